This design comes from an exercise in tuning for small area, a short achievable clock period and few clock cycles per item on the open sky130 flow, not from production work. At most, simulation tests tie the RTL to the original design; equivalence was not proved. The runs stand in the order in which they began. Some may have run side by side, so a run need not build on the results above it, and the first need not be the original design. Some runs may be left out. An edit can pass the tests and still lose a function that they never use. The RTL of runs 3 to 5, 9, 12 and 13 was laid out without a check of its function. Power figures rest on the tool's default switching activity, not on a simulated workload.

==> flow/design.v <==
module alu(alu_out, multiply_top_in, divide_top_in, multiplicand_or_divider_in, sel);  
    input [64:0] multiply_top_in;  
    input [64:0] divide_top_in;  
    input [64:0] multiplicand_or_divider_in;  
    input sel;  
    output [64:0] alu_out;  
    wire [64:0] sum;  
    wire [64:0] diff;  
    assign sum = multiplicand_or_divider_in + multiply_top_in;
    assign diff = divide_top_in - multiplicand_or_divider_in;
    assign alu_out = sel ? sum : diff;
endmodule
module control(clk, reset, start, m_d, data_in, alu_sel, ready, wr, initial_wr, sh_right, sh_left);  
    input clk, reset, start, m_d;  
    input [1:0] data_in;  
    output ready, wr, initial_wr, sh_right, sh_left, alu_sel;  
    wire ready_check;
    wire wr_check;
    wire initial_wr_check;
    wire sh_right_check;
    wire sh_left_check;
    wire mul_wr;
    wire div_wr;
    reg [1:0] state;
    reg [9:0] counter;
    always @(posedge clk) begin
        if (reset) begin  
            state <= 2'd0;
            counter <= 10'd0;
        end
        else begin  
            case (state)  
                2'b00: begin  
                    if (start == 1) state <= 2'b01;  
                end
                2'b01: begin  
                    counter <= 0;  
                    state <= 2'b10;  
                end
                2'b10: begin  
                    if (counter == 63) state <= 2'b00;  
                    counter <= counter + 1;  
                end
            endcase
        end
    end
    assign alu_sel = m_d;  
    assign mul_wr = data_in[0] && m_d;  
    assign div_wr = !(data_in[1] || m_d);  
    assign wr_check = (state == 2'b10) && (mul_wr || div_wr);  
    assign wr = wr_check ? 1 : 0;  
    assign initial_wr_check = (state == 2'b01);  
    assign initial_wr = initial_wr_check ? 1 : 0;  
    assign sh_right_check = (state == 2'b10) && m_d;  
    assign sh_right = sh_right_check ? 1 : 0;  
    assign sh_left_check = (state == 2'b10) && (!m_d);  
    assign sh_left = sh_left_check ? 1 : 0;  
    assign ready_check = (state == 2'b00);  
    assign ready = ready_check ? 1 : 0;  
endmodule
module multiplicand_n_divider_register(clk, reset, data_in, data_out);
    input [63:0] data_in;  
    input clk, reset;  
    output [63:0] data_out;  
    reg [63:0] mul_div_reg;  
    always @(posedge clk) begin
        if (reset)  
            mul_div_reg <= 64'd0;  
        else 
            mul_div_reg <= data_in;  
    end
    assign data_out = mul_div_reg;
endmodule
module result_register(clk, reset, data_in, wr, initial_data_in, initial_wr, sh_right, sh_left, result);
    input [64:0] data_in;  
    input [63:0] initial_data_in;  
    input clk, reset, wr, initial_wr, sh_right, sh_left;  
    output [128:0] result;  
    reg [128:0] result_reg;  
    always @(posedge clk) begin
        if (reset)  
            result_reg <= 129'd0;  
        else begin
            if (initial_wr == 1)  
                result_reg <= {65'd0, initial_data_in};  
            else begin
                if (wr && sh_right)  
                    result_reg <= {1'd0, data_in, result_reg[63:1]}; 
                else if (wr && sh_left)  
                    result_reg <= {data_in, result_reg[62:0], 1'b1};
                else if (sh_right)  
                    result_reg <= {1'd0, result_reg[128:1]};
                else if (sh_left)  
                    result_reg <= {result_reg[127:0], 1'b0};
            end
        end
    end
    assign result = result_reg;
endmodule
module multiply_n_divide_top(clk, reset, a_in, b_in, m_d, start, result, ready);
    input [63:0] a_in, b_in;  
    input clk, reset, start, m_d;  
    output ready;  
    output [128:0] result;  
    wire [63:0] mul_div_reg_out;  
    wire [64:0] alu_out;  
    wire [128:0] res_reg_out;  
    wire control_wr;  
    wire control_initial_wr;  
    wire control_sh_right;  
    wire control_alu_sel;  
    wire control_sh_left;  
    multiplicand_n_divider_register mndr1(
        .clk(clk),
        .reset(reset),
        .data_in(b_in),
        .data_out(mul_div_reg_out)
    );
    alu alu1(
        .multiply_top_in(res_reg_out[128:64]),
        .divide_top_in(res_reg_out[127:63]),
        .multiplicand_or_divider_in({1'b0,mul_div_reg_out}),
        .sel(control_alu_sel),
        .alu_out(alu_out)
    );
    result_register resr1(
        .clk(clk),
        .reset(reset),
        .data_in(alu_out),
        .wr(control_wr),
        .initial_data_in(a_in),
        .initial_wr(control_initial_wr),
        .sh_right(control_sh_right),
        .sh_left(control_sh_left),
        .result(res_reg_out)
    );
    control cu1(
        .clk(clk),
        .reset(reset),
        .start(start),
        .m_d(m_d),
        .data_in({alu_out[64], res_reg_out[0]}),
        .alu_sel(control_alu_sel),
        .ready(ready),
        .wr(control_wr),
        .initial_wr(control_initial_wr),
        .sh_right(control_sh_right),
        .sh_left(control_sh_left)
    );
    assign result = res_reg_out;
endmodule
==> flow/run.sh <==
#!/bin/bash
# synth_recipe.tcl (not shown) runs the flow's synth.tcl, then flattens the netlist and writes it again
# the make line also repeats each setting of config.mk as NAME=value (left out here)
make -C /OpenROAD-flow-scripts/flow DESIGN_CONFIG=/design/flow/config.mk WORK_HOME=/design/flow/orfs CLKGATE_MAP_FILE= SYNTH_SCRIPT=/design/flow/synth_recipe.tcl finish
==> flow/config.mk <==
export PLATFORM = sky130hd
export DESIGN_NAME = multiply_n_divide_top
export DESIGN_NICKNAME = multiply_n_divide_top
export VERILOG_FILES = /design/flow/design.v
export SDC_FILE = /design/flow/constraint.sdc
export NUM_CORES = 4
export LEC_CHECK = 0
export CAP_MARGIN = 20
export CORE_MARGIN = 2
export CORE_UTILIZATION = 40
export SLEW_MARGIN = 20
==> flow/constraint.sdc <==
create_clock -name core_clock -period 4.5 [get_ports {clk}]
set_input_delay 0.9000 -clock core_clock [delete_from_list [all_inputs] [get_ports {clk}]]
set_output_delay 0.9000 -clock core_clock [all_outputs]
set_load 0.01 [all_outputs]
==> impl_metrics.json, run 1 <==
{
  "drv_slew": 0,
  "yosys_warnings": 3,
  "finalSetupViolations": 0,
  "drtIter0Drc": 1245,
  "ctsHoldBuffers": 0,
  "critPathKind": "reg2reg",
  "finClkSkew_ps": 25.0,
  "stdcell_area_sq_um": 21400,
  "syn_avg_cell_area_sq_um": 7.59,
  "die_y_um": 213,
  "numCtsBuffers": 27,
  "netSwitchingFraction": 0.440,
  "num_io_pins": 262,
  "grt_pass1_vias": 17632,
  "setup_ws_ps": 475,
  "cts_buffer_depth": 3,
  "grt.overflow.total": 0,
  "cts_resized": 0,
  "globalplace.congestion": 0.940,
  "drtAntennaViolNets": 0,
  "io_buffers": 261,
  "largest_reg_flops": 129,
  "yosysSeqAreaShare": 0.235,
  "clock_sinks": 205,
  "post-place-ws_ps": 502,
  "final.fill_count": 4262,
  "power_per_cell_area_nw_per_um2": 485,
  "hp-class": "reg2reg",
  "synth_common_cells": "217 x nor2_1, 205 x dfxtp_1, 200 x a21oi_1",
  "syn_nets": 2563,
  "cts_tree": "built",
  "grt_max_degree": 127,
  "p_switching_w": 0.00456,
  "tns_ps": 0,
  "syn_area_sq_um": 17400,
  "outcome": "no timing/DRC/antenna violations",
  "dr_wl_met3_um": 5120,
  "initial_utilization": 0.405,
  "cts-root-buf": "clkbuf_16",
  "rrSetupSlack_ps": 480,
  "cp.required_ps": 4930,
  "synth-edff-count": 0,
  "dieArea_sq_um": 45300,
  "antenna_cells": 0,
  "p_clk_frac": 0.216,
  "finish.net_count": 2734,
  "route.met2.wl_um": 28300,
  "wire_per_inst_um": 20.7,
  "fmax_mhz": 248,
  "synth.area.top_cells": "dfxtp_1 24%, ha_1 9.5%, mux2i_1 8.2%, a21oi_1 5.7%, o21ai_0 5.1%",
  "hold_violations": 0,
  "seqPwrFrac": 0.239,
  "intPower_w": 0.00580,
  "grt_first_pass_wirelength_um": 97900,
  "synth_most_common_cell": "nor2_1",
  "htreeDepth": 1,
  "rows": 76,
  "finalCritPeriodShare": 0.894,
  "drcViolationCount": 0,
  "coreArea_sq_um": 43100,
  "p_leak_nw": 9.28,
  "worst_pin_slew_ps": 1080,
  "cap_viol_max_count": 0,
  "rsz0062_at_grt": "false",
  "min_period_ps": 4020,
  "yosys.area.top_type": "dfxtp_1",
  "layout-drive-gt1-share": 0.0535,
  "die_w_um": 213,
  "endpoint_kind": "flop",
  "postCtsSetupBuffers": 0,
  "async_flop_share": 0,
  "clkLatencyLatePin_ps": 590,
  "synth.distinct_cells": 94,
  "cp_max_fo": 16,
  "peakVddDrop_uv": 330,
  "combPwrFrac": 0.545,
  "finalWirelength_um": 63500,
  "relSlewSlack": 0.280,
  "routed.top_layer": "met5",
  "path_clk_slew_ps": 70,
  "ys.flop_type": "dfxtp_1",
  "wl_met1_um": 27300,
  "syn_inst": 2296,
  "dp_hpwl_um": 47600,
  "grtUsageTotal": 0.274,
  "cp-start-kind": "flop",
  "route.vias.total": 17920,
  "ys_ff_latch": 205,
  "synth_top_area_frac": 0.235,
  "crit_arrival_ps": 4450,
  "area_growth_pct": 22.7,
  "firstDrtPassIters": 5,
  "antenna_found_initial": 1,
  "viasPerCell": 5.84,
  "post_dp_cell_area_sq_um": 20500
}
layout by cell type, fill, tap and decap left out, drive strengths merged, types with 19 or more instances in the layout:
cell type      netlist  layout
a21o                74      74
a31oi               26      26
dfxtp              205     205
nor3                40      40
buf                 41      37
xor2                51      51
nand2              195     195
o21ai              200     200
a211oi              30      30
nor2b               74      74
ha                 133     133
clkdlybuf4s50        0     259
nor2               217     217
xnor2               74      74
o31ai               20      20
a21oi              202     202
clkbuf             113      43
inv                 96      97
nand4               45      45
mux2i              144     144
o221ai              26      26
o22ai               19      19
nand3               48      48
power groups by stage:
stage / Combinational [W] / Sequential (W) / Clock [W]
after floorplan: 0.00376 / 0.00247 / 0
after global placement: 0.00555 / 0.00250 / 0
after detailed placement: 0.00557 / 0.00251 / 0
after CTS: 0.00560 / 0.00247 / 0.00229
after global routing: 0.00614 / 0.00251 / 0.00236
final: 0.00564 / 0.00248 / 0.00224
area by class of cell:
class | instances | area, sq um | share of cell area
Sequential cell | 205 | 4100 | 0.192
Tap cell | 585 | 732 | 0.0342
Multi-Input combinational cell | 1840 | 12400 | 0.579
Timing Repair Buffer | 296 | 2900 | 0.135
Clock buffer | 43 | 806 | 0.0377
Inverter | 97 | 364 | 0.0170
Clock inverter | 5 | 92.6 | 0.00433
kinds of logic (layout without fill, tap and decap cells):
kind of cell / count (synthesis) / count (layout) / share of synthesized area
muxes: 151 / 151 / 0.0879
DFF: 205 / 205 / 0.235
and+or+nand+nor: 698 / 698 / 0.187
buffers and inverters: 251 / 441 / 0.0571
AOI/OAI and AO/OA: 731 / 731 / 0.271
adders and majority gates: 135 / 135 / 0.0978
xor gates and xnor gates: 125 / 125 / 0.0639
through the flow:
stage,hold WS (ps),util,power (W),cells
4_1_cts,492,0.496,0.0104,3071
3_3_place_gp,470,0.476,0.00805,3023
5_1_grt,528,0.496,0.0110,3071
6_report,489,0.496,0.0104,3071
2_1_floorplan,458,-,0.00623,2296
3_5_place_dp,486,0.476,0.00808,3023
worst paths after layout:
kind | cells after the start | start | endpoint
min reg2reg | 2 | cu1.counter[1] | cu1.counter[1]
min | 2 | cu1.counter[1] | cu1.counter[1]
max reg2reg | 13 | resr1.result_reg[64] | resr1.result_reg[78]
max | 13 | resr1.result_reg[64] | resr1.result_reg[78]
metal layers:
| layer | up-vias | GRT usage |
|---|---|---|
| met5 | - | 0 |
| met3 | 154 | 0.0644 |
| li1 | 8661 | - |
| met4 | 2 | 0.114 |
| met2 | 680 | 0.447 |
| met1 | 8423 | 0.347 |
worst max-delay path, cell delays in order, from the launching register on:
cell	delay, ps
dfxtp_1	410
inv_1	130
fa_1	450
nand2b_1	190
a21oi_1	240
o21ai_1	180
o31ai_1	380
a31oi_1	230
o21ba_4	300
xnor2_4	140
a21oi_4	510
nand2_1	330
a211oi_1	290
a311oi_1	80
Testbench counts, summed over its fixed seeds: cycles 84,480, items 1,280.
==> run 2: changes to the inputs <==
==> flow/design.v (replaced) <==
module multiply_n_divide_top(clk, reset, a_in, b_in, m_d, start, result, ready);
    input [63:0] a_in, b_in;
    input clk, reset, start, m_d;
    output ready;
    output [128:0] result;
    function [6:0] len64;
        input [63:0] x;
        integer i;
        begin
            len64 = 7'd0;
            for (i = 0; i < 64; i = i + 1)
                if (x[i]) len64 = i + 1;
        end
    endfunction
    reg [63:0] H, L, Y;
    reg [5:0]  idx;
    reg        mb, op_mul, swap, busy, run;
    assign ready  = ~busy;
    assign result = {1'b0, H, L};
    wire [6:0] la = len64(a_in);
    wire [6:0] lb = len64(b_in);
    wire        sw_n   = lb < la;                  
    wire [6:0]  m_n    = sw_n ? lb : la;
    wire [63:0] mlt_n  = sw_n ? b_in : a_in;       
    wire [63:0] mcd_n  = sw_n ? a_in : b_in;       
    wire [5:0]  mi_n   = m_n[5:0] - 6'd2;          
    wire        b_zero = (lb == 7'd0);
    wire        a_lt_b = la < lb;
    wire [6:0]  k_n    = la - lb;
    wire [5:0]  kr_n   = k_n[5:0] | 6'd15;
    wire [5:0]  la1    = la[5:0] - 6'd1;
    wire        use_la = la1 <= kr_n;
    wire [5:0]  s0_n   = b_zero ? 6'd63 : (use_la ? la1 : kr_n);
    reg  [63:0] r0_n;
    always @* begin
        if (b_zero || use_la) r0_n = 64'd0;
        else case (kr_n[5:4])
            2'd0: r0_n = {16'd0, a_in[63:16]};
            2'd1: r0_n = {32'd0, a_in[63:32]};
            default: r0_n = {48'd0, a_in[63:48]};
        endcase
    end
    wire [63:0] src = (op_mul & swap) ? b_in : a_in;
    wire [5:0]  idx_m1 = idx - 6'd1;
    wire [64:0] xa = op_mul ? {L, 1'b0} : {H, mb};
    wire [64:0] xb = op_mul ? {1'b0, Y & {64{mb}}} : {1'b1, ~Y};
    wire [65:0] s  = {1'b0, xa} + {1'b0, xb} + {65'd0, ~op_mul};
    wire        co = s[65];
    wire [62:0] hinc = H[62:0] + {62'd0, co};
    always @(posedge clk) begin
        if (reset) begin
            busy <= 1'b0;
            run  <= 1'b0;
        end else if (!busy) begin
            if (start) begin
                busy   <= 1'b1;
                op_mul <= m_d;
                swap   <= sw_n;
                if (m_d) begin
                    Y   <= mcd_n;
                    H   <= 64'd0;
                    L   <= (m_n == 7'd0) ? 64'd0 : mcd_n;
                    idx <= mi_n;
                    mb  <= mlt_n[mi_n];
                    run <= (m_n >= 7'd2);
                end else begin
                    Y   <= b_in;
                    L   <= 64'd0;
                    idx <= s0_n;
                    mb  <= a_in[s0_n];
                    if (a_lt_b && !b_zero) begin
                        H   <= a_in;
                        run <= 1'b0;
                    end else begin
                        H   <= r0_n;
                        run <= 1'b1;
                    end
                end
            end
        end else begin
            if (run) begin
                if (op_mul) begin
                    H <= {hinc, s[64]};
                    L <= s[63:0];
                end else begin
                    H <= co ? s[63:0] : xa[63:0];
                    L <= {L[62:0], co};
                end
                idx <= idx_m1;
                mb  <= src[idx_m1];
                if (idx == 6'd0) begin
                    busy <= 1'b0;
                    run  <= 1'b0;
                end
            end else
                busy <= 1'b0;
        end
    end
endmodule
==> run 2 against run 1 <==
Net effect: now fails the layout checks on setup timing; non-clock buffer count increased by 900; sequential power decreased by 5%; sequential share of layout area decreased by 2.5 points; critical path type unchanged; highest routed layer unchanged.
==> impl_metrics.json, run 2 <==
{
  "num_io_pins": 262,
  "synth.area.top_cells": "edfxtp_1 27%, mux2i_1 9.1%, mux2_2 6.9%, nand2_1 6.4%, o21ai_0 4.8%",
  "so.violations": "setup timing",
  "initial_utilization": 0.404,
  "viasPerCell": 6.19,
  "route.vias.total": 27739,
  "rsz0062_at_grt": "true",
  "globalplace.congestion": 0.988,
  "post-place-cells": 4314,
  "io_buffers": 260,
  "outcome": "failed layout checks",
  "clock_sinks": 203,
  "fin_util": 0.648,
  "async_flop_share": 0,
  "syn_nets": 2896,
  "worst_pin_slew_ps": 988,
  "area_growth_pct": 60.5,
  "coreArea_sq_um": 56300,
  "slowest_stage": "edfxtp_1",
  "cts_buffer_depth": 3,
  "yosysSeqAreaShare": 0.268,
  "hold_violations": 0,
  "critPathKind": "reg2reg",
  "final_common_cell": "buf_4",
  "layout_common_cells": "803 x buf_4, 370 x nand2_1, 205 x mux2i_1",
  "endpoint_kind": "flop",
  "cp.required_ps": 4840,
  "antenna_found_initial": 6,
  "yosys.area.top_type": "edfxtp_1",
  "crit_arrival_ps": 6900,
  "dp_hpwl_um": 92100,
  "p_leak_nw": 15.3,
  "path_clk_slew_ps": 70,
  "grt.overflow.total": 0,
  "peakVddDrop_uv": 314,
  "wire_per_inst_um": 27.5,
  "min_period_ps": 6550,
  "synth.distinct_cells": 92,
  "ys_ff_latch": 203,
  "synth-edff-count": 201,
  "ys.flop_type": "edfxtp_1",
  "syn_avg_cell_area_sq_um": 8.46,
  "finalCritPeriodShare": 1.46,
  "layout-drive-gt1-share": 0.409,
  "drv_slew": 0,
  "cts_tree": "built",
  "relSlewSlack": 0.341,
  "setup_ws_ps": -2050,
  "synth_top_area_frac": 0.266,
  "finalWirelength_um": 123000,
  "synth_common_cells": "388 x nand2_1, 218 x o21ai_0, 206 x mux2i_1",
  "grt_pass1_vias": 27066,
  "firstDrtPassIters": 7,
  "drtIter0Drc": 3542,
  "grtUsageTotal": 0.403,
  "dieArea_sq_um": 58700,
  "cpPeakStageDelay_ps": 490,
  "syn_area_sq_um": 22700,
  "htreeDepth": 1,
  "crit_path_frequent_cell": "buf_6",
  "drtAntennaViolNets": 0,
  "grt_first_pass_wirelength_um": 178000,
  "syn_inst": 2683,
  "grt_max_degree": 77,
  "rows": 87,
  "die_y_um": 242,
  "clkLatencyLatePin_ps": 600,
  "final.fill_count": 4822,
  "cts-root-buf": "clkbuf_16",
  "hp-class": "reg2reg",
  "cp_max_fo": 4,
  "numCtsBuffers": 26,
  "yosys_warnings": 1,
  "cap_viol_max_count": 0,
  "cp-start-kind": "flop",
  "die_w_um": 242,
  "tns_ps": -137650,
  "drcViolationCount": 0,
  "finClkSkew_ps": 26.4,
  "fmax_mhz": 153,
  "synth_most_common_cell": "nand2_1",
  "finalSetupViolations": 198,
  "power_per_cell_area_nw_per_um2": 270,
  "fin_cells": 4484,
  "finish.net_count": 3916
}
run 2: changes by cell type after synthesis, sizes merged, moves of 32 or more:
cell	before	now
dfxtp	205	2
edfxtp	0	201
nand2	195	390
mux2	7	141
mux2i	144	207
a21oi	202	148
ha	133	79
nor2b	74	27
clkbuf	113	154
mux4	0	41
nor2	217	177
a21o	74	39
inv	96	64
run 2: final timing paths:
check,cells after the start,end,slack (ps),startpoint
setup / recovery,33,H[59],-2050,op_mul
hold / removal,2,run,590,run
setup reg to reg,33,H[59],-2050,op_mul
hold reg to reg,2,run,590,run
run 2: area by class of cell:
| type | instances | area, sq um | share of cell area |
|---|---|---|---|
| diodes | 6 | 15.0 | 0.000412 |
| clock buffers | 34 | 681 | 0.0187 |
| clock inverters | 13 | 179 | 0.00491 |
| inverters | 65 | 263 | 0.00721 |
| multi-input cells | 2211 | 17700 | 0.486 |
| flip-flops and latches | 203 | 6080 | 0.167 |
| well taps | 756 | 946 | 0.0260 |
| repair buffers | 1196 | 10600 | 0.290 |
run 2: routing by layer:
metal / track usage / share of wire / routed length, um
met1: 0.563 / 0.41 / 51000
met2: 0.598 / 0.42 / 52300
met3: 0.0802 / 0.11 / 13700
met4: 0.185 / 0.052 / 6440
met5: 0 / 0.00011 / 13
run 2: kinds of logic after synthesis:
family / Yosys count / synth area share
compound gates: 730 / 0.208
flops: 203 / 0.268
buf+inv: 269 / 0.0477
fa+ha+maj: 81 / 0.0453
other cells: 1 / 0.000165
xor+xnor: 128 / 0.0494
mux: 389 / 0.203
simple gates: 882 / 0.180
run 2: what timing repair did:
item,CTS,global route
buffers inserted,99,17
cloned,10,2
gates resized for setup,655,69
hold buffers,0,0
setup endpoints to repair,200,199
pin swaps,214,73
run 2: per-stage QoR:
stage	setup slack, ps	hold slack [ps]	cell area (sq um)	power [W]
floorplan	-1670	534	23200	0.00481
global placement	-2490	559	32200	0.00695
detailed placement	-2720	577	32200	0.00699
CTS	-1830	597	36000	0.00965
global route	-2270	666	36400	0.0102
finish	-2050	588	36400	0.00985
run 2: where the power goes:
group	total (W)	leakage (nW)	internal, W	switching [W]
clock network	0.00224	0.412	0.00129	0.000950
logic	0.00526	13.0	0.00245	0.00281
registers	0.00235	1.92	0.00227	0.0000763
total	0.00985	15.3	0.00601	0.00384
run 2: worst max-delay path: cells and delay by family, from the launching register on:
family / cells / cell delay [ps]
AOI/OAI and AO/OA: 10 / 1640
adders and majority gates: 3 / 720
xor gates and xnor gates: 1 / 60
and+or+nand+nor: 9 / 1880
buffers and inverters: 10 / 1510
DFF: 1 / 490
Testbench counts for the RTL of run 2, summed over its fixed seeds: cycles 23,631, items 1,280.
==> run 3: changes to the inputs <==
==> flow/design.v (replaced) <==
module multiply_n_divide_top(clk, reset, a_in, b_in, m_d, start, result, ready);
    input [63:0] a_in, b_in;
    input clk, reset, start, m_d;
    output ready;
    output [128:0] result;
    function [6:0] len64;
        input [63:0] x;
        integer i;
        begin
            len64 = 7'd0;
            for (i = 0; i < 64; i = i + 1)
                if (x[i]) len64 = i + 1;
        end
    endfunction
    reg [63:0] H, L, Y;
    reg [6:0]  la, lb;
    reg [5:0]  idx;
    reg        mb, op_mul, swap, busy, setup, run;
    assign ready  = ~busy;
    assign result = {1'b0, H, L};
    wire        sw_n   = lb < la;                  
    wire [6:0]  m_n    = sw_n ? lb : la;
    wire [63:0] mlt_n  = sw_n ? b_in : a_in;       
    wire [63:0] mcd_n  = sw_n ? a_in : b_in;       
    wire [5:0]  mi_n   = m_n[5:0] - 6'd2;          
    wire        b_zero = (lb == 7'd0);
    wire        a_lt_b = (la < lb) & ~b_zero;
    wire [6:0]  k_n    = la - lb;
    wire [5:0]  kr_n   = k_n[5:0] | 6'd15;
    wire [5:0]  la1    = la[5:0] - 6'd1;
    wire        use_la = la1 <= kr_n;
    wire [5:0]  s0_n   = b_zero ? 6'd63 : (use_la ? la1 : kr_n);
    reg  [63:0] r0_n;
    reg         d0_n;
    always @* begin
        if (b_zero) begin
            r0_n = 64'd0;
            d0_n = a_in[63];
        end else if (a_lt_b) begin
            r0_n = a_in;
            d0_n = 1'b0;
        end else if (use_la) begin
            r0_n = 64'd0;
            d0_n = 1'b1;
        end else case (kr_n[5:4])
            2'd0: begin r0_n = {16'd0, a_in[63:16]}; d0_n = a_in[15]; end
            2'd1: begin r0_n = {32'd0, a_in[63:32]}; d0_n = a_in[31]; end
            default: begin r0_n = {48'd0, a_in[63:48]}; d0_n = a_in[47]; end
        endcase
    end
    wire run_n = m_d_r ? (m_n >= 7'd2) : ~a_lt_b;
    wire m_d_r = op_mul;
    wire [63:0] src = (op_mul & swap) ? b_in : a_in;
    wire [5:0]  idx_m1 = idx - 6'd1;
    wire [64:0] xa = op_mul ? {L, 1'b0} : {H, mb};
    wire [64:0] xb = op_mul ? {1'b0, Y & {64{mb}}} : {1'b1, ~Y};
    wire [66:0] s1 = {1'b0, xa, 1'b1} + {1'b0, xb, ~op_mul};
    wire [65:0] s  = s1[66:1];
    wire        co = s[65];
    wire [62:0] hp1  = H[62:0] + 63'd1;
    wire [62:0] hinc = co ? hp1 : H[62:0];
    always @(posedge clk) begin
        if (reset) begin
            busy  <= 1'b0;
            setup <= 1'b0;
            run   <= 1'b0;
        end else if (!busy) begin
            if (start) begin
                busy   <= 1'b1;
                setup  <= 1'b1;
                op_mul <= m_d;
                la     <= len64(a_in);
                lb     <= len64(b_in);
            end
        end else if (setup) begin
            setup <= 1'b0;
            run   <= run_n;
            if (!run_n) busy <= 1'b0;
            swap  <= sw_n;
            if (op_mul) begin
                Y   <= mcd_n;
                H   <= 64'd0;
                L   <= (m_n == 7'd0) ? 64'd0 : mcd_n;
                idx <= mi_n;
                mb  <= mlt_n[mi_n];
            end else begin
                Y   <= b_in;
                H   <= r0_n;
                L   <= 64'd0;
                idx <= s0_n;
                mb  <= d0_n;
            end
        end else begin
            if (op_mul) begin
                H <= {hinc, s[64]};
                L <= s[63:0];
            end else begin
                H <= co ? s[63:0] : xa[63:0];
                L <= {L[62:0], co};
            end
            idx <= idx_m1;
            mb  <= src[idx_m1];
            if (idx == 6'd0) begin
                busy <= 1'b0;
                run  <= 1'b0;
            end
        end
    end
endmodule
==> run 3 against run 2 <==
Net effect: combinational power down about 20%; sequential cell count up 14; critical path depth down 13; clock power up 5%; routed wire length down 1.4%; sequential power up 8%; largest power group unchanged; clock-buffer cell count down 3; non-clock buffer count down 390; the layout still fails its checks (setup timing).
==> impl_metrics.json, run 3 <==
{
  "final_common_cell": "buf_4",
  "viasPerCell": 6.56,
  "grt_first_pass_wirelength_um": 170000,
  "drv_slew": 0,
  "die_w_um": 240,
  "synth.area.top_cells": "edfxtp_1 29%, mux4_2 6.6%, mux2i_1 6.3%, mux2_2 5.4%, o21ai_0 5.3%",
  "power_per_cell_area_nw_per_um2": 284,
  "ys.flop_type": "edfxtp_1",
  "rsz0062_at_grt": "true",
  "synth_top_area_frac": 0.289,
  "route.met2.wl_um": 51600,
  "async_flop_share": 0,
  "layout-drive-gt1-share": 0.299,
  "finClkSkew_ps": 12.4,
  "syn_inst": 2565,
  "syn_avg_cell_area_sq_um": 8.71,
  "numCtsBuffers": 29,
  "routed.top_layer": "met4",
  "wire_per_inst_um": 30.6,
  "synth_most_common_cell": "nand2_1",
  "io_buffers": 260,
  "layout_common_cells": "471 x buf_4, 269 x nand2_1, 260 x clkdlybuf4s50_1",
  "path_clk_slew_ps": 60,
  "seqPwrFrac": 0.279,
  "outcome": "failed layout checks",
  "htreeDepth": 1,
  "cts-root-buf": "clkbuf_16",
  "dieArea_sq_um": 57800,
  "finalSetupViolations": 36,
  "synth_common_cells": "278 x nand2_1, 237 x o21ai_0, 215 x edfxtp_1",
  "peakVddDrop_uv": 347,
  "min_period_ps": 4750,
  "worstSetupEndpoint": "H[35]",
  "intPower_w": 0.00558,
  "netSwitchingFraction": 0.384,
  "reg2reg_to": "H[35]",
  "p_switching_w": 0.00349,
  "so.violations": "setup timing",
  "synth-edff-count": 215,
  "grtUsageTotal": 0.404,
  "yosys_warnings": 1,
  "cap_viol_max_count": 0,
  "fmax_mhz": 210,
  "globalplace.congestion": 1.05,
  "min-delay-start": "busy",
  "relSlewSlack": 0.232,
  "grt_pass1_vias": 24929,
  "ys_ff_latch": 217,
  "setup_ws_ps": -253,
  "hold-worst-slack_ps": 469,
  "dr_wl_met3_um": 16000,
  "syn_area_sq_um": 22400,
  "drtIter0Drc": 3866,
  "worst_pin_slew_ps": 1150,
  "num_io_pins": 262,
  "yosys.area.top_type": "edfxtp_1",
  "crit_arrival_ps": 5050,
  "p_leak_nw": 12.4,
  "cts_buffer_depth": 3,
  "p_clk_frac": 0.259,
  "p_total_w": 0.00907,
  "hold_violations": 0,
  "firstDrtPassIters": 7,
  "grt.overflow.total": 0,
  "coreArea_sq_um": 55200,
  "cp-start-kind": "flop",
  "drcViolationCount": 0,
  "route.vias.total": 26126,
  "fin_cells": 3983,
  "combPwrFrac": 0.462,
  "die_y_um": 240,
  "cp_max_fo": 7,
  "startpoint": "op_mul",
  "rows": 86,
  "clkLatencyLatePin_ps": 600,
  "cp.required_ps": 4800,
  "syn_nets": 2776,
  "endpoint_kind": "flop",
  "critPathKind": "reg2reg",
  "cts_tree": "built",
  "wl_met1_um": 47100,
  "r2r-start": "op_mul",
  "initial_utilization": 0.405,
  "drtAntennaViolNets": 0,
  "area_growth_pct": 42.9,
  "finalCritPeriodShare": 1.06,
  "rrSetupSlack_ps": -250,
  "clock_sinks": 217,
  "hp-class": "reg2reg",
  "post-place-cells": 3847,
  "grt_max_degree": 80,
  "antenna_found_initial": 1,
  "r2r_cells": 20,
  "finalWirelength_um": 122000,
  "finish.net_count": 3422,
  "tns_ps": -1930,
  "dp_hpwl_um": 88400,
  "synth.distinct_cells": 91,
  "yosysSeqAreaShare": 0.291
}
[run 3: cell count changes after synthesis, moves of 26 or more]
cell     delta
a21oi_1    +44
mux2_2     -32
mux2i_1    -66
nand2_1   -110
nor2_1     +26
o22ai_1    +28
xnor2_1    -29
[run 3: area by class of cell]
type | count | area [sq um]
well taps | 748 | 936
diodes | 2 | 5.00
flip-flops and latches | 217 | 6500
inverters | 68 | 258
clock inverters | 22 | 183
multi-input cells | 2089 | 16000
clock buffers | 31 | 733
fillers | 4942 | 23300
repair buffers | 806 | 7320
[run 3: power groups by stage]
stage	Clock (W)	Sequential (W)	Combinational [W]
5_1_grt	0.00245	0.00254	0.00435
4_1_cts	0.00236	0.00252	0.00374
3_5_place_dp	0	0.00256	0.00360
2_1_floorplan	0	0.00258	0.00186
6_report	0.00235	0.00253	0.00419
3_3_place_gp	0	0.00256	0.00358
[run 3: kinds of logic (layout without fill, tap and decap cells)]
group / Yosys count / in the layout / synth area share
AOI/OAI and AO/OA: 828 / 828 / 0.234
xor gates and xnor gates: 109 / 109 / 0.0430
adders and majority gates: 79 / 79 / 0.0446
buffers and inverters: 261 / 927 / 0.0466
DFF: 217 / 217 / 0.291
muxes: 314 / 314 / 0.184
other: 1 / 3 / 0.000168
and+or+nand+nor: 756 / 758 / 0.157
[run 3: metrics by stage]
step                      utilization  setup WS (ps)  area (sq um)
after floorplan                     -           2.59         22400
after global placement          0.524           -527         28900
after detailed placement        0.524           -446         28900
after CTS                       0.552           -169         30500
after global routing            0.578           -266         31900
final                           0.579           -253         31900
[run 3: repair_timing]
item / CTS / global route
cloned: 4 / 5
pin swaps: 42 / 101
buffers inserted: 30 / 50
hold buffers: 0 / 0
setup endpoints to repair: 74 / 96
gates resized for setup: 90 / 224
[run 3: critical path: stages (launching register included)]
cell	delay, ps
edfxtp_1	410
buf_12	170
and2_4	240
buf_6	150
buf_4	140
nand2_1	70
o21ai_0	100
ha_1	340
buf_6	150
a21o_1	210
a31oi_4	230
o221ai_4	220
o2111a_2	320
o2111a_2	300
buf_6	130
o21a_4	230
buf_12	140
nand3_4	70
o21ai_4	80
a222oi_1	590
o22ai_1	160
[run 3: metal layers]
layer  vias to the layer above  track usage
li1                      11121            -
met1                     12603        0.548
met2                      1989        0.602
met3                       413       0.0952
met4                         0        0.197
met5                         -            0
[run 3: worst min-delay path by stage]
stage,cells past startpoint,slack [ps],to
after floorplan,1,420,setup
after global placement,1,450,setup
after detailed placement,1,460,setup
after CTS,1,470,setup
after global routing,1,500,setup
final,1,470,setup
==> run 4: changes to the inputs <==
--- a/flow/config.mk
+++ b/flow/config.mk
@@ -6,4 +6,5 @@
 export NUM_CORES = 4
 export LEC_CHECK = 0
+export ABC_CLOCK_PERIOD_IN_PS = 2500
 export CAP_MARGIN = 20
 export CORE_MARGIN = 2
==> run 4 against run 3 <==
Net effect: the layout still fails its checks (setup timing); core utilization stayed put; sequential power about the same; non-clock buffer count did not move; setup slack is the same; clock power about the same; fmax is the same; design area did not move; critical path type unchanged.
==> impl_metrics.json, run 4 <==
{
  "outcome": "failed layout checks",
  "so.violations": "setup timing",
  "startpoint": "op_mul",
  "layout-drive-gt1-share": 0.299,
  "fmax_mhz": 210,
  "grtUsageTotal": 0.404,
  "peakVddDrop_uv": 347,
  "cp_max_fo": 7,
  "clkLatencyLatePin_ps": 600,
  "endpoint_kind": "flop",
  "rrSetupSlack_ps": -250,
  "netSwitchingFraction": 0.384,
  "critPathKind": "reg2reg",
  "cap_viol_max_count": 0,
  "globalplace.congestion": 1.05,
  "syn_nets": 2776,
  "yosysSeqAreaShare": 0.291,
  "synth_common_cells": "278 x nand2_1, 237 x o21ai_0, 215 x edfxtp_1",
  "grt_max_degree": 80,
  "area_growth_pct": 42.9,
  "die_w_um": 240,
  "intPower_w": 0.00558,
  "grt_first_pass_wirelength_um": 170000,
  "syn_avg_cell_area_sq_um": 8.71,
  "viasPerCell": 6.56,
  "cts_tree": "built",
  "dp_hpwl_um": 88400,
  "grt.overflow.total": 0,
  "min_period_ps": 4750,
  "fin_util": 0.579,
  "power_per_cell_area_nw_per_um2": 284,
  "combPwrFrac": 0.462,
  "drcViolationCount": 0,
  "synth_most_common_cell": "nand2_1",
  "path_clk_slew_ps": 60,
  "finalCritPeriodShare": 1.06,
  "ys.flop_type": "edfxtp_1",
  "setup_ws_ps": -253,
  "worstSetupEndpoint": "H[35]",
  "crit_buf_inv": 6,
  "seqPwrFrac": 0.279,
  "crit_arrival_ps": 5050,
  "finish.net_count": 3422,
  "route.vias.total": 26126,
  "r2r_cells": 20,
  "cpPeakStageDelay_ps": 590,
  "finalSetupViolations": 36,
  "wire_per_inst_um": 30.6,
  "drtAntennaViolNets": 0,
  "drv_slew": 0,
  "rows": 86,
  "cts-root-buf": "clkbuf_16",
  "slowest_stage": "a222oi_1",
  "yosys_warnings": 1,
  "relSlewSlack": 0.232,
  "io_buffers": 260,
  "initial_utilization": 0.405,
  "p_clk_frac": 0.259,
  "dieArea_sq_um": 57800,
  "p_switching_w": 0.00349,
  "reg2reg_to": "H[35]",
  "finClkSkew_ps": 12.4,
  "final_common_cell": "buf_4",
  "num_io_pins": 262,
  "die_y_um": 240,
  "r2r-start": "op_mul",
  "hold_violations": 0,
  "cp-start-kind": "flop",
  "crit_path_frequent_cell": "buf_6",
  "clock_sinks": 217,
  "yosys.area.top_type": "edfxtp_1",
  "cp.required_ps": 4800,
  "crit_chain": "buf_12 > and2_4 > buf_6 > buf_4 > nand2_1 > o21ai_0 > ha_1 > buf_6 > a21o_1 > a31oi_4 > o221ai_4 > o2111a_2 > o2111a_2 > buf_6 > o21a_4 > buf_12 > nand3_4 > o21ai_4 > a222oi_1 > o22ai_1",
  "synth.distinct_cells": 91,
  "ys_ff_latch": 217,
  "antenna_found_initial": 1,
  "numCtsBuffers": 29,
  "ctsHoldBuffers": 0,
  "p_leak_nw": 12.4,
  "drtIter0Drc": 3866,
  "cts_buffer_depth": 3,
  "finalWirelength_um": 122000,
  "rsz0062_at_grt": "true",
  "hp-class": "reg2reg",
  "critical_path.top_delay_family": "compound AO/OA/AOI/OAI gates",
  "async_flop_share": 0,
  "htreeDepth": 1,
  "grt_pass1_vias": 24929,
  "worst_pin_slew_ps": 1150,
  "synth-edff-count": 215,
  "coreArea_sq_um": 55200,
  "firstDrtPassIters": 7,
  "p_total_w": 0.00907,
  "min-delay-start": "busy",
  "syn_area_sq_um": 22400,
  "layout_common_cells": "471 x buf_4, 269 x nand2_1, 260 x clkdlybuf4s50_1",
  "final.fill_count": 4942,
  "synth.area.top_cells": "edfxtp_1 29%, mux4_2 6.6%, mux2i_1 6.3%, mux2_2 5.4%, o21ai_0 5.3%",
  "worstSetupPathDepth": 20,
  "synth_top_area_frac": 0.289,
  "syn_inst": 2565
}
==> run 4: timing repair <==
item	CTS	global route
endpoints found under the setup margin	74	96
resized for setup	90	224
setup buffers	30	50
cloned	4	5
pin swaps	42	101
==> run 4: area by class of cell <==
| class | count | area (sq um) | share of cell area |
|---|---|---|---|
| sequential | 217 | 6500 | 0.204 |
| antenna | 2 | 5.00 | 0.000157 |
| timing repair buffer | 806 | 7320 | 0.229 |
| clock buffer | 31 | 733 | 0.0230 |
| tap | 748 | 936 | 0.0293 |
| inverter | 68 | 258 | 0.00807 |
| clock inverter | 22 | 183 | 0.00572 |
| multi-input combinational | 2089 | 16000 | 0.501 |
==> run 4: cells by family after synthesis <==
logic type | Yosys count | synth area share
buffers and inverters | 261 | 0.0466
AOI/OAI and AO/OA | 828 | 0.234
other | 1 | 0.000168
and+or+nand+nor | 756 | 0.157
muxes | 314 | 0.184
adders and majority gates | 79 | 0.0446
DFF | 217 | 0.291
xor gates and xnor gates | 109 | 0.0430
==> run 4: power by group through the flow <==
stage,registers [W],clock network (W),logic (W)
floorplan,0.00258,0,0.00186
global placement,0.00256,0,0.00358
detailed placement,0.00256,0,0.00360
CTS,0.00252,0.00236,0.00374
global route,0.00254,0.00245,0.00435
finish,0.00253,0.00235,0.00419
==> run 4: metal layers <==
metal / wire length, um / track usage / share of wire / up-vias
met1: 47100 / 0.548 / 0.39 / 12603
met4: 7080 / 0.197 / 0.058 / 0
li1: - / - / - / 11121
met5: 0 / 0 / 0 / -
met2: 51600 / 0.602 / 0.42 / 1989
met3: 16000 / 0.0952 / 0.13 / 413
==> run 4: worst min-delay path by stage <==
| stage | end | slack (ps) | cells past startpoint |
|---|---|---|---|
| 3_3_place_gp | setup | 450 | 1 |
| 3_5_place_dp | setup | 460 | 1 |
| 4_1_cts | setup | 470 | 1 |
| 5_1_grt | setup | 500 | 1 |
| 2_1_floorplan | setup | 420 | 1 |
| 6_report | setup | 470 | 1 |
==> run 4: per-stage QoR <==
step	hold WS, ps	cells	setup WS [ps]	setup TNS, ps	area [sq um]
2_1_floorplan	421	2565	2.59	0	22400
3_3_place_gp	449	3847	-527	-8750	28900
3_5_place_dp	456	3847	-446	-7530	28900
4_1_cts	474	3931	-169	-1480	30500
5_1_grt	497	3981	-266	-7760	31900
6_report	469	3983	-253	-1930	31900
==> run 4: worst register-to-register path: stages, from the launching register on <==
cell and delay, ps:
edfxtp_1 410, buf_12 170, and2_4 240, buf_6 170, buf_4 140, nand2_1 70
o21ai_0 100, ha_1 340, buf_6 150, a21o_1 210, a31oi_4 230, o221ai_4 220
o2111a_2 320, o2111a_2 300, buf_6 130, o21a_4 230, buf_12 140, nand3_4 80
o21ai_4 80, a222oi_1 590, o22ai_1 160
==> run 5: changes to the inputs <==
==> flow/design.v (replaced) <==
module multiply_n_divide_top(clk, reset, a_in, b_in, m_d, start, result, ready);
    input [63:0] a_in, b_in;
    input clk, reset, start, m_d;
    output ready;
    output [128:0] result;
    function [6:0] len64;
        input [63:0] x;
        integer i;
        begin
            len64 = 7'd0;
            for (i = 0; i < 64; i = i + 1)
                if (x[i]) len64 = i + 1;
        end
    endfunction
    reg [63:0] H, L, Y;                            
    reg [5:0]  idx;
    reg        mb, g, op_mul, busy, setup;
    assign ready  = ~busy;
    assign result = {1'b0, H, L};
    wire [6:0] la = len64(a_in);
    wire [6:0] lb = len64(b_in);
    wire       sw_i    = lb < la;                  
    wire [6:0] m_i     = sw_i ? lb : la;
    wire [6:0] k_i     = la - lb;
    wire [5:0] kr_i    = k_i[5:0] | 6'd15;
    wire [5:0] la1_i   = la[5:0] - 6'd1;
    wire       bz_i    = (lb == 7'd0);
    wire       use_la  = la1_i <= kr_i;
    reg        sw_r, m0_r, m1_r, alb_r, d0_r;
    reg [5:0]  mi_r, s0_r;
    reg [1:0]  kq_r;
    always @(posedge clk) begin
        sw_r  <= sw_i;
        m0_r  <= (m_i == 7'd0);
        m1_r  <= (m_i == 7'd1);
        mi_r  <= m_i[5:0] - 6'd2;                  
        alb_r <= (la < lb) & ~bz_i;                
        s0_r  <= bz_i ? 6'd63 : (use_la ? la1_i : kr_i);
        kq_r  <= bz_i ? 2'd3 : k_i[5:4];
        d0_r  <= bz_i ? a_in[63] : (use_la ? 1'b1 : a_in[kr_i]);
    end
    wire        ysel = op_mul & sw_r;
    wire [63:0] ydin = ysel ? a_in : b_in;         
    wire [63:0] src  = ysel ? b_in : a_in;         
    reg  [63:0] r0;
    always @* begin
        case (kq_r)
            2'd0: r0 = {16'd0, a_in[63:16]};
            2'd1: r0 = {32'd0, a_in[63:32]};
            2'd2: r0 = {48'd0, a_in[63:48]};
            default: r0 = 64'd0;
        endcase
    end
    wire run_n = op_mul ? ~(m0_r | m1_r) : ~alb_r;
    wire       last   = (idx == 6'd0);
    wire [5:0] idx_nx = setup ? mi_r : idx - 6'd1;
    wire       mb_nx  = (setup & ~op_mul) ? d0_r : src[idx_nx];
    wire [64:0] xa = {L, mb & ~op_mul};
    wire [64:0] xb = {~op_mul, Y & {64{g}}};
    wire [66:0] s1 = {1'b0, xa, 1'b1} + {1'b0, xb, ~op_mul};
    wire [65:0] s  = s1[66:1];
    wire        co = s[65];                        
    wire [63:0] rem = (co | op_mul) ? s[63:0] : xa[63:0];
    wire [62:0] hp1 = H[62:0] + 63'd1;
    wire [62:0] hsh = (co & op_mul) ? hp1 : H[62:0];
    always @(posedge clk) begin
        Y <= op_mul ? ydin : ~b_in;
        if (reset) begin
            busy  <= 1'b0;
            setup <= 1'b0;
        end else if (!busy) begin
            if (start) begin
                busy   <= 1'b1;
                setup  <= 1'b1;
                op_mul <= m_d;
            end
        end else begin
            setup <= 1'b0;
            if (setup ? !run_n : last) busy <= 1'b0;
            idx <= setup & ~op_mul ? s0_r : idx_nx;
            mb  <= mb_nx;
            g   <= mb_nx | ~op_mul;
            if (setup) begin
                H <= (alb_r & ~op_mul) ? a_in : 64'd0;
                L <= op_mul ? (m0_r ? 64'd0 : ydin) : r0;
            end else if (op_mul | !last) begin
                H <= {hsh, op_mul ? s[64] : co};
                L <= rem;
            end else begin
                H <= rem;
                L <= {H[62:0], co};
            end
        end
    end
endmodule
--- a/flow/config.mk
+++ b/flow/config.mk
@@ -6,5 +6,4 @@
 export NUM_CORES = 4
 export LEC_CHECK = 0
-export ABC_CLOCK_PERIOD_IN_PS = 2500
 export CAP_MARGIN = 20
 export CORE_MARGIN = 2
==> run 5 against run 4 <==
Net effect: still fails the layout checks on setup timing; clock-buffer cell count increased by 2; setup slack improved by 200 ps; die area shrank 10%; total power fell by 0.29%; sequential power increased by 3%; synthesized area shrank 10%; routed wire length fell by 14%; fmax grew 4.4%; critical path type is now in2reg; critical endpoint is now s0_r[4]; highest routed layer is now met5.
==> impl_metrics.json, run 5 <==
{
  "outcome": "failed layout checks",
  "so.violations": "setup timing",
  "cts_buffer_depth": 3,
  "grt_pass1_vias": 22621,
  "synth.area.top_cells": "edfxtp_1 20%, dfxtp_1 8.5%, mux2i_1 7.0%, a21oi_1 5.8%, ha_1 4.9%",
  "globalplace.congestion": 1.02,
  "synth-edff-count": 137,
  "cts-root-buf": "clkbuf_16",
  "ys_ff_latch": 222,
  "post-place-ws_ps": -1340,
  "layout-drive-gt1-share": 0.267,
  "critPathKind": "in2reg",
  "stdcell_area_sq_um": 29000,
  "regArea_sq_um": 5820,
  "area_growth_pct": 44.3,
  "yosys.area.top_type": "edfxtp_1",
  "final_common_cell": "buf_4",
  "syn_area_sq_um": 20100,
  "synth.distinct_cells": 86,
  "synth_top_area_frac": 0.205,
  "route.vias.total": 23811,
  "relSlewSlack": 0.334,
  "worst_pin_slew_ps": 1000,
  "grtUsageTotal": 0.377,
  "ys.flop_type": "edfxtp_1",
  "initial_utilization": 0.403,
  "synth_mux_area_frac": 0.112,
  "post_dp_cell_area_sq_um": 26800,
  "p_leak_nw": 11.8,
  "fmax_mhz": 220,
  "yosys_warnings": 1,
  "clkLatencyLatePin_ps": 580,
  "p_total_w": 0.00904,
  "drv_slew": 0,
  "synth_most_common_cell": "a21oi_1",
  "synth_fa_ha_area_frac": 0.0502,
  "finalSetupViolations": 5,
  "hold_violations": 0,
  "die_y_um": 228,
  "finClkSkew_ps": 18.3,
  "drtIter0Drc": 3294,
  "slowest_stage": "clkdlybuf4s50_1",
  "endpoint_kind": "flop",
  "drcViolationCount": 0,
  "grt_max_degree": 74,
  "min_period_ps": 4550,
  "synthSimpleGateAreaFrac": 0.191,
  "cpPeakStageDelay_ps": 440,
  "layout_common_cells": "511 x buf_4, 209 x a21oi_1, 202 x nand2_1",
  "async_flop_share": 0,
  "syn_nets": 2655,
  "yosysSeqAreaShare": 0.290,
  "coreArea_sq_um": 49900,
  "num_io_pins": 262,
  "synth-xor-area-share": 0.0506,
  "firstDrtPassIters": 8,
  "setup_ws_ps": -53.2,
  "io_buffers": 260,
  "drtAntennaViolNets": 0,
  "syn_inst": 2443,
  "cp-start-kind": "input pin",
  "peakVddDrop_uv": 249,
  "synth_compound_area_frac": 0.255,
  "viasPerCell": 6.32,
  "rsz0062_at_grt": "true",
  "cp.required_ps": 4950,
  "hp-class": "reg2reg",
  "power_per_cell_area_nw_per_um2": 312,
  "path_clk_slew_ps": 60,
  "die_w_um": 228,
  "finalCritPeriodShare": 1.01,
  "clock_sinks": 222,
  "hold-worst-slack_ps": 459,
  "rows": 82,
  "dieArea_sq_um": 52000,
  "multi_input_area_sq_um": 14200,
  "syn_avg_cell_area_sq_um": 8.22,
  "grt.overflow.total": 0,
  "cap_viol_max_count": 0,
  "finish.net_count": 3284,
  "htreeDepth": 1,
  "dp_hpwl_um": 78700,
  "finalWirelength_um": 104000,
  "synth_top_family_by_area": "compound AO/OA/AOI/OAI gates",
  "grt_first_pass_wirelength_um": 149000,
  "final.fill_count": 4619,
  "synth_common_cells": "231 x a21oi_1, 209 x nand2_1, 208 x nor2_1",
  "numCtsBuffers": 27,
  "cp_max_fo": 5,
  "crit_arrival_ps": 5000,
  "cts_tree": "built",
  "wire_per_inst_um": 27.6,
  "antenna_found_initial": 3,
  "crit_chain": "clkdlybuf4s50_1 > a211oi_2 > buf_4 > o311ai_4 > a2111oi_2 > buf_4 > o21ai_2 > nor2b_4 > ha_4 > nor2b_1 > o21a_1 > o21a_1 > o21ai_2 > nand2_1 > xnor2_2 > ha_1 > nand3_2 > nor4b_4 > a211o_1 > mux2i_1 > nand2_1"
}
-- run 5: area by class of cell --
cell class                      instances  share of cell area
Tap cell                              672              0.0290
Timing Repair Buffer                  802               0.238
Antenna cell                            2            0.000173
Inverter                               68             0.00889
Clock inverter                         17             0.00764
Clock buffer                           33              0.0244
Sequential cell                       222               0.201
Multi-Input combinational cell       1951               0.491
-- run 5: worst paths after layout --
kind	startpoint	endpoint	slack, ps	cells after the start
hold / removal	busy	setup	460	1
hold reg to reg	busy	setup	460	1
setup / recovery	a_in[10]	s0_r[4]	-50	21
setup reg to reg	g	L[41]	20	18
-- run 5: repair_timing --
action,in CTS,in global routing
setup endpoints to repair,107,113
resized for setup,204,135
gates cloned,0,3
hold buffers,0,0
pin swaps,63,43
setup buffers,24,18
-- run 5: logic make-up after synthesis --
family / Yosys count
other cells: 1
buf+inv: 270
simple gates: 784
fa+ha+maj: 80
flops: 222
compound gates: 788
mux: 182
xor+xnor: 116
-- run 5: critical path, delay by kind of cell --
| family | cells | cell delay [ps] |
|---|---|---|
| XOR/XNOR | 1 | 150 |
| adder cells (fa/ha/maj) | 2 | 550 |
| multiplexers | 1 | 200 |
| AO/OA/AOI/OAI | 8 | 1560 |
| buffers and inverters | 3 | 830 |
| AND/OR/NAND/NOR | 6 | 800 |
-- run 5: metal layers --
metal / GRT usage / vias to the layer above / wire, um
li1: - / 10471 / -
met1: 0.525 / 11472 / 42100
met2: 0.571 / 1611 / 44400
met3: 0.0674 / 255 / 12000
met4: 0.165 / 2 / 5710
met5: 0 / - / 13
-- run 5: through the flow --
| stage | cells | utilization | setup TNS (ps) |
|---|---|---|---|
| floorplan | 2443 | - | -101 |
| CTS | 3743 | 0.567 | 0 |
| finish | 3767 | 0.581 | -144 |
| global route | 3766 | 0.581 | -1380 |
| global placement | 3671 | 0.537 | -35020 |
| detailed placement | 3671 | 0.537 | -31270 |
-- run 5: power by group --
group / total (W) / internal, W / switching [W]
Sequential: 0.00260 / 0.00243 / 0.000170
Clock: 0.00239 / 0.00141 / 0.000979
Combinational: 0.00406 / 0.00182 / 0.00224
Total: 0.00904 / 0.00565 / 0.00339
==> run 6: changes to the inputs <==
--- a/flow/design.v
+++ b/flow/design.v
@@ -18,8 +18,14 @@
     assign ready  = ~busy;
     assign result = {1'b0, H, L};
-    wire [6:0] la = len64(a_in);
-    wire [6:0] lb = len64(b_in);
-    wire       sw_i    = lb < la;                  
-    wire [6:0] m_i     = sw_i ? lb : la;
+    reg  [6:0] la, lb;
+    always @(posedge clk) begin
+        la <= len64(a_in);
+        lb <= len64(b_in);
+    end
+    wire       sw_r    = lb < la;                  
+    wire [6:0] m_i     = sw_r ? lb : la;
+    wire       m0_r    = (m_i == 7'd0);
+    wire       m1_r    = (m_i == 7'd1);
+    wire [5:0] mi_r    = m_i[5:0] - 6'd2;          
     wire [6:0] k_i     = la - lb;
     wire [5:0] kr_i    = k_i[5:0] | 6'd15;
@@ -27,17 +33,8 @@
     wire       bz_i    = (lb == 7'd0);
     wire       use_la  = la1_i <= kr_i;
-    reg        sw_r, m0_r, m1_r, alb_r, d0_r;
-    reg [5:0]  mi_r, s0_r;
-    reg [1:0]  kq_r;
-    always @(posedge clk) begin
-        sw_r  <= sw_i;
-        m0_r  <= (m_i == 7'd0);
-        m1_r  <= (m_i == 7'd1);
-        mi_r  <= m_i[5:0] - 6'd2;                  
-        alb_r <= (la < lb) & ~bz_i;                
-        s0_r  <= bz_i ? 6'd63 : (use_la ? la1_i : kr_i);
-        kq_r  <= bz_i ? 2'd3 : k_i[5:4];
-        d0_r  <= bz_i ? a_in[63] : (use_la ? 1'b1 : a_in[kr_i]);
-    end
+    wire       alb_r   = (la < lb) & ~bz_i;        
+    wire [5:0] s0_r    = bz_i ? 6'd63 : (use_la ? la1_i : kr_i);
+    wire [1:0] kq_r    = bz_i ? 2'd3 : k_i[5:4];
+    wire       d0_r    = bz_i ? a_in[63] : (use_la ? 1'b1 : a_in[kr_i]);
     wire        ysel = op_mul & sw_r;
     wire [63:0] ydin = ysel ? a_in : b_in;         
==> run 6 against run 5 <==
Net effect: the run now finishes clean; critical path depth is 6 lower; worst hold slack improved by 54 ps; critical endpoint is now L[45]; register-to-register slack improved by 130 ps; synthesized cell count rose by 10%; sequential power is essentially flat; synthesized area increased by 2.1%; largest cell class unchanged; highest routed layer unchanged; via count up 1.9%; routed wire length is 4.8% higher.
==> impl_metrics.json, run 6 <==
{
  "route.vias.total": 24270,
  "area_growth_pct": 24.5,
  "numCtsBuffers": 29,
  "async_flop_share": 0,
  "layout_common_cells": "274 x nand2_1, 261 x nor2_1, 260 x clkdlybuf4s50_1",
  "reg2reg_to": "L[45]",
  "fmax_mhz": 230,
  "hold-worst-slack_ps": 513,
  "drv_slew": 0,
  "cp.required_ps": 4820,
  "worstHoldEndpoint": "setup",
  "rsz0062_at_grt": "true",
  "power_per_cell_area_nw_per_um2": 338,
  "min_period_ps": 4350,
  "r2r-start": "g",
  "slowest_stage": "edfxtp_1",
  "layout-drive-gt1-share": 0.0899,
  "cp-start-kind": "flop",
  "rows": 82,
  "ys.flop_type": "edfxtp_1",
  "drcViolationCount": 0,
  "finalSetupViolations": 0,
  "synth_top_area_frac": 0.201,
  "cap_viol_max_count": 0,
  "initial_utilization": 0.407,
  "drtIter0Drc": 3893,
  "hp-class": "reg2reg",
  "syn_area_sq_um": 20500,
  "crit_chain": "buf_12 > and2_1 > ha_1 > o21ai_0 > nand2b_1 > a41oi_1 > nand3_1 > a221oi_2 > buf_4 > o21a_2 > o21ai_4 > buf_4 > mux2i_1 > a21oi_1 > a221o_1",
  "crit_path_frequent_cell": "buf_4",
  "grt_first_pass_wirelength_um": 155000,
  "peakVddDrop_uv": 299,
  "worst_pin_slew_ps": 1070,
  "regArea_sq_um": 5720,
  "hold_depth": 2,
  "antenna_found_initial": 8,
  "die_y_um": 230,
  "yosysSeqAreaShare": 0.279,
  "r2r_cells": 15,
  "dp_hpwl_um": 83100,
  "critical_path.top_delay_family": "compound AO/OA/AOI/OAI gates",
  "finalWirelength_um": 109000,
  "cts_buffer_depth": 3,
  "critPathKind": "reg2reg",
  "p_leak_nw": 9.60,
  "relSlewSlack": 0.285,
  "synth_common_cells": "276 x nand2_1, 267 x nor2_1, 229 x a21oi_1",
  "finClkSkew_ps": 23.5,
  "endpoint_kind": "flop",
  "synth-edff-count": 137,
  "path_clk_slew_ps": 70,
  "coreArea_sq_um": 50400,
  "grt.overflow.total": 0,
  "globalplace.congestion": 1.01,
  "setup_ws_ps": 146,
  "synth.distinct_cells": 82,
  "yosys_warnings": 1,
  "min-delay-start": "busy",
  "drtAntennaViolNets": 0,
  "firstDrtPassIters": 7,
  "syn_nets": 2903,
  "cts-root-buf": "clkbuf_16",
  "final.fill_count": 4931,
  "num_io_pins": 262,
  "ys_ff_latch": 217,
  "cpPeakStageDelay_ps": 450,
  "synth_most_common_cell": "nand2_1",
  "cp_max_fo": 45,
  "tns_ps": 0,
  "grt_max_degree": 116,
  "final_common_cell": "nand2_1",
  "cts_tree": "built",
  "grtUsageTotal": 0.394,
  "syn_avg_cell_area_sq_um": 7.62,
  "io_buffers": 260,
  "clock_sinks": 217,
  "wire_per_inst_um": 30.1,
  "post-place-ws_ps": 53.6,
  "outcome": "no timing/DRC/antenna violations",
  "yosys.area.top_type": "edfxtp_1",
  "grt_pass1_vias": 22218,
  "die_w_um": 230,
  "synth.area.top_cells": "edfxtp_1 20%, dfxtp_1 7.8%, a21oi_1 5.6%, nand2_1 5.1%, nor2_1 4.9%",
  "rrSetupSlack_ps": 150,
  "hold_violations": 0,
  "htreeDepth": 1,
  "viasPerCell": 6.68,
  "crit_arrival_ps": 4670,
  "finalCritPeriodShare": 0.968,
  "multi_input_area_sq_um": 13800,
  "finish.net_count": 3148,
  "clkLatencyLatePin_ps": 590,
  "dieArea_sq_um": 53100,
  "syn_inst": 2692,
  "crit_buf_inv": 3
}
run 6: changes by cell type after synthesis, sizes merged, moves of 52 or more:
| cell | delta |
|---|---|
| nor3 | +70 |
| nand2 | +67 |
| o211ai | +52 |
| nor2 | +58 |
| o22ai | -57 |
| mux2i | -57 |
run 6: per-layer routing:
layer  wire [um]  GRT usage  share of wire  vias to the layer above
met4        4180      0.130          0.038                        8
li1            -          -              -                    10539
met3       16400      0.111           0.15                      283
met1       44700      0.572           0.41                    11499
met2       43800      0.555           0.40                     1941
met5         104          0        0.00095                        -
run 6: worst max-delay path by stage:
stage / from / end / slack [ps] / cells past startpoint
floorplan: lb[1] / mb / 310 / 20
global placement: g / L[58] / 10 / 15
detailed placement: g / L[58] / 50 / 15
CTS: op_mul / L[58] / 4 / 14
global route: g / H[0] / -9 / 17
finish: g / L[45] / 150 / 15
run 6: repair_timing:
item,4_1_cts,5_1_grt
resized for setup,0,8
hold buffers,0,0
setup endpoints to repair,0,19
setup buffers,0,1
run 6: power by group:
| part | switching, W | internal (W) | total [W] |
|---|---|---|---|
| sequential | 0.000215 | 0.00237 | 0.00258 |
| clock | 0.000978 | 0.00131 | 0.00229 |
| combinational | 0.00231 | 0.00144 | 0.00375 |
run 6: final cells by class:
| class | instances | area share |
|---|---|---|
| Tap cell | 672 | 0.0329 |
| Clock buffer | 46 | 0.0342 |
| Sequential cell | 217 | 0.224 |
| Clock inverter | 6 | 0.00118 |
| Multi-Input combinational cell | 2182 | 0.539 |
| Inverter | 81 | 0.0120 |
| Antenna cell | 1 | 0.0000980 |
| Timing Repair Buffer | 426 | 0.157 |
run 6: metrics by stage:
step           cells  area (sq um)  total power (W)   util
2_1_floorplan   2692         20500          0.00469      -
3_3_place_gp    3577         24600          0.00619  0.488
3_5_place_dp    3577         24600          0.00620  0.488
4_1_cts         3629         25500          0.00846  0.506
5_1_grt         3631         25500          0.00891  0.507
6_report        3631         25500          0.00863  0.507
run 6: tightest hold or removal path: stages (launching register included):
cell	delay, ps
dfxtp_1	330
nor2_1	60
o21a_1	90
run 6: cell families (layout without fill, tap and decap cells):
kind of cell | after synthesis | count (layout) | synth area share
other | 1 | 2 | 0.000183
and+or+nand+nor | 1001 | 1001 | 0.229
buffers and inverters | 293 | 559 | 0.0569
DFF | 217 | 217 | 0.279
AOI/OAI and AO/OA | 872 | 872 | 0.282
xor gates and xnor gates | 126 | 126 | 0.0538
adders and majority gates | 79 | 79 | 0.0486
muxes | 103 | 103 | 0.0515
Testbench counts for the RTL of run 6, summed over its fixed seeds: cycles 24,540, items 1,280.
==> run 7: changes to the inputs <==
==> flow/flow/run.sh (new file) <==
#!/bin/bash
set -e
export BUFFER_PORTS_ARGS="-buffer_cell sky130_fd_sc_hd__buf_1"
echo 'export BUFFER_PORTS_ARGS = -buffer_cell sky130_fd_sc_hd__buf_1' >> config.mk
bash standard.sh finish > standard_sh.log 2>&1
==> flow/standard.sh (new file) <==
#!/bin/bash
# synth_recipe.tcl (not shown) runs the flow's synth.tcl, then flattens the netlist and writes it again
# the make line also repeats each setting of config.mk as NAME=value (left out here)
make -C /OpenROAD-flow-scripts/flow DESIGN_CONFIG=/design/flow/config.mk WORK_HOME=/design/flow/orfs CLKGATE_MAP_FILE= SYNTH_SCRIPT=/design/flow/synth_recipe.tcl "${@:-finish}"
--- a/flow/config.mk
+++ b/flow/config.mk
@@ -8,4 +8,6 @@
 export CAP_MARGIN = 20
 export CORE_MARGIN = 2
-export CORE_UTILIZATION = 40
+export CORE_UTILIZATION = 60
+export SETUP_SLACK_MARGIN = 0.1
 export SLEW_MARGIN = 20
+export BUFFER_PORTS_ARGS = -buffer_cell sky130_fd_sc_hd__buf_1
removed: flow/run.sh
==> run 7 against run 6 <==
Net effect: clock power is 4% lower; core utilization is 19 points higher; via count is 0.69% higher; total power is 6.2% lower; clock-buffer cell count is 4 lower; worst hold slack worse by 19 ps; final cell count is 7.6% lower; global-route usage is 9.0 points higher.
==> impl_metrics.json, run 7 <==
{
  "synth-edff-count": 137,
  "grtUsageTotal": 0.484,
  "finalSetupViolations": 0,
  "drcViolationCount": 0,
  "grt.overflow.total": 0,
  "cp_max_fo": 17,
  "cts-root-buf": "clkbuf_16",
  "synth.distinct_cells": 82,
  "grt_max_degree": 138,
  "rsz0062_at_grt": "true",
  "relSlewSlack": 0.231,
  "power_per_cell_area_nw_per_um2": 347,
  "firstDrtPassIters": 8,
  "ys.flop_type": "edfxtp_1",
  "drv_slew": 0,
  "finClkSkew_ps": 19.3,
  "crit_arrival_ps": 4630,
  "yosys_warnings": 1,
  "initial_utilization": 0.610,
  "htreeDepth": 1,
  "yosys.area.top_type": "edfxtp_1",
  "async_flop_share": 0,
  "finalCritPeriodShare": 0.966,
  "routed.top_layer": "met5",
  "hp-class": "in2reg",
  "post_dp_cell_area_sq_um": 22200,
  "fmax_mhz": 230,
  "post-place-ws_ps": -152,
  "cts_tree": "built",
  "stdcell_area_sq_um": 23300,
  "layout-drive-gt1-share": 0.0816,
  "die_w_um": 189,
  "globalplace.congestion": 1.17,
  "drtIter0Drc": 4242,
  "synth_most_common_cell": "nand2_1",
  "synth_top_area_frac": 0.201,
  "min_period_ps": 4350,
  "clkLatencyLatePin_ps": 580,
  "cap_viol_max_count": 0,
  "fin_util": 0.694,
  "tns_ps": 0,
  "antenna_found_initial": 4,
  "wl_met1_um": 32200,
  "cts_buffer_depth": 3,
  "area_growth_pct": 13.8,
  "hold_depth": 1,
  "route.met2.wl_um": 37100,
  "grt_pass1_vias": 22292,
  "outcome": "no timing/DRC/antenna violations",
  "viasPerCell": 7.28,
  "setup_ws_ps": 151,
  "dr_wl_met3_um": 15000,
  "drtAntennaViolNets": 0,
  "dp_hpwl_um": 63900,
  "critPathKind": "reg2reg",
  "route.vias.total": 24437,
  "layout_common_cells": "273 x nand2_1, 260 x nor2_1, 260 x buf_1",
  "finalWirelength_um": 90800,
  "r2r_cells": 14,
  "syn_avg_cell_area_sq_um": 7.62,
  "synth_common_cells": "276 x nand2_1, 267 x nor2_1, 229 x a21oi_1",
  "numCtsBuffers": 27,
  "yosysSeqAreaShare": 0.279,
  "cp.required_ps": 4780,
  "synth.area.top_cells": "edfxtp_1 20%, dfxtp_1 7.8%, a21oi_1 5.6%, nand2_1 5.1%, nor2_1 4.9%",
  "reg2reg_to": "L[57]",
  "clock_sinks": 217,
  "syn_nets": 2903,
  "cp-start-kind": "flop",
  "syn_inst": 2692,
  "syn_area_sq_um": 20500,
  "finish.net_count": 3095,
  "coreArea_sq_um": 33600,
  "num_io_pins": 262,
  "hold_violations": 0,
  "io_buffers": 260,
  "dieArea_sq_um": 35700,
  "worst_pin_slew_ps": 1150,
  "die_y_um": 189,
  "ys_ff_latch": 217,
  "endpoint_kind": "flop",
  "rows": 67,
  "peakVddDrop_uv": 313,
  "min-delay-start": "m_d",
  "p_leak_nw": 8.66,
  "p_total_w": 0.00809,
  "rrSetupSlack_ps": 150,
  "wire_per_inst_um": 27.1,
  "final_common_cell": "nand2_1",
  "worstHoldEndpoint": "op_mul",
  "grt_first_pass_wirelength_um": 133000,
  "path_clk_slew_ps": 60,
  "r2r-start": "g"
}
[run 7: changes by cell type in the layout (fill, tap and decap cells not counted), moves of 3 or more]
cell             previous run  this run
buf_1                       0       260
clkdlybuf4s50_1           260         0
buf_4                     153       103
ha_1                       78        73
ha_2                        0         5
buf_12                     13        10
clkbuf_1                   11         8
diode_2                     1         4
mux2i_1                    82        79
[run 7: cell type report]
cell class	count	area, sq um
Sequential cell	217	5720
Timing Repair Buffer	375	1990
Inverter	81	307
Tap cell	448	561
Clock buffer	42	825
Antenna cell	4	10.0
Clock inverter	7	36.3
Fill cell	2801	10300
Multi-Input combinational cell	2182	13900
[run 7: worst max path at each step]
stage          startpoint    end  slack [ps]  depth (start not counted)
3_5_place_dp            g  H[19]        -150                         15
5_1_grt                 g  L[52]          80                         16
3_3_place_gp            g  H[19]           8                         15
6_report                g  L[57]         150                         14
4_1_cts                 g  H[19]          30                         15
2_1_floorplan       lb[1]     mb         310                         20
[run 7: metal layers]
layer / global-route usage / vias to the layer above
li1: - / 10463
met1: 0.626 / 11146
met2: 0.705 / 2293
met3: 0.164 / 533
met4: 0.272 / 2
met5: 0 / -
[run 7: cells by family (layout without fill, tap and decap cells)]
kind of cell	Yosys count	count (layout)	synth area share
AO/OA/AOI/OAI	872	872	0.282
XOR/XNOR	126	126	0.0538
adder cells (fa/ha/maj)	79	79	0.0486
buffers and inverters	293	505	0.0569
flip-flops	217	217	0.279
multiplexers	103	103	0.0515
other	1	5	0.000183
AND/OR/NAND/NOR	1001	1001	0.229
[run 7: through the flow]
stage,hold slack [ps],instances
after floorplan,482,2692
after global placement,504,3289
after detailed placement,510,3289
after CTS,487,3341
after global routing,521,3353
final,494,3356
[run 7: repair_timing]
action	in CTS	in global routing
pin swaps	1	8
setup endpoints to repair	29	100
resized for setup	3	33
gates cloned	0	1
buffers inserted	3	10
hold buffers	0	0
[run 7: worst max-delay path, stage by stage (launching register included)]
cell	delay, ps
edfxtp_1	400
buf_4	220
and2_1	190
fa_1	450
a211oi_2	250
o21ai_1	240
a41oi_1	270
nand3_2	220
buf_4	220
a31o_2	340
a221o_1	460
a211oi_1	430
o31ai_2	130
nor2_1	120
o32ai_1	110
[run 7: power by group]
part | leakage (nW) | total [W] | internal, W | switching, W
Sequential | 1.95 | 0.00251 | 0.00237 | 0.000142
Clock | 0.424 | 0.00219 | 0.00125 | 0.000941
Combinational | 6.29 | 0.00339 | 0.00122 | 0.00217
==> run 8: changes to the inputs <==
--- a/flow/config.mk
+++ b/flow/config.mk
@@ -9,5 +9,5 @@
 export CORE_MARGIN = 2
 export CORE_UTILIZATION = 60
-export SETUP_SLACK_MARGIN = 0.1
+export SETUP_SLACK_MARGIN = 0.4
 export SLEW_MARGIN = 20
 export BUFFER_PORTS_ARGS = -buffer_cell sky130_fd_sc_hd__buf_1
==> run 8 against run 7 <==
Net effect: synthesized cell count stayed put; clock skew is 7.0 ps higher; combinational power is 12% higher; via count is 3.0% higher; total power is 7.0% higher; fmax is 3.2% higher; synthesized area stayed put; worst hold slack worse by 17 ps; global-route usage is 2.0 points higher; non-clock buffer count is 44 higher; critical path depth is 4 higher; critical path type unchanged; largest cell class unchanged; highest routed layer unchanged.
==> impl_metrics.json, run 8 <==
{
  "post-place-ws_ps": -54.2,
  "finalCritPeriodShare": 0.937,
  "async_flop_share": 0,
  "final_common_cell": "nand2_1",
  "crit_arrival_ps": 4540,
  "finish.net_count": 3140,
  "cts-root-buf": "clkbuf_16",
  "grt_pass1_vias": 22799,
  "syn_area_sq_um": 20500,
  "yosys.area.top_type": "edfxtp_1",
  "yosysSeqAreaShare": 0.279,
  "synth.distinct_cells": 82,
  "area_growth_pct": 21.5,
  "syn_avg_cell_area_sq_um": 7.62,
  "layout-drive-gt1-share": 0.131,
  "ys.flop_type": "edfxtp_1",
  "dp_hpwl_um": 64900,
  "finalSetupViolations": 0,
  "antenna_found_initial": 8,
  "die_y_um": 189,
  "cp.required_ps": 4830,
  "hold-worst-slack_ps": 477,
  "cts_buffer_depth": 3,
  "wire_per_inst_um": 28.3,
  "finalWirelength_um": 96400,
  "drv_slew": 0,
  "p_total_w": 0.00866,
  "viasPerCell": 7.39,
  "synth_common_cells": "276 x nand2_1, 267 x nor2_1, 229 x a21oi_1",
  "fin_util": 0.741,
  "drcViolationCount": 0,
  "finClkSkew_ps": 26.3,
  "min_period_ps": 4210,
  "final.fill_count": 2578,
  "rsz0062_at_grt": "true",
  "multi_input_area_sq_um": 14800,
  "drtIter0Drc": 4414,
  "hp-class": "in2reg",
  "synth.area.top_cells": "edfxtp_1 20%, dfxtp_1 7.8%, a21oi_1 5.6%, nand2_1 5.1%, nor2_1 4.9%",
  "worst_pin_slew_ps": 1160,
  "grt_max_degree": 138,
  "outcome": "no timing/DRC/antenna violations",
  "ctsHoldBuffers": 0,
  "grtUsageTotal": 0.504,
  "endpoint_kind": "flop",
  "firstDrtPassIters": 9,
  "rows": 67,
  "fmax_mhz": 237,
  "layout_common_cells": "269 x nand2_1, 259 x buf_1, 256 x nor2_1",
  "clock_sinks": 217,
  "syn_nets": 2903,
  "cts_tree": "built",
  "yosys_warnings": 1,
  "synth-edff-count": 137,
  "synth_most_common_cell": "nand2_1",
  "path_clk_slew_ps": 60,
  "critPathKind": "reg2reg",
  "peakVddDrop_uv": 436,
  "grt_first_pass_wirelength_um": 138000,
  "numCtsBuffers": 28,
  "ys_ff_latch": 217,
  "initial_utilization": 0.610,
  "grt.overflow.total": 0,
  "relSlewSlack": 0.226,
  "cp-start-kind": "flop",
  "cp_max_fo": 25,
  "cap_viol_max_count": 0,
  "coreArea_sq_um": 33600,
  "synth_top_area_frac": 0.201,
  "dieArea_sq_um": 35700,
  "regArea_sq_um": 5720,
  "num_io_pins": 262,
  "route.vias.total": 25166,
  "drtAntennaViolNets": 0,
  "power_per_cell_area_nw_per_um2": 348,
  "p_leak_nw": 9.11,
  "clkLatencyLatePin_ps": 600,
  "htreeDepth": 1,
  "io_buffers": 260,
  "syn_inst": 2692,
  "hold_violations": 0,
  "globalplace.congestion": 1.07,
  "die_w_um": 189,
  "setup_ws_ps": 286
}
run 8: cell counts after synthesis:
Identical to the previous run, type by type.
run 8: logic make-up (layout without fill, tap and decap cells):
family | count (synthesis) | after routing | synth area share
adders and majority gates | 79 | 79 | 0.0486
AOI/OAI and AO/OA | 872 | 872 | 0.282
other | 1 | 6 | 0.000183
buffers and inverters | 293 | 552 | 0.0569
muxes | 103 | 103 | 0.0515
xor gates and xnor gates | 126 | 126 | 0.0538
DFF | 217 | 217 | 0.279
and+or+nand+nor | 1001 | 1001 | 0.229
run 8: worst paths after layout:
check             slack (ps)  endpoint  cells after the start  startpoint
setup / recovery         290     L[42]                     18           g
hold / removal           480    op_mul                      1         m_d
setup reg to reg         290     L[42]                     18           g
hold reg to reg          520     setup                      2        busy
run 8: what timing repair did:
item / in CTS / in global routing
endpoints found under the setup margin: 120 / 115
gates cloned: 4 / 7
pin swaps: 24 / 35
setup buffers: 16 / 24
gates resized for setup: 74 / 137
run 8: stage by stage:
step	area, sq um	TNS, ps	std cells
2_1_floorplan	20500	0	2692
3_3_place_gp	22300	0	3296
3_5_place_dp	22300	-68.1	3296
4_1_cts	23800	0	3368
5_1_grt	24900	0	3401
6_report	24900	0	3404
run 8: layout make-up:
class,count,area share
clock inverter,12,0.00517
sequential,217,0.230
antenna,5,0.000502
inverter,81,0.0123
timing repair buffer,419,0.106
tap,448,0.0225
clock buffer,40,0.0312
multi-input combinational,2182,0.592
run 8: critical path: stages, from the launching register on:
cell,delay (ps)
edfxtp_1,380
buf_6,160
buf_12,160
and2_4,150
fa_2,410
a211oi_4,280
o21ai_4,110
a41oi_2,280
nand3_4,150
buf_12,170
a221oi_4,280
buf_6,160
o21a_4,180
o21ai_4,90
buf_12,190
nor2_1,140
a21oi_1,80
mux2_2,270
a221o_1,280
run 8: power by group:
group	internal, W	switching [W]
Sequential	0.00237	0.000160
Combinational	0.00146	0.00234
Clock	0.00136	0.000969
Total	0.00519	0.00347
run 8: metal layers:
metal	vias up	wire, um	global-route usage	share of wire
met3	605	16500	0.170	0.17
met2	2469	38600	0.724	0.40
met4	10	7750	0.304	0.080
met5	-	61	0	0.00063
li1	10566	-	-	-
met1	11516	33500	0.654	0.35
==> run 9: changes to the inputs <==
--- a/flow/design.v
+++ b/flow/design.v
@@ -15,5 +15,5 @@
     reg [63:0] H, L, Y;                            
     reg [5:0]  idx;
-    reg        mb, g, op_mul, busy, setup;
+    reg        mb, op_mul, busy, setup;
     assign ready  = ~busy;
     assign result = {1'b0, H, L};
@@ -54,5 +54,5 @@
     wire       mb_nx  = (setup & ~op_mul) ? d0_r : src[idx_nx];
     wire [64:0] xa = {L, mb & ~op_mul};
-    wire [64:0] xb = {~op_mul, Y & {64{g}}};
+    wire [64:0] xb = {~op_mul, Y};
     wire [66:0] s1 = {1'b0, xa, 1'b1} + {1'b0, xb, ~op_mul};
     wire [65:0] s  = s1[66:1];
@@ -62,5 +62,5 @@
     wire [62:0] hsh = (co & op_mul) ? hp1 : H[62:0];
     always @(posedge clk) begin
-        Y <= op_mul ? ydin : ~b_in;
+        Y <= op_mul ? (ydin & {64{mb_nx}}) : ~b_in;
         if (reset) begin
             busy  <= 1'b0;
@@ -77,5 +77,4 @@
             idx <= setup & ~op_mul ? s0_r : idx_nx;
             mb  <= mb_nx;
-            g   <= mb_nx | ~op_mul;
             if (setup) begin
                 H <= (alb_r & ~op_mul) ? a_in : 64'd0;
==> run 9 against run 8 <==
Net effect: highest routed layer unchanged; first-iteration DRC count down 3.6%; critical path type unchanged; sequential share of layout area rose by 0.27 points; global-route usage is 2.0 points higher; setup slack worse by 150 ps; critical endpoint is now Y[45].
==> impl_metrics.json, run 9 <==
{
  "worstHoldEndpoint": "setup",
  "hold_violations": 0,
  "coreArea_sq_um": 34400,
  "clkLatencyLatePin_ps": 580,
  "cp.required_ps": 4930,
  "worst_pin_slew_ps": 1190,
  "power_per_cell_area_nw_per_um2": 412,
  "numCtsBuffers": 27,
  "viasPerCell": 7.54,
  "dp_hpwl_um": 68600,
  "grtUsageTotal": 0.524,
  "rsz0062_at_grt": "true",
  "finalWirelength_um": 101000,
  "min_period_ps": 4370,
  "cts_buffer_depth": 3,
  "async_flop_share": 0,
  "clock_sinks": 216,
  "min-delay-start": "busy",
  "ctsHoldBuffers": 0,
  "synth_most_common_cell": "nor2_1",
  "synth-edff-count": 136,
  "layout_common_cells": "260 x buf_1, 223 x nor2_1, 217 x nand2_1",
  "synth.area.top_cells": "edfxtp_1 20%, mux2i_1 8.7%, dfxtp_1 7.7%, a21oi_1 5.2%, ha_1 4.7%",
  "cp_max_fo": 6,
  "htreeDepth": 1,
  "drcViolationCount": 0,
  "slowest_stage": "dfxtp_1",
  "antenna_found_initial": 14,
  "syn_area_sq_um": 20800,
  "endpoint_kind": "flop",
  "relSlewSlack": 0.206,
  "crit_chain": "inv_2 > ha_1 > nor2b_1 > o31ai_2 > a21oi_2 > buf_4 > nand2_4 > nor2_4 > a21oi_4 > ha_4 > or3_1 > a211oi_2 > a211oi_4 > nor3b_1 > a22oi_1 > o211ai_1 > o221ai_2 > o32a_4 > buf_12 > buf_8 > clkbuf_16 > o22ai_2",
  "globalplace.congestion": 1.05,
  "r2r_cells": 22,
  "area_growth_pct": 17.9,
  "grt.overflow.total": 0,
  "route.vias.total": 24527,
  "r2r-start": "la[0]",
  "layout-drive-gt1-share": 0.135,
  "yosysSeqAreaShare": 0.273,
  "critPathKind": "reg2reg",
  "yosys.area.top_type": "edfxtp_1",
  "num_io_pins": 262,
  "grt_max_degree": 66,
  "fmax_mhz": 229,
  "syn_avg_cell_area_sq_um": 8.22,
  "p_leak_nw": 9.83,
  "finalCritPeriodShare": 0.970,
  "finalSetupViolations": 0,
  "hold_depth": 2,
  "hp-class": "reg2reg",
  "outcome": "no timing/DRC/antenna violations",
  "post_dp_cell_area_sq_um": 22500,
  "finClkSkew_ps": 17.3,
  "wire_per_inst_um": 30.9,
  "io_buffers": 260,
  "dieArea_sq_um": 36200,
  "ys_ff_latch": 216,
  "cap_viol_max_count": 0,
  "reg2reg_to": "Y[45]",
  "cts-root-buf": "clkbuf_16",
  "die_w_um": 190,
  "yosys_warnings": 1,
  "grt_first_pass_wirelength_um": 142000,
  "grt_pass1_vias": 22677,
  "final_common_cell": "buf_1",
  "firstDrtPassIters": 11,
  "rows": 68,
  "cpPeakStageDelay_ps": 420,
  "syn_inst": 2534,
  "cts_tree": "built",
  "crit_arrival_ps": 4800,
  "drtIter0Drc": 4257,
  "tns_ps": 0,
  "die_y_um": 190,
  "drtAntennaViolNets": 0,
  "stdcell_area_sq_um": 24600,
  "synth_top_area_frac": 0.196,
  "initial_utilization": 0.606,
  "ys.flop_type": "edfxtp_1",
  "rrSetupSlack_ps": 130,
  "finish.net_count": 2978,
  "path_clk_slew_ps": 60,
  "peakVddDrop_uv": 309,
  "drv_slew": 0,
  "syn_nets": 2746,
  "cp-start-kind": "flop",
  "synth.distinct_cells": 85,
  "synth_common_cells": "230 x nor2_1, 219 x nand2_1, 216 x a21oi_1"
}
==> run 9: changes by cell type after synthesis, sizes merged, moves of 38 or more <==
cell / delta
nor2: -38
nor3: -63
and2: -61
mux2i: +97
a21o: +68
o22ai: +52
o211ai: -53
o21ai: -73
nand2: -57
==> run 9: repair_timing <==
action / 4_1_cts / 5_1_grt
pin swaps: 17 / 63
setup buffers: 23 / 11
hold endpoints to repair: 0 / 0
gates cloned: 5 / 7
resized for setup: 56 / 80
setup endpoints to repair: 102 / 162
==> run 9: critical path, delay by kind of cell (launching register included) <==
kind                     cells  cell delay, ps
adder cells (fa/ha/maj)      2             400
buffers and inverters        5             740
flip-flops                   1             420
AND/OR/NAND/NOR              5             860
AO/OA/AOI/OAI               10            1780
==> run 9: how the worst max path moves through the flow <==
stage | slack, ps | to | cells after the start | startpoint
2_1_floorplan | 400 | mb | 22 | lb[4]
3_3_place_gp | 140 | H[50] | 13 | op_mul
3_5_place_dp | 70 | H[50] | 13 | op_mul
4_1_cts | 400 | H[50] | 13 | op_mul
5_1_grt | 20 | Y[45] | 22 | la[1]
6_report | 130 | Y[45] | 22 | la[0]
==> run 9: cells by family after synthesis <==
family                     count (synthesis)  synth area share
adders and majority gates                 80            0.0484
xor gates and xnor gates                 126            0.0530
other                                      1          0.000180
and+or+nand+nor                          769             0.173
buffers and inverters                    261            0.0517
muxes                                    209             0.102
DFF                                      216             0.273
AOI/OAI and AO/OA                        872             0.298
==> run 9: final cells by class <==
class / count / area [sq um]
diodes: 11 / 27.5
fillers: 2739 / 9820
clock buffers: 37 / 733
repair buffers: 397 / 2490
flip-flops and latches: 216 / 5700
inverters: 67 / 254
well taps: 455 / 569
clock inverters: 13 / 75.1
multi-input cells: 2057 / 14700
==> run 9: metal layers <==
layer	wire (um)	global-route usage
met1	32600	0.627
met2	40200	0.757
met3	16800	0.188
met4	10900	0.422
met5	102	0.00687
==> run 9: power by group <==
group          leakage [nW]  switching, W  internal (W)
Combinational          7.50       0.00314       0.00218
Clock                 0.388      0.000968       0.00114
Sequential             1.93      0.000248       0.00244
==> run 9: stage by stage <==
stage	instances	hold slack, ps	setup slack (ps)	util	power, W
finish	3253	534	134	0.714	0.0101
global route	3246	575	17.9	0.714	0.0104
CTS	3224	537	402	0.695	0.00943
detailed placement	3146	526	72.9	0.653	0.00702
global placement	3146	510	144	0.653	0.00694
floorplan	2534	482	404	-	0.00570
==> run 10: changes to the inputs <==
--- a/flow/design.v
+++ b/flow/design.v
@@ -19,7 +19,9 @@
     assign result = {1'b0, H, L};
     reg  [6:0] la, lb;
+    reg  [7:0] kd;                                 
     always @(posedge clk) begin
         la <= len64(a_in);
         lb <= len64(b_in);
+        kd <= {1'b0, len64(a_in)} - {1'b0, len64(b_in)};
     end
     wire       sw_r    = lb < la;                  
@@ -28,25 +30,34 @@
     wire       m1_r    = (m_i == 7'd1);
     wire [5:0] mi_r    = m_i[5:0] - 6'd2;          
-    wire [6:0] k_i     = la - lb;
-    wire [5:0] kr_i    = k_i[5:0] | 6'd15;
+    wire [5:0] kr_i    = kd[5:0] | 6'd7;
     wire [5:0] la1_i   = la[5:0] - 6'd1;
     wire       bz_i    = (lb == 7'd0);
     wire       use_la  = la1_i <= kr_i;
-    wire       alb_r   = (la < lb) & ~bz_i;        
+    wire       alb_r   = kd[7] & ~bz_i;            
     wire [5:0] s0_r    = bz_i ? 6'd63 : (use_la ? la1_i : kr_i);
-    wire [1:0] kq_r    = bz_i ? 2'd3 : k_i[5:4];
-    wire       d0_r    = bz_i ? a_in[63] : (use_la ? 1'b1 : a_in[kr_i]);
+    reg  [63:0] r0;
+    reg         d0_r;
+    always @* begin
+        case (kd[5:3])
+            3'd0: begin r0 = {8'd0,  a_in[63:8]};  d0_r = a_in[7];  end
+            3'd1: begin r0 = {16'd0, a_in[63:16]}; d0_r = a_in[15]; end
+            3'd2: begin r0 = {24'd0, a_in[63:24]}; d0_r = a_in[23]; end
+            3'd3: begin r0 = {32'd0, a_in[63:32]}; d0_r = a_in[31]; end
+            3'd4: begin r0 = {40'd0, a_in[63:40]}; d0_r = a_in[39]; end
+            3'd5: begin r0 = {48'd0, a_in[63:48]}; d0_r = a_in[47]; end
+            3'd6: begin r0 = {56'd0, a_in[63:56]}; d0_r = a_in[55]; end
+            default: begin r0 = 64'd0; d0_r = a_in[63]; end
+        endcase
+        if (bz_i) begin
+            r0 = 64'd0;
+            d0_r = a_in[63];
+        end else if (use_la) begin
+            r0 = 64'd0;
+            d0_r = 1'b1;
+        end
+    end
     wire        ysel = op_mul & sw_r;
     wire [63:0] ydin = ysel ? a_in : b_in;         
     wire [63:0] src  = ysel ? b_in : a_in;         
-    reg  [63:0] r0;
-    always @* begin
-        case (kq_r)
-            2'd0: r0 = {16'd0, a_in[63:16]};
-            2'd1: r0 = {32'd0, a_in[63:32]};
-            2'd2: r0 = {48'd0, a_in[63:48]};
-            default: r0 = 64'd0;
-        endcase
-    end
     wire run_n = op_mul ? ~(m0_r | m1_r) : ~alb_r;
     wire       last   = (idx == 6'd0);
==> run 10 against run 9 <==
Net effect: synthesized cell count up 3.6%; synthesized area up 0.22%; clock skew up 1.7 ps; worst hold slack worse by 24 ps; largest cell class unchanged.
==> impl_metrics.json, run 10 <==
{
  "outcome": "no timing/DRC/antenna violations",
  "syn_area_sq_um": 20900,
  "layout-drive-gt1-share": 0.166,
  "syn_inst": 2625,
  "clkLatencyLatePin_ps": 570,
  "p_total_w": 0.0103,
  "viasPerCell": 7.49,
  "finalWirelength_um": 107000,
  "post-place-cells": 3374,
  "min_period_ps": 4300,
  "critPathKind": "reg2reg",
  "p_leak_nw": 10.3,
  "hp-class": "reg2reg",
  "synth-edff-count": 136,
  "fmax_mhz": 232,
  "firstDrtPassIters": 13,
  "finalSetupViolations": 0,
  "async_flop_share": 0,
  "relSlewSlack": 0.172,
  "r2r_cells": 21,
  "fin_util": 0.740,
  "final_common_cell": "nand2_1",
  "cp-start-kind": "flop",
  "yosys_warnings": 1,
  "cap_viol_max_count": 0,
  "layout_common_cells": "271 x nand2_1, 257 x buf_1, 238 x buf_4",
  "dp_hpwl_um": 77200,
  "cts-root-buf": "clkbuf_16",
  "syn_nets": 2843,
  "finalCritPeriodShare": 0.956,
  "post_dp_cell_area_sq_um": 23500,
  "endpoint_kind": "flop",
  "yosysSeqAreaShare": 0.276,
  "top_usage_layer": "met2",
  "syn_avg_cell_area_sq_um": 7.95,
  "wire_per_inst_um": 30.9,
  "path_clk_slew_ps": 60,
  "io_buffers": 260,
  "numCtsBuffers": 26,
  "num_io_pins": 262,
  "post-place-ws_ps": -257,
  "stdcell_area_sq_um": 25400,
  "worst_pin_slew_ps": 1240,
  "synth.area.top_cells": "edfxtp_1 20%, mux2i_1 8.8%, dfxtp_1 8.1%, o21ai_0 5.2%, a21oi_1 5.2%",
  "yosys.area.top_type": "edfxtp_1",
  "dieArea_sq_um": 36300,
  "power_per_cell_area_nw_per_um2": 405,
  "die_w_um": 191,
  "route.vias.total": 25906,
  "fin_cells": 3457,
  "globalplace.congestion": 1.10,
  "crit_arrival_ps": 4610,
  "peakVddDrop_uv": 375,
  "grt_util_met3": 0.224,
  "worstHoldEndpoint": "setup",
  "ys_ff_latch": 220,
  "synth_top_area_frac": 0.196,
  "synth.distinct_cells": 87,
  "met2_usage": 0.768,
  "coreArea_sq_um": 34400,
  "r2r-start": "la[5]",
  "antenna_found_initial": 6,
  "grt_pass1_vias": 23700,
  "finish.net_count": 3196,
  "cp_max_fo": 6,
  "htreeDepth": 1,
  "drtAntennaViolNets": 0,
  "area_growth_pct": 21.8,
  "hold_depth": 2,
  "ys.flop_type": "edfxtp_1",
  "cts_buffer_depth": 3,
  "clock_sinks": 220,
  "die_y_um": 191,
  "grt_first_pass_wirelength_um": 150000,
  "grt.overflow.total": 0,
  "grt_max_degree": 76,
  "min-delay-start": "busy",
  "grtUsageTotal": 0.555,
  "synth_most_common_cell": "nand2_1",
  "rrSetupSlack_ps": 200,
  "reg2reg_to": "mb",
  "setup_ws_ps": 199,
  "cts_tree": "built",
  "cp.required_ps": 4810,
  "rows": 68,
  "final.fill_count": 2585,
  "drv_slew": 0,
  "synth_common_cells": "274 x nand2_1, 216 x o21ai_0, 215 x a21oi_1, 215 x nor2_1, 184 x mux2i_1",
  "drtIter0Drc": 4793,
  "drcViolationCount": 0,
  "use_met1": 0.702,
  "initial_utilization": 0.607,
  "finClkSkew_ps": 19.0,
  "rsz0062_at_grt": "true",
  "ctsHoldBuffers": 0,
  "hold_violations": 0
}
## run 10: changes by cell type after synthesis, moves of 16 or more
cell and delta:
o21ai_0 +98, o22ai_1 +88, nand2_1 +55, o22ai_2 -49
o221ai_1 -37, o21a_1 -16
## run 10: per-stage QoR
step                      hold slack, ps  setup TNS [ps]
after floorplan                      482               0
after global placement               487           -59.1
after CTS                            511               0
after global routing                 546               0
final                                510               0
after detailed placement             495            -642
## run 10: cells by family (layout without fill, tap and decap cells)
logic type      after synthesis  count (layout)  share of synthesized area
flops                       220             220                      0.276
compound gates              935             935                      0.290
simple gates                777             777                      0.170
buf+inv                     268             641                     0.0546
other cells                   1               5                   0.000180
mux                         213             213                      0.104
fa+ha+maj                    86              86                     0.0519
xor+xnor                    125             125                     0.0525
## run 10: report_power, final
part	switching (W)	total [W]	internal [W]
clock	0.000947	0.00215	0.00121
sequential	0.000223	0.00269	0.00247
combinational	0.00334	0.00545	0.00211
## run 10: worst max-delay path: stages, from the launching register on
cell	delay, ps
dfxtp_2	330
inv_2	50
ha_4	280
o2111ai_4	140
or3_4	450
nand3_4	80
and2_4	160
ha_4	140
nor3b_4	180
xnor2_1	150
a41oi_2	240
nand2_4	200
buf_6	170
nand2b_4	80
o22ai_2	180
a221oi_2	50
mux2_4	290
o2111ai_2	160
and4_4	340
buf_6	120
buf_12	150
mux2i_1	90
## run 10: final cells by class
cell class	instances	area, sq um	area share
Inverter	70	264	0.0104
Sequential cell	220	5780	0.227
Clock buffer	38	788	0.0310
Antenna cell	4	10.0	0.000394
Timing Repair Buffer	523	3230	0.127
Tap cell	455	569	0.0224
Clock inverter	10	47.5	0.00187
Multi-Input combinational cell	2137	14700	0.579
## run 10: per-layer routing
metal	part of all wire	wire length, um
met4	0.095	10200
met2	0.38	41100
met3	0.18	19800
met5	0.00025	27
met1	0.34	36000
## run 10: worst max path at each step
| stage | start | to | slack [ps] | cells after the start |
|---|---|---|---|---|
| 6_report | la[5] | mb | 200 | 21 |
| 5_1_grt | la[3] | Y[42] | 150 | 21 |
| 4_1_cts | la[1] | mb | 330 | 21 |
| 3_5_place_dp | a_in[2] | kd[7] | -260 | 20 |
| 3_3_place_gp | a_in[2] | kd[7] | -60 | 20 |
| 2_1_floorplan | op_mul | H[45] | 430 | 16 |
## run 10: timing repair
action                     in CTS  in global routing
setup endpoints to repair     136                168
setup buffers                  12                 14
cloned                          3                  2
resized for setup              66                 98
pin swaps                      21                 37
hold endpoints to repair        0                  0
Testbench counts for the RTL of run 10, summed over its fixed seeds: cycles 23,523, items 1,280.
==> run 11: changes to the inputs <==
==> flow/design.v: back to that of run 6 <==
--- a/flow/config.mk
+++ b/flow/config.mk
@@ -8,6 +8,6 @@
 export CAP_MARGIN = 20
 export CORE_MARGIN = 2
-export CORE_UTILIZATION = 60
-export SETUP_SLACK_MARGIN = 0.4
+export CORE_UTILIZATION = 40
+export SETUP_SLACK_MARGIN = 0.1
 export SLEW_MARGIN = 20
 export BUFFER_PORTS_ARGS = -buffer_cell sky130_fd_sc_hd__buf_1
==> run 11 against run 10 <==
Net effect: still clean on timing, DRC and antenna; synthesized area down 1.8%; setup slack worse by 37 ps; sequential power decreased by 4%; clock-buffer cell count shrank 2; critical path type unchanged.
==> impl_metrics.json, run 11 <==
{
  "outcome": "no timing/DRC/antenna violations",
  "worst_pin_slew_ps": 1200,
  "clkLatencyLatePin_ps": 590,
  "cap_viol_max_count": 0,
  "drv_slew": 0,
  "cts-root-buf": "clkbuf_16",
  "yosysSeqAreaShare": 0.279,
  "ctsHoldBuffers": 0,
  "io_buffers": 260,
  "drtIter0Drc": 4158,
  "crit_arrival_ps": 4630,
  "tns_ps": 0,
  "wire_per_inst_um": 27.8,
  "synth_common_cells": "276 x nand2_1, 267 x nor2_1, 229 x a21oi_1",
  "hp-class": "in2reg",
  "final_common_cell": "nand2_1",
  "hold_depth": 1,
  "grt_pass1_vias": 21265,
  "antenna_found_initial": 16,
  "min-delay-start": "m_d",
  "initial_utilization": 0.407,
  "cp_max_fo": 46,
  "coreArea_sq_um": 50400,
  "syn_area_sq_um": 20500,
  "relSlewSlack": 0.203,
  "dieArea_sq_um": 53100,
  "finish.net_count": 3108,
  "ys_ff_latch": 217,
  "synth_top_area_frac": 0.201,
  "syn_inst": 2692,
  "layout_common_cells": "274 x nand2_1, 260 x buf_1, 259 x nor2_1",
  "cts_tree": "built",
  "endpoint_kind": "flop",
  "viasPerCell": 6.64,
  "area_growth_pct": 16.1,
  "fin_util": 0.473,
  "firstDrtPassIters": 7,
  "async_flop_share": 0,
  "cp-start-kind": "flop",
  "grt_first_pass_wirelength_um": 143000,
  "finalWirelength_um": 100000,
  "hold_violations": 0,
  "synth.area.top_cells": "edfxtp_1 20%, dfxtp_1 7.8%, a21oi_1 5.6%, nand2_1 5.1%, nor2_1 4.9%",
  "dp_hpwl_um": 74700,
  "route.vias.total": 23887,
  "synth-edff-count": 137,
  "min_period_ps": 4340,
  "syn_nets": 2903,
  "fmax_mhz": 230,
  "synth.distinct_cells": 82,
  "cp.required_ps": 4800,
  "p_leak_nw": 8.70,
  "numCtsBuffers": 27,
  "globalplace.congestion": 0.995,
  "yosys.area.top_type": "edfxtp_1",
  "layout-drive-gt1-share": 0.0891,
  "syn_avg_cell_area_sq_um": 7.62,
  "ys.flop_type": "edfxtp_1",
  "peakVddDrop_uv": 281,
  "cts_buffer_depth": 3,
  "hold-worst-slack_ps": 496,
  "die_y_um": 230,
  "power_per_cell_area_nw_per_um2": 353,
  "critPathKind": "reg2reg",
  "rrSetupSlack_ps": 160,
  "startpoint": "g",
  "grt_max_degree": 93,
  "grtUsageTotal": 0.358,
  "synth_most_common_cell": "nand2_1",
  "finalSetupViolations": 0,
  "grt.overflow.total": 0,
  "finalCritPeriodShare": 0.964,
  "die_w_um": 230,
  "yosys_warnings": 1,
  "clock_sinks": 217,
  "num_io_pins": 262,
  "drtAntennaViolNets": 0,
  "rsz0062_at_grt": "true",
  "finClkSkew_ps": 38.3,
  "r2r-start": "g",
  "path_clk_slew_ps": 60,
  "r2r_cells": 14,
  "htreeDepth": 1,
  "p_total_w": 0.00841,
  "drcViolationCount": 0,
  "rows": 82
}
[run 11: changes by cell type after synthesis, moves of 27 or more]
| cell | change |
|---|---|
| nor2_1 | +52 |
| a22oi_1 | -27 |
| o21ai_0 | -88 |
| a21o_1 | -63 |
| o21ai_1 | +65 |
| nand3_1 | +38 |
| o221ai_1 | +63 |
| o211ai_1 | +52 |
| clkbuf_1 | +30 |
| o22ai_1 | -91 |
| nor3_1 | +71 |
| mux2i_1 | -101 |
| and2_1 | +63 |
[run 11: layer usage]
metal,global-route usage,up-vias,part of all wire
met5,0,-,0.00092
met4,0.116,14,0.038
met3,0.109,282,0.15
met2,0.496,1826,0.40
met1,0.524,11263,0.41
li1,-,10502,-
[run 11: stage by stage]
step                instance area [sq um]  setup WS [ps]  std cells
finish                              23800            161       3599
CTS                                 23500           44.8       3579
detailed placement                  22500          -2.99       3529
global placement                    22500           21.5       3529
floorplan                           20500            312       2692
global route                        23800           65.4       3595
[run 11: power by group]
part	internal (W)	total, W	leakage [nW]	switching [W]
Sequential	0.00237	0.00257	1.95	0.000203
Combinational	0.00126	0.00349	6.31	0.00223
Clock	0.00139	0.00234	0.444	0.000956
[run 11: cell families after synthesis]
logic type               share of synthesized area
flip-flops                                   0.279
adder cells (fa/ha/maj)                     0.0486
XOR/XNOR                                    0.0538
buffers and inverters                       0.0569
multiplexers                                0.0515
other                                     0.000183
AO/OA/AOI/OAI                                0.282
AND/OR/NAND/NOR                              0.229
[run 11: area by class of cell]
| class | count | area, sq um |
|---|---|---|
| fill | 5035 | 26600 |
| inverter | 81 | 305 |
| timing repair buffer | 388 | 2060 |
| multi-input combinational | 2182 | 13900 |
| antenna | 10 | 25.0 |
| tap | 672 | 841 |
| clock buffer | 36 | 749 |
| clock inverter | 13 | 165 |
| sequential | 217 | 5720 |
[run 11: what timing repair did]
item	in CTS	in global routing
buffers inserted	1	9
resized for setup	6	44
cloned	0	1
endpoints found under the setup margin	20	94
pin swaps	1	6
[run 11: path summary, 6_finish.rpt]
check | to
setup / recovery | L[47]
hold / removal | op_mul
setup reg to reg | L[47]
hold reg to reg | setup
[run 11: critical path, cell delays in order, from the launching register on]
cell      delay [ps]
edfxtp_1         440
buf_12           190
and2_1           170
ha_2             420
nand4_1          200
or4_4            500
a211oi_4         220
a221oi_4          60
buf_4            170
o21a_2           240
o21ai_4          410
buf_12           240
mux2i_4          270
a21oi_1          120
a221o_1          340
Testbench counts for the RTL of run 11, summed over its fixed seeds: cycles 24,540, items 1,280.
==> run 12: changes to the inputs <==
--- a/flow/design.v
+++ b/flow/design.v
@@ -15,5 +15,5 @@
     reg [63:0] H, L, Y;                            
     reg [5:0]  idx;
-    reg        mb, g, op_mul, busy, setup;
+    reg        mb, op_mul, busy, setup;
     assign ready  = ~busy;
     assign result = {1'b0, H, L};
@@ -54,5 +54,5 @@
     wire       mb_nx  = (setup & ~op_mul) ? d0_r : src[idx_nx];
     wire [64:0] xa = {L, mb & ~op_mul};
-    wire [64:0] xb = {~op_mul, Y & {64{g}}};
+    wire [64:0] xb = {~op_mul, Y};
     wire [66:0] s1 = {1'b0, xa, 1'b1} + {1'b0, xb, ~op_mul};
     wire [65:0] s  = s1[66:1];
@@ -62,5 +62,5 @@
     wire [62:0] hsh = (co & op_mul) ? hp1 : H[62:0];
     always @(posedge clk) begin
-        Y <= op_mul ? ydin : ~b_in;
+        Y <= op_mul ? (ydin & {64{mb_nx}}) : ~b_in;
         if (reset) begin
             busy  <= 1'b0;
@@ -77,5 +77,4 @@
             idx <= setup & ~op_mul ? s0_r : idx_nx;
             mb  <= mb_nx;
-            g   <= mb_nx | ~op_mul;
             if (setup) begin
                 H <= (alb_r & ~op_mul) ? a_in : 64'd0;
==> run 12 against run 11 <==
Net effect: worst hold slack improved by 17 ps; core utilization is 0.092 points lower; first-iteration DRC count shrank 30%; sequential share of layout area fell by 0.55 points; design area is 1.8% higher; fmax increased by 0.22%; clock-buffer cell count rose by 8; synthesized area is 1.6% higher; non-clock buffer count is 20 higher; register-to-register slack barely moved; critical endpoint is now H[39]; largest power group unchanged.
==> impl_metrics.json, run 12 <==
{
  "outcome": "no timing/DRC/antenna violations",
  "finalSetupViolations": 0,
  "final_common_cell": "buf_1",
  "yosysSeqAreaShare": 0.273,
  "ys_ff_latch": 216,
  "drtAntennaViolNets": 0,
  "grt_pass1_vias": 21873,
  "final.fill_count": 5158,
  "layout-drive-gt1-share": 0.114,
  "cts_buffer_depth": 3,
  "rows": 83,
  "synth-edff-count": 136,
  "drtIter0Drc": 2919,
  "finish.net_count": 2990,
  "drcViolationCount": 0,
  "firstDrtPassIters": 8,
  "min_period_ps": 4330,
  "syn_area_sq_um": 20800,
  "die_w_um": 232,
  "fmax_mhz": 231,
  "hold_violations": 0,
  "cp-start-kind": "flop",
  "yosys.area.top_type": "edfxtp_1",
  "synth_most_common_cell": "nor2_1",
  "p_leak_nw": 9.74,
  "synth_common_cells": "230 x nor2_1, 219 x nand2_1, 216 x a21oi_1",
  "cp_max_fo": 8,
  "cts-root-buf": "clkbuf_16",
  "r2r-start": "mb",
  "wire_per_inst_um": 29.7,
  "num_io_pins": 262,
  "cpPeakStageDelay_ps": 410,
  "r2r_cells": 15,
  "tns_ps": 0,
  "grt.overflow.total": 0,
  "drv_slew": 0,
  "die_y_um": 232,
  "crit_buf_inv": 2,
  "io_buffers": 260,
  "async_flop_share": 0,
  "grt_first_pass_wirelength_um": 148000,
  "finClkSkew_ps": 12.7,
  "crit_arrival_ps": 4640,
  "globalplace.congestion": 0.996,
  "critical_path.top_delay_family": "compound AO/OA/AOI/OAI gates",
  "startpoint": "mb",
  "grtUsageTotal": 0.369,
  "crit_chain": "nor2b_1 > fa_1 > a21o_1 > a21oi_1 > o21ai_1 > and3_1 > o21ai_2 > a21oi_1 > o21ai_1 > buf_4 > a2111oi_2 > buf_4 > nand2_1 > xor2_1 > o21ai_0",
  "peakVddDrop_uv": 293,
  "synth_top_area_frac": 0.196,
  "worst_pin_slew_ps": 1130,
  "cp.required_ps": 4810,
  "worstSetupEndpoint": "H[39]",
  "rrSetupSlack_ps": 170,
  "route.vias.total": 23183,
  "synth.area.top_cells": "edfxtp_1 20%, mux2i_1 8.7%, dfxtp_1 7.7%, a21oi_1 5.2%, ha_1 4.7%",
  "relSlewSlack": 0.247,
  "rsz0062_at_grt": "false",
  "slowest_stage": "edfxtp_1",
  "clock_sinks": 216,
  "worstSetupPathDepth": 15,
  "coreArea_sq_um": 51400,
  "cap_viol_max_count": 0,
  "reg2reg_to": "H[39]",
  "hold-worst-slack_ps": 513,
  "power_per_cell_area_nw_per_um2": 402,
  "synth.distinct_cells": 85,
  "finalWirelength_um": 104000,
  "htreeDepth": 1,
  "numCtsBuffers": 28,
  "area_growth_pct": 16.4,
  "hp-class": "in2reg",
  "grt_max_degree": 101,
  "syn_nets": 2746,
  "antenna_found_initial": 8,
  "finalCritPeriodShare": 0.962,
  "critPathKind": "reg2reg",
  "ys.flop_type": "edfxtp_1",
  "ctsHoldBuffers": 0,
  "layout_common_cells": "260 x buf_1, 226 x nor2_1, 218 x nand2_1",
  "initial_utilization": 0.405,
  "syn_inst": 2534,
  "dieArea_sq_um": 53900,
  "viasPerCell": 6.65,
  "clkLatencyLatePin_ps": 580,
  "yosys_warnings": 1,
  "cts_tree": "built",
  "endpoint_kind": "flop",
  "syn_avg_cell_area_sq_um": 8.22,
  "dp_hpwl_um": 76800,
  "path_clk_slew_ps": 60
}
## run 12: changes by cell type after synthesis, moves of 26 or more
cell / delta
o211ai_1: -53
mux2i_1: +97
o22ai_2: +49
o221ai_1: -26
o31ai_1: +27
nor3_1: -64
nand2_1: -57
o21ai_1: -63
and2_1: -60
clkbuf_1: -26
a21o_1: +68
nor2_1: -37
## run 12: cell families (layout without fill, tap and decap cells)
| family | count (synthesis) | after routing | synth area share |
|---|---|---|---|
| adders and majority gates | 80 | 80 | 0.0484 |
| and+or+nand+nor | 769 | 769 | 0.173 |
| xor gates and xnor gates | 126 | 126 | 0.0530 |
| DFF | 216 | 216 | 0.273 |
| muxes | 209 | 209 | 0.102 |
| AOI/OAI and AO/OA | 872 | 872 | 0.298 |
| other | 1 | 6 | 0.000180 |
| buffers and inverters | 261 | 526 | 0.0517 |
## run 12: final cells by class
cell class	instances	area, sq um	share of cell area
clock buffers	44	802	0.0331
clock inverters	7	57.6	0.00237
well taps	680	851	0.0351
diodes	5	12.5	0.000516
repair buffers	408	2350	0.0968
multi-input cells	2057	14200	0.587
flip-flops and latches	216	5690	0.235
inverters	67	251	0.0104
## run 12: how the worst min path moves through the flow
stage	depth (start not counted)	slack (ps)	from	to
CTS	1	490	m_d	op_mul
global placement	2	490	busy	setup
finish	1	510	m_d	op_mul
detailed placement	2	500	busy	setup
floorplan	2	480	busy	setup
global route	1	510	m_d	op_mul
## run 12: stage by stage
step / util / setup WS [ps] / power (W) / instance area, sq um / instances
after floorplan: - / 200 / 0.00570 / 20800 / 2534
after global placement: 0.449 / 113 / 0.00717 / 23100 / 3417
after detailed placement: 0.449 / 29.9 / 0.00720 / 23100 / 3417
after CTS: 0.466 / 141 / 0.00941 / 24000 / 3468
after global routing: 0.471 / 41.3 / 0.0101 / 24200 / 3480
final: 0.472 / 171 / 0.00975 / 24200 / 3484
## run 12: power breakdown
group          total, W  internal, W  switching (W)
Clock           0.00221      0.00127       0.000947
Combinational   0.00489      0.00194        0.00295
Sequential      0.00265      0.00244       0.000212
Total           0.00975      0.00565        0.00411
## run 12: timing repair
| item | 4_1_cts | 5_1_grt |
|---|---|---|
| cloned | 0 | 4 |
| pin swaps | 0 | 5 |
| endpoints found under the setup margin | 47 | 92 |
| setup buffers | 0 | 7 |
| resized for setup | 4 | 20 |
## run 12: per-layer routing
| metal | track usage | vias to the layer above | share of wire |
|---|---|---|---|
| li1 | - | 10086 | - |
| met3 | 0.0780 | 359 | 0.11 |
| met2 | 0.575 | 1564 | 0.44 |
| met5 | 0 | - | 0.00077 |
| met4 | 0.196 | 12 | 0.061 |
| met1 | 0.477 | 11162 | 0.39 |
## run 12: worst reg2reg max path, stage by stage, from the launching register on
cell,delay (ps)
edfxtp_1,410
nor2b_1,180
fa_1,400
a21o_1,170
a21oi_1,260
o21ai_1,200
and3_1,280
o21ai_2,300
a21oi_1,200
o21ai_1,380
buf_4,310
a2111oi_2,100
buf_4,250
nand2_1,110
xor2_1,370
o21ai_0,130
==> run 13: changes to the inputs <==
--- a/flow/design.v
+++ b/flow/design.v
@@ -15,11 +15,13 @@
     reg [63:0] H, L, Y;                            
     reg [5:0]  idx;
-    reg        mb, op_mul, busy, setup;
+    reg        mb, g, op_mul, busy, setup;
     assign ready  = ~busy;
     assign result = {1'b0, H, L};
     reg  [6:0] la, lb;
+    reg  [7:0] kd;                                 
     always @(posedge clk) begin
         la <= len64(a_in);
         lb <= len64(b_in);
+        kd <= {1'b0, len64(a_in)} - {1'b0, len64(b_in)};
     end
     wire       sw_r    = lb < la;                  
@@ -28,25 +30,34 @@
     wire       m1_r    = (m_i == 7'd1);
     wire [5:0] mi_r    = m_i[5:0] - 6'd2;          
-    wire [6:0] k_i     = la - lb;
-    wire [5:0] kr_i    = k_i[5:0] | 6'd15;
+    wire [5:0] kr_i    = kd[5:0] | 6'd7;
     wire [5:0] la1_i   = la[5:0] - 6'd1;
     wire       bz_i    = (lb == 7'd0);
     wire       use_la  = la1_i <= kr_i;
-    wire       alb_r   = (la < lb) & ~bz_i;        
+    wire       alb_r   = kd[7] & ~bz_i;            
     wire [5:0] s0_r    = bz_i ? 6'd63 : (use_la ? la1_i : kr_i);
-    wire [1:0] kq_r    = bz_i ? 2'd3 : k_i[5:4];
-    wire       d0_r    = bz_i ? a_in[63] : (use_la ? 1'b1 : a_in[kr_i]);
+    reg  [63:0] r0;
+    reg         d0_r;
+    always @* begin
+        case (kd[5:3])
+            3'd0: begin r0 = {8'd0,  a_in[63:8]};  d0_r = a_in[7];  end
+            3'd1: begin r0 = {16'd0, a_in[63:16]}; d0_r = a_in[15]; end
+            3'd2: begin r0 = {24'd0, a_in[63:24]}; d0_r = a_in[23]; end
+            3'd3: begin r0 = {32'd0, a_in[63:32]}; d0_r = a_in[31]; end
+            3'd4: begin r0 = {40'd0, a_in[63:40]}; d0_r = a_in[39]; end
+            3'd5: begin r0 = {48'd0, a_in[63:48]}; d0_r = a_in[47]; end
+            3'd6: begin r0 = {56'd0, a_in[63:56]}; d0_r = a_in[55]; end
+            default: begin r0 = 64'd0; d0_r = a_in[63]; end
+        endcase
+        if (bz_i) begin
+            r0 = 64'd0;
+            d0_r = a_in[63];
+        end else if (use_la) begin
+            r0 = 64'd0;
+            d0_r = 1'b1;
+        end
+    end
     wire        ysel = op_mul & sw_r;
     wire [63:0] ydin = ysel ? a_in : b_in;         
     wire [63:0] src  = ysel ? b_in : a_in;         
-    reg  [63:0] r0;
-    always @* begin
-        case (kq_r)
-            2'd0: r0 = {16'd0, a_in[63:16]};
-            2'd1: r0 = {32'd0, a_in[63:32]};
-            2'd2: r0 = {48'd0, a_in[63:48]};
-            default: r0 = 64'd0;
-        endcase
-    end
     wire run_n = op_mul ? ~(m0_r | m1_r) : ~alb_r;
     wire       last   = (idx == 6'd0);
@@ -54,5 +65,5 @@
     wire       mb_nx  = (setup & ~op_mul) ? d0_r : src[idx_nx];
     wire [64:0] xa = {L, mb & ~op_mul};
-    wire [64:0] xb = {~op_mul, Y};
+    wire [64:0] xb = {~op_mul, Y & {64{g}}};
     wire [66:0] s1 = {1'b0, xa, 1'b1} + {1'b0, xb, ~op_mul};
     wire [65:0] s  = s1[66:1];
@@ -62,5 +73,5 @@
     wire [62:0] hsh = (co & op_mul) ? hp1 : H[62:0];
     always @(posedge clk) begin
-        Y <= op_mul ? (ydin & {64{mb_nx}}) : ~b_in;
+        Y <= op_mul ? ydin : ~b_in;
         if (reset) begin
             busy  <= 1'b0;
@@ -77,4 +88,5 @@
             idx <= setup & ~op_mul ? s0_r : idx_nx;
             mb  <= mb_nx;
+            g   <= mb_nx | ~op_mul;
             if (setup) begin
                 H <= (alb_r & ~op_mul) ? a_in : 64'd0;
==> run 13 against run 12 <==
Net effect: fmax fell by 0.79%; routed wire length is 5.7% higher; total power down 7.2%; first-iteration DRC count is 31% higher; setup slack got worse by 34 ps; critical path type unchanged; largest power group unchanged.
==> impl_metrics.json, run 13 <==
{
  "finalSetupViolations": 0,
  "finish.net_count": 3344,
  "startpoint": "g",
  "seqPwrFrac": 0.289,
  "yosysSeqAreaShare": 0.264,
  "relSlewSlack": 0.161,
  "syn_inst": 2871,
  "num_io_pins": 262,
  "ys_ff_latch": 221,
  "crit_chain": "buf_12 > and2_1 > ha_1 > a211oi_1 > o21ai_0 > and3_1 > o31a_1 > or3_1 > o2111ai_1 > a21oi_1 > buf_4 > nor2_1 > o21ai_0 > xnor2_1 > a21oi_1",
  "grt.overflow.total": 0,
  "netSwitchingFraction": 0.408,
  "layout_common_cells": "374 x nand2_1, 260 x buf_1, 246 x nor2_1",
  "io_buffers": 260,
  "intPower_w": 0.00535,
  "drv_slew": 0,
  "syn_nets": 3089,
  "critPathKind": "reg2reg",
  "outcome": "no timing/DRC/antenna violations",
  "antenna_found_initial": 13,
  "cp_max_fo": 51,
  "slowest_stage": "edfxtp_1",
  "cp-start-kind": "flop",
  "finClkSkew_ps": 18.7,
  "area_growth_pct": 17.4,
  "drtAntennaViolNets": 0,
  "rrSetupSlack_ps": 140,
  "synth_common_cells": "374 x nand2_1, 250 x nor2_1, 241 x a21oi_1",
  "synth.area.top_cells": "edfxtp_1 19%, mux2i_1 10%, dfxtp_1 7.7%, nand2_1 6.4%, a21oi_1 5.5%",
  "grt_max_degree": 71,
  "drcViolationCount": 0,
  "wire_per_inst_um": 28.4,
  "cp.required_ps": 4830,
  "cpPeakStageDelay_ps": 440,
  "p_leak_nw": 10.3,
  "hold_violations": 0,
  "finalCritPeriodShare": 0.970,
  "rows": 85,
  "syn_area_sq_um": 22000,
  "async_flop_share": 0,
  "min-delay-start": "m_d",
  "grt_pass1_vias": 23135,
  "yosys.area.top_type": "edfxtp_1",
  "numCtsBuffers": 29,
  "cts_buffer_depth": 3,
  "grt_first_pass_wirelength_um": 156000,
  "drtIter0Drc": 3830,
  "viasPerCell": 6.53,
  "fin_util": 0.477,
  "p_clk_frac": 0.285,
  "crit_buf_inv": 2,
  "globalplace.congestion": 1.02,
  "htreeDepth": 1,
  "hold-worst-slack_ps": 476,
  "synth-edff-count": 137,
  "route.vias.total": 25159,
  "yosys_warnings": 1,
  "die_w_um": 238,
  "cap_viol_max_count": 0,
  "coreArea_sq_um": 54000,
  "grtUsageTotal": 0.369,
  "dieArea_sq_um": 56800,
  "critical_path.top_delay_family": "compound AO/OA/AOI/OAI gates",
  "clkLatencyLatePin_ps": 610,
  "syn_avg_cell_area_sq_um": 7.65,
  "synth_most_common_cell": "nand2_1",
  "post-place-ws_ps": -130,
  "p_switching_w": 0.00369,
  "endpoint_kind": "flop",
  "power_per_cell_area_nw_per_um2": 351,
  "clock_sinks": 221,
  "rsz0062_at_grt": "true",
  "tns_ps": 0,
  "dp_hpwl_um": 82000,
  "synth_top_area_frac": 0.187,
  "die_y_um": 238,
  "ys.flop_type": "edfxtp_1",
  "path_clk_slew_ps": 60,
  "setup_ws_ps": 136,
  "ctsHoldBuffers": 0,
  "finalWirelength_um": 109000,
  "cts_tree": "built",
  "peakVddDrop_uv": 323,
  "fmax_mhz": 229,
  "r2r-start": "g",
  "combPwrFrac": 0.426,
  "cts-root-buf": "clkbuf_16",
  "synth.distinct_cells": 84,
  "min_period_ps": 4360,
  "hp-class": "in2reg",
  "firstDrtPassIters": 6,
  "worst_pin_slew_ps": 1250,
  "initial_utilization": 0.407,
  "layout-drive-gt1-share": 0.108,
  "crit_arrival_ps": 4690,
  "final_common_cell": "nand2_1"
}
-- run 13: cell count changes after synthesis, sizes merged, moves of 30 or more --
cell,before,now
nand2,219,374
a21o,92,31
clkbuf,151,212
and2,18,78
o21ai,124,184
o22ai,62,6
nor3,57,111
mux2i,180,221
o211ai,16,46
-- run 13: metal layers --
layer  vias to the layer above  part of all wire  track usage  wire [um]
met5                         -           0.00066            0         72
met4                        10             0.048        0.158       5270
met3                       320              0.15        0.142      16000
met2                      1823              0.40        0.513      43900
met1                     11932              0.40        0.503      44300
li1                      11074                 -            -          -
-- run 13: area by class of cell --
class                      count  area (sq um)
fill                        5438         28200
multi-input combinational   2323         15100
sequential                   221          5800
timing repair buffer         481          2760
tap                          696           871
clock buffer                  36           812
inverter                      70           263
clock inverter                17           205
antenna                        8          20.0
-- run 13: metrics by stage --
stage                     power [W]  std cells  cell area, sq um
after floorplan             0.00495       2871             22000
after global placement      0.00628       3789             24600
after detailed placement    0.00631       3789             24600
after CTS                   0.00887       3842             25700
after global routing        0.00937       3850             25800
final                       0.00905       3852             25800
-- run 13: logic make-up after synthesis --
group | share of synthesized area
other | 0.000171
DFF | 0.264
xor gates and xnor gates | 0.0482
buffers and inverters | 0.0578
adders and majority gates | 0.0493
and+or+nand+nor | 0.213
muxes | 0.109
AOI/OAI and AO/OA | 0.258
-- run 13: final timing paths --
kind	endpoint	cells past startpoint
hold reg to reg	setup	2
hold / removal	op_mul	1
setup reg to reg	H[0]	15
setup / recovery	H[0]	15
-- run 13: power by group through the flow --
stage	registers, W	logic, W	clock network [W]
finish	0.00262	0.00385	0.00258
global route	0.00262	0.00410	0.00265
CTS	0.00260	0.00369	0.00258
detailed placement	0.00265	0.00367	0
global placement	0.00265	0.00364	0
floorplan	0.00258	0.00237	0
-- run 13: repair_timing --
action / CTS / global route
resized for setup: 6 / 17
gates cloned: 0 / 1
setup endpoints to repair: 48 / 104
pin swaps: 0 / 4
buffers inserted: 0 / 1
==> run 14: changes to the inputs <==
--- a/flow/design.v
+++ b/flow/design.v
@@ -15,5 +15,5 @@
     reg [63:0] H, L, Y;                            
     reg [5:0]  idx;
-    reg        mb, g, op_mul, busy, setup;
+    reg        mb, op_mul, busy, setup;
     assign ready  = ~busy;
     assign result = {1'b0, H, L};
@@ -65,5 +65,5 @@
     wire       mb_nx  = (setup & ~op_mul) ? d0_r : src[idx_nx];
     wire [64:0] xa = {L, mb & ~op_mul};
-    wire [64:0] xb = {~op_mul, Y & {64{g}}};
+    wire [64:0] xb = {~op_mul, Y};
     wire [66:0] s1 = {1'b0, xa, 1'b1} + {1'b0, xb, ~op_mul};
     wire [65:0] s  = s1[66:1];
@@ -73,5 +73,5 @@
     wire [62:0] hsh = (co & op_mul) ? hp1 : H[62:0];
     always @(posedge clk) begin
-        Y <= op_mul ? ydin : ~b_in;
+        Y <= op_mul ? (ydin & {64{mb_nx}}) : ~b_in;
         if (reset) begin
             busy  <= 1'b0;
@@ -88,5 +88,4 @@
             idx <= setup & ~op_mul ? s0_r : idx_nx;
             mb  <= mb_nx;
-            g   <= mb_nx | ~op_mul;
             if (setup) begin
                 H <= (alb_r & ~op_mul) ? a_in : 64'd0;
==> run 14 against run 13 <==
Net effect: critical path depth up 1; critical endpoint is now L[62]; routed wire length shrank 6.0%; sequential power about the same; die area shrank 4.9%; clock-buffer cell count fell by 1; combinational power rose by 27%; final cell count decreased by 5.4%; largest power group unchanged; sequential share of layout area grew 0.48 points; first-iteration DRC count down 14%; clock power grew 5%; largest cell class unchanged.
==> impl_metrics.json, run 14 <==
{
  "met2_usage": 0.553,
  "globalplace.congestion": 1.04,
  "finalWirelength_um": 103000,
  "cap_viol_max_count": 0,
  "synth-edff-count": 136,
  "ctsHoldBuffers": 0,
  "num_io_pins": 262,
  "yosys.area.top_type": "edfxtp_1",
  "synth_top_area_frac": 0.196,
  "firstDrtPassIters": 8,
  "ys.flop_type": "edfxtp_1",
  "min_period_ps": 4230,
  "yosysSeqAreaShare": 0.276,
  "syn_inst": 2625,
  "io_buffers": 260,
  "cp.required_ps": 4830,
  "cts-root-buf": "clkbuf_16",
  "ys_ff_latch": 220,
  "route.vias.total": 23771,
  "die_w_um": 232,
  "antenna_found_initial": 12,
  "grt_first_pass_wirelength_um": 146000,
  "endpoint_kind": "flop",
  "viasPerCell": 6.52,
  "grt_util_met3": 0.0799,
  "grt.overflow.total": 0,
  "finalCritPeriodShare": 0.940,
  "cp_max_fo": 6,
  "grtUsageTotal": 0.363,
  "setup_ws_ps": 268,
  "relSlewSlack": 0.245,
  "dp_hpwl_um": 76400,
  "peakVddDrop_uv": 269,
  "critPathKind": "reg2reg",
  "htreeDepth": 1,
  "rsz0062_at_grt": "true",
  "finish.net_count": 3149,
  "synth.area.top_cells": "edfxtp_1 20%, mux2i_1 8.8%, dfxtp_1 8.1%, o21ai_0 5.2%, a21oi_1 5.2%",
  "die_y_um": 232,
  "worst_pin_slew_ps": 1130,
  "finClkSkew_ps": 24.2,
  "syn_nets": 2843,
  "cts_buffer_depth": 3,
  "top_usage_layer": "met2",
  "outcome": "no timing/DRC/antenna violations",
  "clock_sinks": 220,
  "grt_max_degree": 137,
  "cts_tree": "built",
  "drcViolationCount": 0,
  "crit_arrival_ps": 4560,
  "p_total_w": 0.0102,
  "power_per_cell_area_nw_per_um2": 406,
  "fmax_mhz": 236,
  "drtAntennaViolNets": 0,
  "hp-class": "reg2reg",
  "hold_violations": 0,
  "syn_area_sq_um": 20900,
  "drv_slew": 0,
  "post-place-ws_ps": -94.5,
  "p_leak_nw": 10.1,
  "final_common_cell": "nand2_1",
  "dieArea_sq_um": 54000,
  "clkLatencyLatePin_ps": 580,
  "cp-start-kind": "flop",
  "layout_common_cells": "271 x nand2_1, 260 x buf_1, 212 x a21oi_1",
  "async_flop_share": 0,
  "finalSetupViolations": 0,
  "syn_avg_cell_area_sq_um": 7.95,
  "final.fill_count": 5099,
  "numCtsBuffers": 28,
  "path_clk_slew_ps": 60,
  "synth_most_common_cell": "nand2_1",
  "rows": 83,
  "grt_pass1_vias": 22262,
  "initial_utilization": 0.406,
  "coreArea_sq_um": 51400,
  "wire_per_inst_um": 28.2,
  "use_met1": 0.491,
  "layout-drive-gt1-share": 0.130,
  "drtIter0Drc": 3294,
  "yosys_warnings": 1,
  "synth.distinct_cells": 87,
  "synth_common_cells": "274 x nand2_1, 216 x o21ai_0, 215 x a21oi_1, 215 x nor2_1, 184 x mux2i_1",
  "area_growth_pct": 20.5
}
-- run 14: changes by cell type after synthesis, sizes merged, moves of 37 or more --
| cell | before | now |
|---|---|---|
| clkbuf | 212 | 147 |
| o221ai | 75 | 21 |
| o22ai | 6 | 101 |
| nor3 | 111 | 50 |
| a21o | 31 | 87 |
| mux2i | 221 | 184 |
| and2 | 78 | 15 |
| nand2 | 374 | 275 |
-- run 14: path summary, 6_finish.rpt --
kind / start / endpoint / slack, ps / cells after the start
worst max-delay path: L[12] / L[62] / 270 / 16
worst min-delay path: busy / setup / 510 / 2
worst max register to register: L[12] / L[62] / 270 / 16
worst min register to register: busy / setup / 510 / 2
-- run 14: layout make-up --
cell class,count,area (sq um),area share
Sequential cell,220,5780,0.230
Clock inverter,17,250,0.00995
Clock buffer,35,843,0.0335
Multi-Input combinational cell,2137,14300,0.568
Timing Repair Buffer,474,2860,0.114
Antenna cell,12,30.0,0.00119
Tap cell,680,851,0.0338
Inverter,70,263,0.0104
-- run 14: through the flow --
stage | utilization | cells | hold WS (ps) | cell area [sq um] | TNS [ps]
global placement | 0.459 | 3570 | 505 | 23600 | -153
CTS | 0.482 | 3624 | 504 | 24800 | 0
floorplan | - | 2625 | 482 | 20900 | 0
finish | 0.489 | 3645 | 512 | 25200 | 0
global route | 0.489 | 3640 | 521 | 25100 | 0
detailed placement | 0.459 | 3570 | 491 | 23600 | -113
-- run 14: logic make-up (layout without fill, tap and decap cells) --
| group | Yosys count | count (layout) | synth area share |
|---|---|---|---|
| fa+ha+maj | 86 | 86 | 0.0519 |
| simple gates | 777 | 777 | 0.170 |
| mux | 213 | 213 | 0.104 |
| other cells | 1 | 13 | 0.000180 |
| buf+inv | 268 | 596 | 0.0546 |
| flops | 220 | 220 | 0.276 |
| compound gates | 935 | 935 | 0.290 |
| xor+xnor | 125 | 125 | 0.0525 |
-- run 14: critical path: stages, from the launching register on --
cell,delay [ps]
edfxtp_1,420
ha_1,310
buf_4,160
a21o_1,150
a21o_1,180
a211oi_1,460
o211ai_1,360
nand4_1,200
buf_4,170
a211oi_2,90
buf_4,200
a21oi_1,290
o21ai_2,110
a31oi_2,300
xnor2_2,170
o21ai_1,90
a221o_1,320
-- run 14: report_power, final --
part	switching, W	internal (W)	total, W
sequential	0.000183	0.00247	0.00265
combinational	0.00297	0.00191	0.00488
clock	0.00102	0.00168	0.00270
total	0.00417	0.00605	0.0102
-- run 14: per-layer routing --
layer	up-vias	share of wire
li1	10474	-
met5	-	0.00055
met1	11392	0.40
met3	313	0.11
met4	8	0.050
met2	1584	0.43
-- run 14: what timing repair did --
| item | 4_1_cts | 5_1_grt |
|---|---|---|
| setup endpoints to repair | 56 | 189 |
| gates cloned | 2 | 2 |
| buffers inserted | 0 | 7 |
| gates resized for setup | 4 | 50 |
| pin swaps | 4 | 22 |
Testbench counts for the RTL of run 14, summed over its fixed seeds: cycles 23,523, items 1,280.
==> run 15: changes to the inputs <==
--- a/flow/config.mk
+++ b/flow/config.mk
@@ -9,5 +9,5 @@
 export CORE_MARGIN = 2
 export CORE_UTILIZATION = 40
-export SETUP_SLACK_MARGIN = 0.1
+export SETUP_SLACK_MARGIN = 0.2
 export SLEW_MARGIN = 20
 export BUFFER_PORTS_ARGS = -buffer_cell sky130_fd_sc_hd__buf_1
==> run 15 against run 14 <==
Net effect: worst hold slack gained 14 ps; via count grew 2.6%; synthesized cell count is the same; global-route usage grew 2.2 points; non-clock buffer count grew 27; critical path type unchanged; critical endpoint is now H[9]; largest power group unchanged.
==> impl_metrics.json, run 15 <==
{
  "ctsHoldBuffers": 0,
  "grt_pass1_vias": 22727,
  "clock_sinks": 220,
  "cts_tree": "built",
  "numCtsBuffers": 28,
  "drcViolationCount": 0,
  "htreeDepth": 1,
  "fin_util": 0.490,
  "ys.flop_type": "edfxtp_1",
  "io_buffers": 260,
  "cp-start-kind": "flop",
  "cap_viol_max_count": 0,
  "die_w_um": 232,
  "syn_area_sq_um": 20900,
  "async_flop_share": 0,
  "drtAntennaViolNets": 0,
  "yosys_warnings": 1,
  "finalSetupViolations": 0,
  "critical_path.top_delay_family": "simple AND/OR/NAND/NOR gates",
  "peakVddDrop_uv": 328,
  "synth_top_area_frac": 0.196,
  "setup_ws_ps": 267,
  "crit_buf_inv": 2,
  "finalWirelength_um": 109000,
  "grt_first_pass_wirelength_um": 153000,
  "syn_avg_cell_area_sq_um": 7.95,
  "cts-root-buf": "clkbuf_16",
  "cts_buffer_depth": 3,
  "globalplace.congestion": 1.11,
  "synth-edff-count": 136,
  "crit_chain": "ha_2 > nand4_1 > nor2_4 > nand4_1 > or4_1 > a21oi_2 > o311ai_4 > a21oi_1 > buf_4 > nand2_1 > buf_4 > nor2_1 > xnor2_1 > o21ai_0",
  "viasPerCell": 6.66,
  "hp-class": "reg2reg",
  "grtUsageTotal": 0.384,
  "route.vias.total": 24384,
  "syn_inst": 2625,
  "clkLatencyLatePin_ps": 590,
  "min_period_ps": 4230,
  "hold_violations": 0,
  "yosys.area.top_type": "edfxtp_1",
  "antenna_found_initial": 12,
  "synth.distinct_cells": 87,
  "die_y_um": 232,
  "crit_arrival_ps": 4530,
  "coreArea_sq_um": 51400,
  "grt_max_degree": 137,
  "critPathKind": "reg2reg",
  "endpoint_kind": "flop",
  "rows": 83,
  "cp_max_fo": 8,
  "initial_utilization": 0.406,
  "fmax_mhz": 236,
  "relSlewSlack": 0.170,
  "finish.net_count": 3176,
  "syn_nets": 2843,
  "synth_most_common_cell": "nand2_1",
  "power_per_cell_area_nw_per_um2": 397,
  "cpPeakStageDelay_ps": 610,
  "dieArea_sq_um": 54000,
  "final_common_cell": "nand2_1",
  "finClkSkew_ps": 16.0,
  "wire_per_inst_um": 29.6,
  "firstDrtPassIters": 6,
  "p_leak_nw": 10.1,
  "drv_slew": 0,
  "dp_hpwl_um": 82200,
  "cp.required_ps": 4800,
  "min-delay-start": "busy",
  "drtIter0Drc": 3496,
  "yosysSeqAreaShare": 0.276,
  "synth_common_cells": "274 x nand2_1, 216 x o21ai_0, 215 x a21oi_1, 215 x nor2_1, 184 x mux2i_1",
  "startpoint": "L[42]",
  "synth.area.top_cells": "edfxtp_1 20%, mux2i_1 8.8%, dfxtp_1 8.1%, o21ai_0 5.2%, a21oi_1 5.2%",
  "num_io_pins": 262,
  "rsz0062_at_grt": "true",
  "finalCritPeriodShare": 0.941,
  "slowest_stage": "or4_1",
  "ys_ff_latch": 220,
  "path_clk_slew_ps": 60,
  "layout-drive-gt1-share": 0.141,
  "post-place-ws_ps": -59.4,
  "grt.overflow.total": 0,
  "layout_common_cells": "271 x nand2_1, 260 x buf_1, 213 x o21ai_0, 213 x buf_4, 209 x a21oi_1",
  "outcome": "no timing/DRC/antenna violations",
  "worst_pin_slew_ps": 1230,
  "area_growth_pct": 20.6,
  "r2r-start": "L[42]"
}
-- run 15: stage by stage --
step | hold slack, ps | power, W | TNS (ps) | instance area (sq um) | cells
2_1_floorplan | 482 | 0.00569 | 0 | 20900 | 2625
3_3_place_gp | 524 | 0.00730 | 0 | 23800 | 3594
3_5_place_dp | 525 | 0.00736 | -64.5 | 23800 | 3594
4_1_cts | 527 | 0.00963 | 0 | 24700 | 3646
5_1_grt | 558 | 0.0104 | 0 | 25200 | 3660
6_report | 526 | 0.0100 | 0 | 25200 | 3664
-- run 15: final timing paths --
check	cells past startpoint	endpoint	slack [ps]
worst max register to register	14	H[9]	270
worst min-delay path	2	setup	530
worst min register to register	2	setup	530
worst max-delay path	14	H[9]	270
-- run 15: cells by family (layout without fill, tap and decap cells) --
family / after synthesis / count (layout) / share of synthesized area
AND/OR/NAND/NOR: 777 / 777 / 0.170
multiplexers: 213 / 213 / 0.104
AO/OA/AOI/OAI: 935 / 935 / 0.290
buffers and inverters: 268 / 623 / 0.0546
flip-flops: 220 / 220 / 0.276
XOR/XNOR: 125 / 125 / 0.0525
other: 1 / 5 / 0.000180
adder cells (fa/ha/maj): 86 / 86 / 0.0519
-- run 15: where the power goes --
part | total, W | switching [W] | internal (W)
Clock | 0.00229 | 0.00101 | 0.00128
Sequential | 0.00269 | 0.000222 | 0.00247
Combinational | 0.00503 | 0.00303 | 0.00199
Total | 0.0100 | 0.00426 | 0.00574
-- run 15: routing by layer --
metal,up-vias,global-route usage,part of all wire
met4,12,0.229,0.071
li1,10531,-,-
met2,1756,0.569,0.42
met5,-,0,0.00070
met1,11691,0.503,0.39
met3,394,0.0972,0.12
-- run 15: layout make-up --
cell class	count	area, sq um
fill	5134	26200
multi-input combinational	2137	14300
sequential	220	5790
timing repair buffer	501	3100
tap	680	851
clock buffer	37	790
inverter	70	263
clock inverter	15	97.6
antenna	4	10.0
-- run 15: worst min-delay path, cell delays in order, from the launching register on --
cell and delay, ps:
dfxtp_1 320, nor2_1 70, o21a_1 100
-- run 15: timing repair --
item	4_1_cts	5_1_grt
resized for setup	4	65
hold endpoints to repair	0	0
gates cloned	0	3
pin swaps	1	21
endpoints found under the setup margin	11	165
buffers inserted	0	11
==> run 16: changes to the inputs <==
==> flow/design.v: back to that of run 6 <==
==> run 16 against run 15 <==
Net effect: register-to-register slack improved by 30 ps; critical path depth rose by 3; still clean; design area down 4.1%; die area decreased by 1.7%; largest cell class unchanged; highest routed layer unchanged; sequential share of layout area rose by 0.68 points; clock power up 2%; synthesized cell count increased by 2.6%; routed wire length is 6.8% lower.
==> impl_metrics.json, run 16 <==
{
  "peakVddDrop_uv": 281,
  "min-delay-start": "m_d",
  "cts_buffer_depth": 3,
  "cts_tree": "built",
  "syn_inst": 2692,
  "async_flop_share": 0,
  "firstDrtPassIters": 7,
  "layout_common_cells": "274 x nand2_1, 260 x buf_1, 259 x nor2_1",
  "fmax_mhz": 238,
  "cp-start-kind": "flop",
  "yosys_warnings": 1,
  "dp_hpwl_um": 74700,
  "finClkSkew_ps": 34.1,
  "num_io_pins": 262,
  "path_clk_slew_ps": 60,
  "syn_nets": 2903,
  "hp-class": "in2reg",
  "drtAntennaViolNets": 0,
  "clkLatencyLatePin_ps": 580,
  "drv_slew": 0,
  "hold_depth": 1,
  "htreeDepth": 1,
  "die_y_um": 230,
  "p_leak_nw": 8.77,
  "drtIter0Drc": 4163,
  "wire_per_inst_um": 28.1,
  "synth.area.top_cells": "edfxtp_1 20%, dfxtp_1 7.8%, a21oi_1 5.6%, nand2_1 5.1%, nor2_1 4.9%",
  "tns_ps": 0,
  "synth_common_cells": "276 x nand2_1, 267 x nor2_1, 229 x a21oi_1",
  "rows": 82,
  "r2r_cells": 17,
  "hold-worst-slack_ps": 499,
  "crit_buf_inv": 7,
  "synth_most_common_cell": "nand2_1",
  "initial_utilization": 0.407,
  "ys_ff_latch": 217,
  "grt_first_pass_wirelength_um": 144000,
  "area_growth_pct": 17.8,
  "cpPeakStageDelay_ps": 580,
  "crit_arrival_ps": 4470,
  "route.vias.total": 23942,
  "coreArea_sq_um": 50400,
  "worstSetupPathDepth": 17,
  "relSlewSlack": 0.166,
  "syn_avg_cell_area_sq_um": 7.62,
  "outcome": "no timing/DRC/antenna violations",
  "drcViolationCount": 0,
  "r2r-start": "g",
  "crit_path_frequent_cell": "buf_12",
  "fin_cells": 3604,
  "post-place-cells": 3529,
  "yosys.area.top_type": "edfxtp_1",
  "stdcell_area_sq_um": 24200,
  "final_common_cell": "nand2_1",
  "viasPerCell": 6.64,
  "rrSetupSlack_ps": 290,
  "grt.overflow.total": 0,
  "cp_max_fo": 23,
  "die_w_um": 230,
  "grtUsageTotal": 0.360,
  "worst_pin_slew_ps": 1250,
  "yosysSeqAreaShare": 0.279,
  "finish.net_count": 3116,
  "slowest_stage": "or4_4",
  "critical_path.top_delay_family": "buffers and inverters",
  "finalCritPeriodShare": 0.935,
  "io_buffers": 260,
  "syn_area_sq_um": 20500,
  "reg2reg_to": "H[60]",
  "cap_viol_max_count": 0,
  "final.fill_count": 5000,
  "grt_max_degree": 93,
  "crit_chain": "buf_4 > clkbuf_16 > and2_1 > ha_1 > nand2_1 > or4_4 > nor3_2 > a221oi_4 > buf_6 > o21a_4 > o21ai_4 > buf_12 > buf_12 > buf_4 > buf_12 > mux2i_1 > o221ai_1",
  "dieArea_sq_um": 53100,
  "critPathKind": "reg2reg",
  "clock_sinks": 217,
  "grt_pass1_vias": 21312,
  "hold_violations": 0,
  "cp.required_ps": 4760,
  "ys.flop_type": "edfxtp_1",
  "worstHoldEndpoint": "op_mul",
  "finalSetupViolations": 0,
  "min_period_ps": 4210,
  "endpoint_kind": "flop",
  "globalplace.congestion": 0.995,
  "cts-root-buf": "clkbuf_16",
  "synth.distinct_cells": 82,
  "power_per_cell_area_nw_per_um2": 353,
  "finalWirelength_um": 101000,
  "synth_top_area_frac": 0.201,
  "numCtsBuffers": 27,
  "antenna_found_initial": 14,
  "synth-edff-count": 137,
  "layout-drive-gt1-share": 0.0995,
  "rsz0062_at_grt": "true",
  "post_dp_cell_area_sq_um": 22500
}
## run 16: cell types whose count changed in the layout (fill, tap and decap cells not counted), moves of 63 or more
cell | previous run | this run
mux2i_1 | 184 | 66
and2_1 | 13 | 77
nor3_1 | 47 | 118
buf_4 | 213 | 117
o22ai_1 | 100 | 9
o21ai_0 | 213 | 125
a21o_1 | 87 | 24
## run 16: cell families after synthesis
| family | synth area share |
|---|---|
| muxes | 0.0515 |
| buffers and inverters | 0.0569 |
| and+or+nand+nor | 0.229 |
| DFF | 0.279 |
| xor gates and xnor gates | 0.0538 |
| other | 0.000183 |
| AOI/OAI and AO/OA | 0.282 |
| adders and majority gates | 0.0486 |
## run 16: stage by stage
step	total power (W)	utilization	setup WS, ps
2_1_floorplan	0.00469	-	312
3_3_place_gp	0.00583	0.447	21.5
3_5_place_dp	0.00586	0.447	-2.99
4_1_cts	0.00821	0.469	190
5_1_grt	0.00880	0.479	166
6_report	0.00852	0.479	293
## run 16: worst register-to-register path, delay by kind of cell (launching register included)
| kind | cells | cell delay, ps |
|---|---|---|
| flops | 1 | 380 |
| fa+ha+maj | 1 | 360 |
| simple gates | 4 | 1050 |
| mux | 1 | 240 |
| compound gates | 4 | 610 |
| buf+inv | 7 | 1250 |
## run 16: worst max path at each step
| stage | start | to | slack [ps] |
|---|---|---|---|
| finish | g | H[60] | 290 |
| CTS | g | L[47] | 190 |
| global route | g | L[55] | 170 |
| detailed placement | g | L[13] | -3 |
| global placement | g | L[13] | 20 |
| floorplan | lb[1] | mb | 310 |
## run 16: area by class of cell
| cell class | count | area [sq um] | share of cell area |
|---|---|---|---|
| antenna | 7 | 17.5 | 0.000725 |
| timing repair buffer | 395 | 2210 | 0.0915 |
| clock buffer | 36 | 749 | 0.0310 |
| tap | 672 | 841 | 0.0348 |
| clock inverter | 13 | 165 | 0.00684 |
| sequential | 217 | 5720 | 0.237 |
| multi-input combinational | 2183 | 14100 | 0.586 |
| inverter | 81 | 305 | 0.0126 |
## run 16: per-layer routing
layer | global-route usage | routed length, um | vias up | share of wire
met5 | 0 | 113 | - | 0.0011
met4 | 0.114 | 4020 | 16 | 0.040
met3 | 0.110 | 15100 | 283 | 0.15
met2 | 0.501 | 40400 | 1811 | 0.40
met1 | 0.526 | 41600 | 11331 | 0.41
li1 | - | - | 10501 | -
## run 16: power by group
part	total (W)	leakage [nW]	internal, W	switching [W]
Sequential	0.00257	1.95	0.00237	0.000206
Combinational	0.00360	6.38	0.00132	0.00228
Clock	0.00234	0.444	0.00139	0.000954
Total	0.00852	8.77	0.00508	0.00344
## run 16: timing repair
| item | CTS | global route |
|---|---|---|
| gates resized for setup | 19 | 68 |
| hold buffers | 0 | 0 |
| buffers inserted | 6 | 9 |
| endpoints found under the setup margin | 68 | 104 |
| pin swaps | 3 | 9 |
| cloned | 2 | 2 |
Testbench counts for the RTL of run 16, summed over its fixed seeds: cycles 24,540, items 1,280.

separate check: timing with driven ports:
Ports are ideal in the flow. The routed layouts listed here were re-timed in OpenROAD. Step 1 assumes that a clkbuf_16 drives the clock port and a buf_2 every other input. Step 2 also shifts input and output timing later by t, the mid clock arrival at the registers, as if the neighbouring blocks saw the same clock. Slacks: ideal ports / drivers / drivers and shift; pairs: ideal ports / drivers.
run	t, ns	slack for setup (ns)	hold slack, ns	worst setup path after step 2	worst slew at a driven data input, ns
run 1	0.635	0.475 / 0.475 / 0.475	0.489 / 0.489 / 0.489	register to register	0.08
run 2	0.645	-2.053 / -2.053 / -2.053	0.588 / 0.588 / 0.588	register to register	0.10
run 3	0.649	-0.253 / -0.253 / -0.253	0.469 / 0.469 / 0.469	register to register	0.06
run 4	0.649	-0.253 / -0.253 / -0.253	0.469 / 0.469 / 0.469	register to register	0.06
run 5	0.629	-0.053 / -0.018 / -0.647	0.459 / 0.459 / 0.459	input to register	0.11
run 6	0.633	0.146 / 0.146 / 0.109	0.513 / 0.513 / 0.513	input to register	0.09
run 7	0.627	0.151 / 0.151 / 0.151	0.494 / 0.468 / 0.515	register to register	0.08
run 8	0.642	0.286 / 0.286 / 0.286	0.477 / 0.441 / 0.516	register to register	0.10
run 9	0.635	0.134 / 0.134 / 0.134	0.534 / 0.514 / 0.534	register to register	0.13
run 10	0.621	0.199 / 0.199 / -0.114	0.510 / 0.510 / 0.510	input to register	0.09
run 11	0.625	0.161 / 0.161 / 0.161	0.496 / 0.461 / 0.507	register to register	0.10
run 12	0.645	0.171 / 0.171 / 0.171	0.513 / 0.470 / 0.513	register to register	0.09
run 13	0.663	0.136 / 0.136 / -0.151	0.476 / 0.434 / 0.523	input to register	0.10
run 14	0.635	0.268 / 0.268 / -0.276	0.512 / 0.497 / 0.512	input to register	0.10
run 15	0.650	0.267 / 0.267 / -0.087	0.526 / 0.489 / 0.526	input to register	0.15
run 16	0.624	0.293 / 0.293 / 0.293	0.499 / 0.464 / 0.508	register to register	0.10
Met with ideal ports but missed after step 2: setup timing in run 10, run 13, run 14 and run 15. The setup slack of run 5, which loses most, moves by +0.035 ns with the drivers and by -0.594 ns with both steps.
